What follows belongs to an exercise in optimizing a design on an open flow for small area; a production flow would make more cautious choices. At most, simulation tests tie the RTL to the original design; equivalence was not proved. Runs are listed by start time; runs that overlapped did not see each other's results, and the first one shown may already differ from the original design. Some runs may be left out. An edit can pass the tests and still lose a function that they never use. Function not checked in runs 3 to 5: the RTL went through the layout flow alone. Power and IR drop assume default switching activity.

### run.sh
#!/bin/bash
# synth_recipe.tcl (not shown) runs the flow's synth.tcl, then flattens the netlist and writes it again
# the make line also repeats each setting of config.mk as NAME=value (left out here)
make -C /OpenROAD-flow-scripts/flow DESIGN_CONFIG=/design/flow/config.mk WORK_HOME=/design/flow/orfs CLKGATE_MAP_FILE= SYNTH_SCRIPT=/design/flow/synth_recipe.tcl finish
### config.mk
export PLATFORM = sky130hd
export DESIGN_NAME = CounterSelector
export DESIGN_NICKNAME = CounterSelector
export VERILOG_FILES = /design/flow/design.v
export SDC_FILE = /design/flow/constraint.sdc
export NUM_CORES = 4
export LEC_CHECK = 0
export CAP_MARGIN = 20
export CORE_MARGIN = 2
export CORE_UTILIZATION = 40
export SLEW_MARGIN = 20
### constraint.sdc
create_clock -name core_clock -period 150.0 [get_ports {clk}]
set_input_delay 30.0000 -clock core_clock [delete_from_list [all_inputs] [get_ports {clk}]]
set_output_delay 30.0000 -clock core_clock [all_outputs]
set_load 0.01 [all_outputs]
### design.v
module Decodificador9(input sw1, sw2, sw3, sw4, output [6:0]salida);
assign salida[0] = ~((~sw1 & ~sw2 & ~sw3 & ~sw4) | (~sw1 & ~sw2 & sw3 & ~sw4) | (~sw1 & ~sw2 & sw3 & sw4) | (~sw1 & sw2 & ~sw3 & sw4) | (~sw1 & sw2 & sw3 & ~sw4) | (~sw1 & sw2 & sw3 & sw4) |(sw1 & ~sw2 & ~sw3 & ~sw4) | (sw1 & ~sw2 & ~sw3 & sw4));
assign salida[1] = ~((~sw1 & ~sw2 & ~sw3 & ~sw4) | (~sw1 & ~sw2 & ~sw3 & sw4) | (~sw1 & ~sw2 & sw3 & ~sw4) | (~sw1 & ~sw2 & sw3 & sw4) | (~sw1 & sw2 & ~sw3 & ~sw4) | (~sw1 & sw2 & sw3 & sw4) | (sw1 & ~sw2 & ~sw3 & ~sw4) | (sw1 & ~sw2 & ~sw3 & sw4));
assign salida[2] = ~((~sw1 & ~sw2 & ~sw3 & ~sw4) | (~sw1 & ~sw2 & ~sw3 & sw4) |(~sw1 & ~sw2 & sw3 & sw4) | (~sw1 & sw2 & ~sw3 & ~sw4) | (~sw1 & sw2 & ~sw3 & sw4) | (~sw1 & sw2 & sw3 & ~sw4) | (~sw1 & sw2 & sw3 & sw4) | (sw1 & ~sw2 & ~sw3 & ~sw4) | (sw1 & ~sw2 & ~sw3 & sw4));
assign salida[3] = ~((~sw1 & ~sw2 & ~sw3 & ~sw4) | (~sw1 & ~sw2 & sw3 & ~sw4) | (~sw1 & ~sw2 & sw3 & sw4)  |(~sw1 & sw2 & ~sw3 & sw4)| (~sw1 & sw2 & sw3 & ~sw4) | (sw1 & ~sw2 & ~sw3 & ~sw4));
assign salida[4] = ~((~sw1 & ~sw2 & ~sw3 & ~sw4) | (~sw1 & ~sw2 & sw3 & ~sw4) | (~sw1 & sw2 & sw3 & ~sw4) | (sw1 & ~sw2 & ~sw3 & ~sw4));
assign salida[5] = ~((~sw1 & ~sw2 & ~sw3 & ~sw4) | (~sw1 & sw2 & ~sw3 & ~sw4) | (~sw1 & sw2 & ~sw3 & sw4) | (~sw1 & sw2 & sw3 & ~sw4) | (sw1 & ~sw2 & ~sw3 & ~sw4) | (sw1 & ~sw2 & ~sw3 & sw4));
assign salida[6] =~((~sw1 & ~sw2 & sw3 & ~sw4) | (~sw1 & ~sw2 & sw3 & sw4) | (~sw1 & sw2 & ~sw3 & ~sw4) | (~sw1 & sw2 & ~sw3 & sw4) | (~sw1 & sw2 & sw3 & ~sw4) | (sw1 & ~sw2 & ~sw3 & ~sw4) | (sw1 & ~sw2 & ~sw3 & sw4));
endmodule
module Decodificador150(
    input logic [7:0] num,           
    output logic [6:0] seg_centenas,  
    output logic [6:0] seg_decenas,   
    output logic [6:0] seg_unidades   
);
    logic [3:0] centenas, decenas, unidades;
    assign centenas = (num / 100) % 10;
    assign decenas = (num / 10) % 10;
    assign unidades = num % 10;
    Decodificador9 dec_centenas (
        .sw1(centenas[3]), 
        .sw2(centenas[2]), 
        .sw3(centenas[1]), 
        .sw4(centenas[0]), 
        .salida(seg_centenas)
    );
    Decodificador9 dec_decenas (
        .sw1(decenas[3]), 
        .sw2(decenas[2]), 
        .sw3(decenas[1]), 
        .sw4(decenas[0]), 
        .salida(seg_decenas)
    );
    Decodificador9 dec_unidades (
        .sw1(unidades[3]), 
        .sw2(unidades[2]), 
        .sw3(unidades[1]), 
        .sw4(unidades[0]), 
        .salida(seg_unidades)
    );
endmodule
module LED_Animation (
    input logic clk,
    input logic reset,
    input logic count_reached,
    output logic [4:0] led  
);
    logic [1:0] toggle_counter;     
    logic animation_active;         
    logic [3:0] animation_step;     
    logic slow_tick;                
    logic [8:0] div_counter;        
    always_ff @(posedge clk or posedge reset) begin
        if (reset)
            div_counter <= 0;
        else
            div_counter <= div_counter + 1;
    end
    assign slow_tick = (div_counter == 9'h0FF);
    always_ff @(posedge clk or posedge reset) begin
        if (reset) begin
            animation_active <= 0;
            toggle_counter <= 2'd0;
            led <= 5'b00000;
            animation_step <= 4'd0;
        end else if (slow_tick) begin
            if (count_reached && !animation_active) begin
                animation_active <= 1;
                animation_step <= 4'd1;
            end else if (animation_active) begin
                case (animation_step)
                    4'd1: begin
                        led <= 5'b00001;  
                        animation_step <= 4'd2;
                    end
                    4'd2: begin
                        led <= 5'b00011;  
                        animation_step <= 4'd3;
                    end
                    4'd3: begin
                        led <= 5'b00111;  
                        animation_step <= 4'd4;
                    end
                    4'd4: begin
                        led <= 5'b01111;  
                        animation_step <= 4'd5;
                    end
                    4'd5: begin
                        led <= 5'b11111;  
                        animation_step <= 4'd6;
                    end
                    4'd6: begin
                        led <= 5'b00000;  
                        animation_step <= 4'd1;  
                        toggle_counter <= toggle_counter + 1;
                        if (toggle_counter == 2'd2) begin
                            animation_active <= 0;  
                            toggle_counter <= 2'd0;
                        end
                    end
                    default: ;
                endcase
            end
        end
    end
endmodule
module Debounce(
    input logic clk,
    input logic reset,
    input logic button_in,
    output logic button_out
);
    parameter integer DEBOUNCE_TIME = 20;  
    logic [4:0] counter;  
    logic button_reg;      
    always_ff @(posedge clk or posedge reset) begin
        if (reset) begin
            counter <= 0;
            button_reg <= 0;
            button_out <= 0;
        end else begin
            if (button_in != button_reg) begin
                counter <= 0;  
            end else if (counter < DEBOUNCE_TIME) begin
                counter <= counter + 1;  
            end else begin
                button_out <= button_in;  
            end
            button_reg <= button_in;  
        end
    end
endmodule
module Adder1Automatic (
    input logic clk,
    input logic reset,
    input logic select_button,
    output logic [6:0] seg_centenas,  
    output logic [6:0] seg_decenas,   
    output logic [6:0] seg_unidades,  
    output logic count_reached,
    output logic [4:0] led
);
    localparam CLK_FREQ = 11'd2000;
    logic [7:0] count;            
    logic slow_pulse_1hz;         
    logic [10:0] div_counter;
    always_ff @(posedge clk or posedge reset) begin
        if (reset) begin
            div_counter <= 11'd0;
            slow_pulse_1hz <= 1'b0;
        end else if (div_counter == CLK_FREQ - 1) begin
            div_counter <= 11'd0;
            slow_pulse_1hz <= 1'b1;   
        end else begin
            div_counter <= div_counter + 1;
            slow_pulse_1hz <= 1'b0;
        end
    end
    Decodificador150 decodificador (
        .num(count),
        .seg_centenas(seg_centenas),
        .seg_decenas(seg_decenas),
        .seg_unidades(seg_unidades)
    );
    always_ff @(posedge clk or posedge reset) begin
        if (reset) begin
            count <= 8'd0;
            count_reached <= 0;
        end else if (slow_pulse_1hz) begin  
            if (count == 8'd150) begin
                count <= 8'd0;
                count_reached <= 1;
            end else if (select_button) begin
                count <= count + 8'd1;
            end else if (~select_button) begin
                count <= 8'd0;
                count_reached <= 0;
            end
        end else begin
            count_reached <= (count == 8'd150) ? 1 : 0;
        end
    end
    LED_Animation led_anim (.clk(clk), .reset(reset), .count_reached(count_reached), .led(led));
endmodule
module Adder4Automatic (
    input logic clk,
    input logic reset,
    input logic select_button,
    output logic [6:0] seg_centenas,  
    output logic [6:0] seg_decenas,   
    output logic [6:0] seg_unidades,  
    output logic count_reached,
    output logic [4:0] led
);
    localparam CLK_FREQ = 11'd2000;
    logic [7:0] count;            
    logic slow_pulse_1hz;         
    logic [10:0] div_counter;
    always_ff @(posedge clk or posedge reset) begin
        if (reset) begin
            div_counter <= 11'd0;
            slow_pulse_1hz <= 1'b0;
        end else if (div_counter == CLK_FREQ - 1) begin
            div_counter <= 11'd0;
            slow_pulse_1hz <= 1'b1;   
        end else begin
            div_counter <= div_counter + 1;
            slow_pulse_1hz <= 1'b0;
        end
    end
    Decodificador150 decodificador (
        .num(count),
        .seg_centenas(seg_centenas),
        .seg_decenas(seg_decenas),
        .seg_unidades(seg_unidades)
    );
    always_ff @(posedge clk or posedge reset) begin
        if (reset) begin
            count <= 8'd0;
            count_reached <= 0;
        end else if (slow_pulse_1hz) begin  
            if (count >= 8'd150) begin
                count <= 8'd0;
                count_reached <= 1;
            end else if (select_button) begin
                count <= count + 8'd4;
            end else if (~select_button) begin
                count <= 8'd0;
                count_reached <= 0;
            end
        end else begin
            count_reached <= (count >= 8'd150) ? 1 : 0;
        end
    end
    LED_Animation led_anim (.clk(clk), .reset(reset), .count_reached(count_reached), .led(led));
endmodule
module Adder10Automatic (
    input logic clk,
    input logic reset,
    input logic select_button,
    output logic [6:0] seg_centenas,  
    output logic [6:0] seg_decenas,   
    output logic [6:0] seg_unidades,  
    output logic count_reached,
    output logic [4:0] led
);
    localparam CLK_FREQ = 11'd2000;
    logic [7:0] count;            
    logic slow_pulse_1hz;         
    logic [10:0] div_counter;
    always_ff @(posedge clk or posedge reset) begin
        if (reset) begin
            div_counter <= 11'd0;
            slow_pulse_1hz <= 1'b0;
        end else if (div_counter == CLK_FREQ - 1) begin
            div_counter <= 11'd0;
            slow_pulse_1hz <= 1'b1;   
        end else begin
            div_counter <= div_counter + 1;
            slow_pulse_1hz <= 1'b0;
        end
    end
    Decodificador150 decodificador (
        .num(count),
        .seg_centenas(seg_centenas),
        .seg_decenas(seg_decenas),
        .seg_unidades(seg_unidades)
    );
    always_ff @(posedge clk or posedge reset) begin
        if (reset) begin
            count <= 8'd0;
            count_reached <= 0;
        end else if (slow_pulse_1hz) begin  
            if (count >= 8'd150) begin
                count <= 8'd0;
                count_reached <= 1;
            end else if (select_button) begin
                count <= count + 8'd10;
            end else if (~select_button) begin
                count <= 8'd0;
                count_reached <= 0;
            end
        end else begin
            count_reached <= (count >= 8'd150) ? 1 : 0;
        end
    end
    LED_Animation led_anim (.clk(clk), .reset(reset), .count_reached(count_reached), .led(led));
endmodule
module Adder1Manual (
    input logic clk,
    input logic reset,
    input logic buttonM,
    input logic selec,
    output logic [6:0] seg_centenas,  
    output logic [6:0] seg_decenas,   
    output logic [6:0] seg_unidades,  
    output logic count_reached,
    output logic [4:0] led
);
    logic [7:0] count;        
    logic buttonM_prev;       
    Decodificador150 decodificador (count, seg_centenas, seg_decenas, seg_unidades);
    always_ff @(posedge clk or posedge reset) begin
        if (reset) begin
            buttonM_prev <= 1'b0;
            count <= 8'd0;
            count_reached <= 0;
        end else begin
            buttonM_prev <= buttonM;
            if (buttonM && ~buttonM_prev) begin
                if (~selec) begin
                    count <= 8'd0;
                    count_reached <= 0;
                end else if (count == 8'd150) begin
                    count <= 8'd0;
                    count_reached <= 1;
                end else begin
                    count_reached <= 0;
                    count <= count + 8'd1;
                end
            end
        end
    end
    LED_Animation led_anim (clk, reset, count_reached, led);
endmodule
module Adder4Manual (
    input logic clk,
    input logic reset,
    input logic buttonM,
    input logic selec,
    output logic [6:0] seg_centenas,  
    output logic [6:0] seg_decenas,   
    output logic [6:0] seg_unidades,  
    output logic count_reached,
    output logic [4:0] led
);
    logic [7:0] count;        
    logic buttonM_prev;       
    Decodificador150 decodificador (count, seg_centenas, seg_decenas, seg_unidades);
    always_ff @(posedge clk or posedge reset) begin
        if (reset) begin
            buttonM_prev <= 1'b0;
            count <= 8'd0;
            count_reached <= 0;
        end else begin
            buttonM_prev <= buttonM;
            if (buttonM && ~buttonM_prev) begin
                if (~selec) begin
                    count <= 8'd0;
                    count_reached <= 0;
                end else if (count >= 8'd150) begin
                    count <= 8'd0;
                    count_reached <= 1;
                end else begin
                    count_reached <= 0;
                    count <= count + 8'd4;
                end
            end
        end
    end
    LED_Animation led_anim (clk, reset, count_reached, led);
endmodule
module Adder10Manual (
    input logic clk,
    input logic reset,
    input logic buttonM,
    input logic selec,
    output logic [6:0] seg_centenas,  
    output logic [6:0] seg_decenas,   
    output logic [6:0] seg_unidades,  
    output logic count_reached,
    output logic [4:0] led
);
    logic [7:0] count;        
    logic buttonM_prev;       
    Decodificador150 decodificador (count, seg_centenas, seg_decenas, seg_unidades);
    always_ff @(posedge clk or posedge reset) begin
        if (reset) begin
            buttonM_prev <= 1'b0;
            count <= 8'd0;
            count_reached <= 0;
        end else begin
            buttonM_prev <= buttonM;
            if (buttonM && ~buttonM_prev) begin
                if (~selec) begin
                    count <= 8'd0;
                    count_reached <= 0;
                end else if (count == 8'd150) begin
                    count <= 8'd0;
                    count_reached <= 1;
                end else begin
                    count_reached <= 0;
                    count <= count + 8'd10;
                end
            end
        end
    end
    LED_Animation led_anim (clk, reset, count_reached, led);
endmodule
module CounterSelector(
    input  logic clk,
    input  logic reset,
    input  logic next_button,
    input  logic select_button,    
    input  logic selec_A_M,
    input  logic buttonM,
    output logic [6:0] display_7seg,
    output logic [6:0] seg_centenas,
    output logic [6:0] seg_decenas,
    output logic [6:0] seg_unidades,
    output logic [4:0] led 
);
    parameter L = 7'b1000111;  
    parameter E = 7'b0000110;  
    parameter U = 7'b1000001;  
    logic [6:0] current_display;
    logic [2:0] active_auto_idx;
    logic [2:0] active_manual_idx;
    logic count_reached1, count_reached4, count_reached10;
    logic count_reached1M, count_reached4M, count_reached10M;
    logic next_button_clean, selec_A_M_clean, buttonM_clean;
    Debounce #(.DEBOUNCE_TIME(20)) db_next (
        .clk(clk), .reset(reset),
        .button_in(next_button),
        .button_out(next_button_clean)
    );
    Debounce #(.DEBOUNCE_TIME(20)) db_mode (
        .clk(clk), .reset(reset),
        .button_in(selec_A_M),
        .button_out(selec_A_M_clean)
    );
    Debounce #(.DEBOUNCE_TIME(20)) db_btnM (
        .clk(clk), .reset(reset),
        .button_in(buttonM),
        .button_out(buttonM_clean)
    );
    logic press;
    logic next_press;
    logic prev_select_button;
    logic prev_next_button;
    always_ff @(posedge clk or posedge reset) begin
      if (reset) begin
        press <= 0;
        next_press <= 0;
        prev_select_button <= 0;
        prev_next_button <= 0;
      end else begin
        prev_select_button <= select_button;
        if (select_button && ~prev_select_button)
            press <= 1;
        else
            press <= 0;
        prev_next_button <= next_button_clean;
        if (next_button_clean && ~prev_next_button)
            next_press <= 1;
        else
            next_press <= 0;
      end
    end
    always_ff @(posedge clk or posedge reset) begin
        if (reset) begin
            current_display   <= L;
            active_auto_idx   <= 3'd0;
            active_manual_idx <= 3'd0;
        end else begin
            if (count_reached1 | count_reached4 | count_reached10)
                active_auto_idx <= 3'd0;
            if (count_reached1M | count_reached4M | count_reached10M)
                active_manual_idx <= 3'd0;
            if (next_press && active_auto_idx == 3'd0 && active_manual_idx == 3'd0) begin
                case (current_display)
                    L: current_display <= E;
                    E: current_display <= U;
                    U: current_display <= L;
                endcase
            end
            if (press && active_auto_idx == 3'd0 && active_manual_idx == 3'd0) begin
                if (~selec_A_M_clean) begin  
                    case (current_display)
                        L: active_auto_idx <= 3'd1;
                        E: active_auto_idx <= 3'd2;
                        U: active_auto_idx <= 3'd3;
                    endcase
                end else begin  
                    case (current_display)
                        L: active_manual_idx <= 3'd1;
                        E: active_manual_idx <= 3'd2;
                        U: active_manual_idx <= 3'd3;
                    endcase
                end
            end
        end
    end
    logic [6:0] seg_centenas_a1, seg_decenas_a1, seg_unidades_a1;
    logic [6:0] seg_centenas_a4, seg_decenas_a4, seg_unidades_a4;
    logic [6:0] seg_centenas_a10, seg_decenas_a10, seg_unidades_a10;
    logic [6:0] seg_centenas_a1M, seg_decenas_a1M, seg_unidades_a1M;
    logic [6:0] seg_centenas_a4M, seg_decenas_a4M, seg_unidades_a4M;
    logic [6:0] seg_centenas_a10M, seg_decenas_a10M, seg_unidades_a10M;
    logic [4:0] led_a1, led_a4, led_a10;
    logic [4:0] led_a1M, led_a4M, led_a10M;
    logic select1, select4, select10;
    logic select1M, select4M, select10M;
    assign select1  = (active_auto_idx   == 3'd1);
    assign select4  = (active_auto_idx   == 3'd2);
    assign select10 = (active_auto_idx   == 3'd3);
    assign select1M  = (active_manual_idx == 3'd1);
    assign select4M  = (active_manual_idx == 3'd2);
    assign select10M = (active_manual_idx == 3'd3);
    Adder1Automatic  adder1  (clk, reset, select1,  seg_centenas_a1,  seg_decenas_a1,  seg_unidades_a1,  count_reached1,  led_a1);
    Adder4Automatic  adder4  (clk, reset, select4,  seg_centenas_a4,  seg_decenas_a4,  seg_unidades_a4,  count_reached4,  led_a4);
    Adder10Automatic adder10 (clk, reset, select10, seg_centenas_a10, seg_decenas_a10, seg_unidades_a10, count_reached10, led_a10);
    Adder1Manual  adder1M (clk, reset, buttonM_clean, select1M,  seg_centenas_a1M,  seg_decenas_a1M,  seg_unidades_a1M,  count_reached1M,  led_a1M);
    Adder4Manual  adder4M (clk, reset, buttonM_clean, select4M,  seg_centenas_a4M,  seg_decenas_a4M,  seg_unidades_a4M,  count_reached4M,  led_a4M);
    Adder10Manual adder10M(clk, reset, buttonM_clean, select10M, seg_centenas_a10M, seg_decenas_a10M, seg_unidades_a10M, count_reached10M, led_a10M);
    assign display_7seg = current_display;
    always_comb begin
        seg_centenas = 7'b0;
        seg_decenas  = 7'b0;
        seg_unidades = 7'b0;
        led          = 5'b0;
        if (selec_A_M_clean) begin  
            case (current_display)
                L: begin 
                    seg_centenas = seg_centenas_a1M;
                    seg_decenas  = seg_decenas_a1M;
                    seg_unidades = seg_unidades_a1M;
                    led = led_a1M;
                end
                E: begin 
                    seg_centenas = seg_centenas_a4M;
                    seg_decenas  = seg_decenas_a4M;
                    seg_unidades = seg_unidades_a4M;
                    led = led_a4M;
                end
                U: begin 
                    seg_centenas = seg_centenas_a10M;
                    seg_decenas  = seg_decenas_a10M;
                    seg_unidades = seg_unidades_a10M;
                    led = led_a10M;
                end
            endcase
        end else begin  
            case (current_display)
                L: begin 
                    seg_centenas = seg_centenas_a1;
                    seg_decenas  = seg_decenas_a1;
                    seg_unidades = seg_unidades_a1;
                    led = led_a1;
                end
                E: begin 
                    seg_centenas = seg_centenas_a4;
                    seg_decenas  = seg_decenas_a4;
                    seg_unidades = seg_unidades_a4;
                    led = led_a4;
                end
                U: begin 
                    seg_centenas = seg_centenas_a10;
                    seg_decenas  = seg_decenas_a10;
                    seg_unidades = seg_unidades_a10;
                    led = led_a10;
                end
            endcase
        end
    end
endmodule
==> impl_metrics.tcl, run 1 <==
set metrics [dict create \
    nets 2695 \
    use_met1_pct 28.21 \
    drtIter0Drc 1757 \
    gr-usage-all-layers_pct 20.31 \
    synth_top_flop_cell "dfrtp_1" \
    place_area_sq_mm 0.02187 \
    yosys.cell_count.top_type "nand2_1" \
    cp-end-kind "primary output" \
    die_x_um 234.1 \
    synthCells 2647 \
    critPathCapture "seg_decenas[0]" \
    synthArstFlopShare_pct 100.0 \
    syn_avg_cell_area_sq_um 8.000 \
    rrSetupSlack_ns 147.25 \
    hold_class "reg2reg" \
    port_buffers 34 \
    synth-seq-area-share_pct 28.14 \
    slew_viol_final 0 \
    slowest_stage "dfrtp_1" \
    rsz0062_at_grt "no" \
    dieArea_sq_mm 0.05480 \
    critPathKind "reg2out" \
    synth_common_cells "nand2_1, dfrtp_1, nor2_1, o21ai_0, a21oi_1" \
    post-dp-hpwl_mm 41.49 \
    synth_area_sq_mm 0.02118 \
    yosysTopAreaCellShare_pct 27.89 \
    gp_congestion 0.9136 \
    fin_ws_ns 110.73 \
    outcome "no timing/DRC/antenna violations" \
    final.setup.tns_ns 0 \
    tightest_slew_ns 1.086 \
    start_kind "flip-flop" \
    vias 20130 \
    instances_no_fill 3297 \
    slew_headroom_pct 27.36 \
    cts_hold_buf 0 \
    netlist_top_cells_area "dfrtp_1, ha_1, o21ai_0, a21oi_1, nand2_1" \
    period_minus_slack_ns 39.28 \
    finalSetupViolCount 0 \
    antenna_found_initial 0 \
    cts_root_buf "clkbuf_16" \
    crit_required_ns 120.00 \
    fp.coreArea_sq_mm 0.05245 \
    io_pins 39 \
    drv_cap 0 \
    place_inst 3245 \
    r2r.worst_path.cells 7 \
    cts_tree "built" \
    reg2reg_from "adder10.count[5]" \
    antenna_cells 0 \
    drc 0 \
    reg.largest.list "adder1.div_counter: 11 flops, adder10.div_counter: 11 flops, adder4.div_counter: 11 flops" \
    htree_levels 1 \
    wl_per_cell_um 17.19 \
    fin_skew_ns 0.01147 \
    crit_arrival_ns 9.28 \
    fp-row-count 84 \
    multi_input_area_sq_mm 0.01409 \
    fmax_ghz 0.02546 \
    clockBufferDepth 3 \
    drt.antenna.violating_nets 0 \
    grt_pass1_vias 18670 \
    crit_fanout 15 \
    drt-pass1-iter-count 6 \
    critPathMaxStageDelay_ns 0.63 \
    initial_utilization_pct 40.38 \
    regArea_sq_mm 0.005958 \
    yosysWarningCount 9 \
    dp_slack_ns 111.35 \
    finalInstanceArea_sq_mm 0.02290 \
    grt_start_max_net_pins 106 \
    ctsResizeCount 0 \
    nFillCells 5128 \
    yosys.cell_types.count 126 \
    clkTransAtPathRegs_ns 0.07 \
    area_growth_pct 8.148 \
    crit_path_start "adder10M.count[1]" \
    drt-total-wl_mm 56.67 \
    grt_most_used_layer "met2" \
    rr_endpoint "adder10.count[5]" \
    finalCritPeriodShare_pct 26.18 \
    yosys.area.top_type "dfrtp_1" \
    clk_latency_ns 0.56 \
    grt_pass1_wl_mm 93.83 \
    finalHoldViolations 0 \
    post_cts_buffers 0 \
    met3_usage_pct 2.797 \
    cpMostUsedCell "ha_1" \
    die_height_um 234.1 \
    synth_edf_count 0 \
    via_per_inst 6.107 \
    cts_buffers 28 \
    ys_ff_latch 238 \
    clock_sinks 238 \
    drive_gt1_share_pct 7.129 \
    overflow 0 \
    grt_use_met2_pct 32.45 \
]
## per-stage QoR
stage | hold slack [ns] | utilization [%]
3_3_place_gp | 0.4050 | 41.71
5_1_grt | 0.4309 | 43.67
4_1_cts | 0.4225 | 43.61
2_1_floorplan | 0.3761 | -
3_5_place_dp | 0.4149 | 41.71
6_report | 0.4103 | 43.67
## cell usage in the layout (no fill, tap or decap), types with 24 or more instances in the layout
cell	netlist	final
nand3_1	92	92
xor2_1	42	42
clkdlybuf4s50_1	0	34
ha_1	101	101
nor3_1	62	62
inv_1	124	123
o21ai_0	195	195
or3_1	24	24
o211ai_1	44	44
mux2i_1	41	41
dfrtp_1	236	236
clkbuf_16	0	29
a21oi_1	180	180
a211oi_1	34	34
a21o_1	29	29
nand2_1	237	237
xnor2_1	77	77
o21a_1	28	28
nor2_1	218	218
a31oi_1	44	43
nor2b_1	33	33
nand2b_1	51	51
nand4_1	34	34
o22ai_1	43	43
and3_1	35	35
and2_1	25	25
## cells by family (layout without fill, tap and decap cells)
logic type | after synthesis | after routing | synth area share (%)
xor gates and xnor gates | 120 | 120 | 4.999
DFF | 238 | 238 | 28.14
muxes | 56 | 56 | 2.806
and+or+nand+nor | 932 | 932 | 22.45
other | 1 | 4 | 0.01771
adders and majority gates | 109 | 109 | 6.346
buffers and inverters | 279 | 238 | 5.436
AOI/OAI and AO/OA | 912 | 912 | 29.81
## per-layer routing
metal  wire length (um)  vias up
met5                  0        -
met4               1579        0
met3               3219      102
met2              25400      609
met1              26480     9659
li1                   -     9764
## layout make-up
type / instances / area share (%)
repair buffers: 49 / 2.032
clock buffers: 36 / 3.415
well taps: 688 / 3.759
inverters: 138 / 2.322
clock inverters: 15 / 0.9397
flip-flops and latches: 238 / 26.02
multi-input cells: 2133 / 61.52
## worst max-delay path, delay by kind of cell, from the launching register on
family	cells	cell delay [ns]
muxes	2	0.39
buffers and inverters	4	1.28
DFF	1	0.63
adders and majority gates	3	1.03
and+or+nand+nor	8	2.30
AOI/OAI and AO/OA	11	3.06
## worst min-delay path by stage
stage | startpoint | endpoint | slack, ns | cells past startpoint
CTS | prev_next_button | next_press | 0.42 | 1
global route | prev_next_button | next_press | 0.43 | 1
detailed placement | prev_select_button | press | 0.41 | 1
global placement | prev_select_button | press | 0.40 | 1
floorplan | db_next.button_out | prev_next_button | 0.38 | 0
finish | prev_next_button | next_press | 0.41 | 1
Power of run 1 is not shown: the default activity estimate is doubtful for this run.
==> run 2, diff against run 1 <==
==> design.v (replaced) <==
module Debounce(
    input logic clk,
    input logic reset,
    input logic button_in,
    output logic button_out
);
    parameter integer DEBOUNCE_TIME = 20;  
    logic [4:0] counter;  
    logic button_reg;      
    logic settled;
    assign settled = counter[4] & counter[2];
    always_ff @(posedge clk or posedge reset) begin
        if (reset) begin
            counter <= 0;
            button_reg <= 0;
            button_out <= 0;
        end else begin
            if (button_in != button_reg) begin
                counter <= 0;  
            end else if (!settled) begin
                counter <= counter + 1;  
            end else begin
                button_out <= button_in;  
            end
            button_reg <= button_in;  
        end
    end
endmodule
module CounterSelector(
    input  logic clk,
    input  logic reset,
    input  logic next_button,
    input  logic select_button,    
    input  logic selec_A_M,
    input  logic buttonM,
    output logic [6:0] display_7seg,
    output logic [6:0] seg_centenas,
    output logic [6:0] seg_decenas,
    output logic [6:0] seg_unidades,
    output logic [4:0] led
);
    function automatic [7:0] step_add(input logic [7:0] b, input logic [1:0] k);
        logic [3:0] q, u;
        q = b[7:4];
        u = b[3:0];
        case (k)
            2'b01: if (u[3] & u[0]) begin q = q + 4'd1; u = 4'd0; end
                   else u = u + 4'd1;
            2'b10: if (u[3] | (u[2] & u[1])) begin q = q + 4'd1; u = u - 4'd6; end
                   else u = u + 4'd4;
            default: q = q + 4'd1;
        endcase
        step_add = {q, u};
    endfunction
    function automatic [6:0] seg7(input logic [3:0] d);
        case (d)
            4'd1: seg7 = 7'b1111001;
            4'd2: seg7 = 7'b0100100;
            4'd3: seg7 = 7'b0110000;
            4'd4: seg7 = 7'b0011001;
            4'd5: seg7 = 7'b0010010;
            4'd6: seg7 = 7'b0000010;
            4'd7: seg7 = 7'b1111000;
            4'd8: seg7 = 7'b0000000;
            4'd9: seg7 = 7'b0011000;
            default: seg7 = 7'b1000000;
        endcase
    endfunction
    logic [3:0] tb_lo;     
    logic [6:0] tb_sec;    
    logic [4:0] tb_led;    
    logic pulse, tick;
    always_ff @(posedge clk or posedge reset) begin
        if (reset) begin
            tb_lo  <= 4'd0;
            tb_sec <= 7'd0;
            tb_led <= 5'd0;
        end else begin
            tb_lo <= tb_lo + 4'd1;
            if (&tb_lo) begin
                tb_led <= tb_led + 5'd1;
                tb_sec <= (tb_sec[6:2] == 5'b11111 && tb_sec[0]) ? 7'd1 : tb_sec + 7'd1;
            end
        end
    end
    assign pulse = (tb_lo == 4'd0) && (tb_sec[6:2] == 5'b11111) && tb_sec[0];
    assign tick  = (&tb_lo) && (tb_led == 5'd15);
    logic next_button_clean, selec_A_M_clean, buttonM_clean;
    Debounce #(.DEBOUNCE_TIME(20)) db_next (
        .clk(clk), .reset(reset), .button_in(next_button), .button_out(next_button_clean));
    Debounce #(.DEBOUNCE_TIME(20)) db_mode (
        .clk(clk), .reset(reset), .button_in(selec_A_M), .button_out(selec_A_M_clean));
    Debounce #(.DEBOUNCE_TIME(20)) db_btnM (
        .clk(clk), .reset(reset), .button_in(buttonM), .button_out(buttonM_clean));
    logic press, next_press, prev_select_button, prev_next_button, buttonM_prev;
    logic bedge;
    always_ff @(posedge clk or posedge reset) begin
        if (reset) begin
            press <= 1'b0;
            next_press <= 1'b0;
            prev_select_button <= 1'b0;
            prev_next_button <= 1'b0;
            buttonM_prev <= 1'b0;
        end else begin
            prev_select_button <= select_button;
            press <= select_button & ~prev_select_button;
            prev_next_button <= next_button_clean;
            next_press <= next_button_clean & ~prev_next_button;
            buttonM_prev <= buttonM_clean;
        end
    end
    assign bedge = buttonM_clean & ~buttonM_prev;
    logic pE, pU;             
    logic [1:0] didx;         
    logic sm;                 
    logic [1:0] si;           
    logic aclr, mclr;
    assign didx = {pE | pU, ~pE};
    always_ff @(posedge clk or posedge reset) begin
        if (reset) begin
            pE <= 1'b0;
            pU <= 1'b0;
            sm <= 1'b0;
            si <= 2'd0;
        end else begin
            if (si == 2'd0) begin
                if (next_press) begin
                    pE <= ~pE & ~pU;
                    pU <= pE;
                end
                if (press) begin
                    sm <= selec_A_M_clean;
                    si <= didx;
                end
            end else if (sm ? mclr : aclr) begin
                si <= 2'd0;
            end
        end
    end
    assign display_7seg = {~pE, 3'b000, ~pU, ~pU, ~pE};
    logic [1:0] aw, ar;       
    logic [7:0] av;
    logic a_lim;
    assign a_lim = &av[7:4];
    always_ff @(posedge clk or posedge reset) begin
        if (reset) begin
            aw <= 2'd0;
            av <= 8'd0;
            ar <= 2'd0;
        end else begin
            ar <= a_lim ? aw : 2'd0;
            if (pulse) begin
                if (!sm && si != 2'd0) begin
                    if (aw == si && a_lim) begin
                        av <= 8'd0;
                    end else begin
                        av <= step_add((aw == si) ? av : 8'd0, si);
                        aw <= si;
                    end
                end else begin
                    av <= 8'd0;
                end
            end
        end
    end
    assign aclr = (ar != 2'd0);
    logic [1:0] mw;
    logic [7:0] mv;
    logic m_lim, m_z;
    assign m_lim = &mv[7:4];
    assign m_z   = mv[3] & mv[1];
    assign mclr  = m_z;
    always_ff @(posedge clk or posedge reset) begin
        if (reset) begin
            mw <= 2'd0;
            mv <= 8'd0;
        end else if (bedge) begin
            if (sm && si != 2'd0) begin
                if (mw == si && m_lim) begin
                    mv <= 8'h0A;
                end else begin
                    mv <= step_add((mw == si && !m_z) ? mv : 8'd0, si);
                    mw <= si;
                end
            end else begin
                mv <= 8'd0;
            end
        end
    end
    logic [1:0] aar;  logic [2:0] aas;  logic [1:0] aaw;    
    logic [1:0] r1, r4, r10;
    logic [2:0] s1, s4, s10;
    function automatic [4:0] anim_next(input logic [1:0] r, input logic [2:0] s, input logic go);
        if (r == 2'd3) begin
            if (go) r = 2'd0;
        end else if (s[2] & s[0]) begin
            s = 3'd0;
            r = r + 2'd1;
        end else begin
            s = s + 3'd1;
        end
        anim_next = {r, s};
    endfunction
    always_ff @(posedge clk or posedge reset) begin
        if (reset) begin
            aar <= 2'd3; aas <= 3'd0; aaw <= 2'd0;
            r1 <= 2'd3;  s1 <= 3'd0;
            r4 <= 2'd3;  s4 <= 3'd0;
            r10 <= 2'd3; s10 <= 3'd0;
        end else if (tick) begin
            {aar, aas} <= anim_next(aar, aas, aclr);
            if (aar == 2'd3) aaw <= ar;
            {r1, s1}   <= anim_next(r1, s1, m_z && mw == 2'd1);
            {r4, s4}   <= anim_next(r4, s4, m_z && mw == 2'd2);
            {r10, s10} <= anim_next(r10, s10, m_z && mw == 2'd3);
        end
    end
    logic [7:0] dv;
    logic [3:0] dq, dt;
    logic [2:0] ds;
    always_comb begin
        if (selec_A_M_clean) begin
            dv = (mw == didx) ? mv : 8'd0;
            case (didx)
                2'b01:   ds = s1;
                2'b10:   ds = s4;
                default: ds = s10;
            endcase
        end else begin
            dv = (aw == didx) ? av : 8'd0;
            ds = (aaw == didx) ? aas : 3'd0;
        end
    end
    assign dq = dv[7:4];
    assign dt = (dq >= 4'd10) ? dq - 4'd10 : dq;
    assign seg_centenas = (dq >= 4'd10) ? 7'b1111001 : 7'b1000000;
    assign seg_decenas  = seg7(dt);
    assign seg_unidades = seg7(dv[3:0]);
    assign led = {ds[2] & ds[0], ds[2], ds[2] | (ds[1] & ds[0]), ds[2] | ds[1], |ds};
endmodule
==> run 2 against run 1 <==
  * Core utilization up 2.0 points
  * Non-clock buffer count down 16
  * Sequential share of layout area up 10 points
  * Still clean
  * Worst setup slack better by 5.6 ns
  * Wire length down 79%
  * Sequential cell count down 147
  * Register-to-register slack better by 0.06 ns
  * Global-route usage down 3.1 points
  * First-iteration DRC count down 81%
  * Via count down 78%
  * Clock-buffer cell count down 25
  * Largest cell class unchanged
==> impl_metrics.tcl, run 2 <==
set metrics [dict create \
    dieArea_sq_mm 0.01501 \
    yosysTopAreaCellShare_pct 36.98 \
    die_height_um 122.5 \
    synth_common_cells "nand2_1, dfrtp_1, o21ai_0, nor2_1, ha_1" \
    fmax_ghz 0.02970 \
    antenna_found_initial 0 \
    gp_congestion 0.8924 \
    clockBufferDepth 2 \
    hold_class "reg2reg" \
    synth_edf_count 0 \
    finalSetupViolCount 0 \
    ctsResizeCount 0 \
    gr-usage-all-layers_pct 17.17 \
    crit_fanout 15 \
    yosys.area.top_type "dfrtp_1" \
    final.setup.tns_ns 0 \
    drt-total-wl_mm 12.13 \
    yosys.cell_count.top_type "nand2_1" \
    p_leak_nw 2.838 \
    drtIter0Drc 342 \
    p_comb_share_pct 23.5 \
    netSwitchingFraction_pct 33.77 \
    drt.antenna.violating_nets 0 \
    fp.coreArea_sq_mm 0.01377 \
    synth_top_flop_cell "dfrtp_1" \
    crit_path_start "pE" \
    p_per_area_mw_per_mm2 10.01 \
    drt-pass1-iter-count 7 \
    crit_arrival_ns 3.67 \
    ys_ff_latch 91 \
    post-route-util_pct 45.71 \
    critPathKind "reg2out" \
    synth_area_sq_mm 0.005617 \
    nets 672 \
    final_common_cell "nand2_1" \
    hp-start "prev_next_button" \
    switching_power_mw 0.02127 \
    p_seq_share_pct 42.8 \
    drv_cap 0 \
    reg2reg_from "si[0]" \
    post-dp-hpwl_mm 8.822 \
    tightest_slew_ns 0.8245 \
    post_cts_buffers 0 \
    slowest_stage "or4b_4" \
    htree_levels 3 \
    cp-end-kind "primary output" \
    cts_buffers 9 \
    syn_avg_cell_area_sq_um 9.208 \
    via_per_inst 5.464 \
    slew_viol_final 0 \
    yosys.cell_types.count 73 \
    fin_skew_ns 0.009802 \
    antenna_cells 0 \
    slew_headroom_pct 45.03 \
    period_minus_slack_ns 33.67 \
    ir_drop_uv 5.834 \
    finalInstanceArea_sq_mm 0.006296 \
    die_x_um 122.5 \
    fin_ws_ns 116.33 \
    path_cells "or4b_4 > a31oi_4 > a32o_2 > nand2_4 > o21ai_0 > inv_1 > ha_1 > mux2_4 > clkdlybuf4s50_1" \
    layout_common_cells "nand2_1, dfrtp_1, o21ai_0" \
    p_int_mw 0.04172 \
    vias 4453 \
    clock_sinks 91 \
    drc 0 \
    clkPwrFrac_pct 33.7 \
    yosysWarningCount 2 \
    drive_gt1_share_pct 8.504 \
    grt_pass1_vias 4129 \
    outcome "no timing/DRC/antenna violations" \
    synthCells 610 \
    synthArstFlopShare_pct 100.0 \
    port_buffers 32 \
    hold_ws_ns 0.3929 \
    wl_per_cell_um 14.88 \
    critPathMaxStageDelay_ns 0.59 \
    netlist_top_cells_area "dfrtp_1, ha_1, nand2_1, o21ai_0, dfstp_2" \
    clk_latency_ns 0.35 \
    dp_slack_ns 116.69 \
    overflow 0 \
    synth-seq-area-share_pct 40.72 \
    reg.largest.list "av: 8 flops, mv: 8 flops, tb_sec: 7 flops" \
    area_growth_pct 12.10 \
    io_pins 39 \
    place_area_sq_mm 0.006016 \
    cts_tree "built" \
    nFillCells 1340 \
    finalHoldViolations 0 \
    grt_start_max_net_pins 66 \
    rsz0062_at_grt "no" \
    finalCritPeriodShare_pct 22.45 \
    cts_hold_buf 0 \
    cts_root_buf "clkbuf_16" \
    grt_pass1_wl_mm 20.57 \
    crit_required_ns 120.00 \
    fp-row-count 43 \
    clkTransAtPathRegs_ns 0.07 \
    start_kind "flip-flop" \
    initial_utilization_pct 40.78 \
]
[run 2: cell count changes in the layout (fill, tap and decap cells not counted), sizes merged, moves of 71 or more]
cell,before,now
dfrtp,236,83
inv,133,28
nor2,218,47
nand2,240,85
nand3,95,24
o21ai,211,60
a21oi,185,16
[run 2: logic make-up (layout without fill, tap and decap cells)]
family                   after synthesis  count (layout)  synth area share (%)
other                                  2               6                0.1337
flip-flops                            91              91                 40.72
XOR/XNOR                              25              25                 3.898
AO/OA/AOI/OAI                        154             154                 18.82
multiplexers                          16              16                 3.208
adder cells (fa/ha/maj)               36              36                 8.020
buffers and inverters                 56              77                 4.901
AND/OR/NAND/NOR                      230             230                 20.29
[run 2: area by class of cell]
class | instances | area [sq um] | area share [%]
Clock inverter | 5 | 37.54 | 0.5962
Sequential cell | 91 | 2287 | 36.33
Clock buffer | 11 | 242.7 | 3.855
Multi-Input combinational cell | 467 | 3069 | 48.75
Inverter | 28 | 106.4 | 1.689
Tap cell | 180 | 225.2 | 3.577
Timing Repair Buffer | 33 | 327.8 | 5.207
[run 2: path summary, 6_finish.rpt]
kind | endpoint | slack [ns] | cells after the start
max | seg_decenas[3] | 116.33 | 9
min | next_press | 0.39 | 1
max reg2reg | mv[6] | 147.31 | 9
min reg2reg | next_press | 0.39 | 1
max in group asynchronous | aas[0] | 118.85 | 3
min in group asynchronous | s1[0] | 29.98 | 2
[run 2: metal layers]
metal	GRT usage (%)	part of all wire [%]	vias up
li1	-	-	2208
met1	24.06	48	2138
met2	26.15	46	92
met3	3.810	3.7	15
met4	6.034	1.3	0
met5	0	0	-
[run 2: stage by stage]
stage | cells | total power [mW]
after global placement | 799 | 0.04196
after floorplan | 614 | 0.03784
final | 815 | 0.06300
after detailed placement | 799 | 0.04193
after CTS | 815 | 0.06368
after global routing | 815 | 0.06674
[run 2: power groups by stage]
| stage | logic (mW) | registers [mW] | clock network (mW) |
|---|---|---|---|
| 2_1_floorplan | 0.0110 | 0.0269 | 0 |
| 5_1_grt | 0.0165 | 0.0271 | 0.0231 |
| 6_report | 0.0148 | 0.0270 | 0.0212 |
| 3_3_place_gp | 0.0146 | 0.0273 | 0 |
| 3_5_place_dp | 0.0145 | 0.0274 | 0 |
| 4_1_cts | 0.0146 | 0.0270 | 0.0221 |
[run 2: worst max-delay path: cells and delay by family (launching register included)]
kind | cells | cell delay [ns]
DFF | 1 | 0.52
AOI/OAI and AO/OA | 3 | 1.00
muxes | 1 | 0.27
and+or+nand+nor | 2 | 0.67
buffers and inverters | 2 | 0.61
adders and majority gates | 1 | 0.24
==> run 3, diff against run 2 <==
--- a/design.v
+++ b/design.v
@@ -1 +1,41 @@
+module Decodificador9(input logic [3:0] d, output logic [6:0] salida);
+    always_comb begin
+        case (d)
+            4'd1: salida = 7'b1111001;
+            4'd2: salida = 7'b0100100;
+            4'd3: salida = 7'b0110000;
+            4'd4: salida = 7'b0011001;
+            4'd5: salida = 7'b0010010;
+            4'd6: salida = 7'b0000010;
+            4'd7: salida = 7'b1111000;
+            4'd8: salida = 7'b0000000;
+            4'd9: salida = 7'b0011000;
+            default: salida = 7'b1000000;
+        endcase
+    end
+endmodule
+module LED_Animation (
+    input  logic clk,
+    input  logic reset,
+    input  logic tick,
+    input  logic count_reached,
+    output logic [2:0] s
+);
+    logic [1:0] r;
+    always_ff @(posedge clk or posedge reset) begin
+        if (reset) begin
+            r <= 2'd3;
+            s <= 3'd0;
+        end else if (tick) begin
+            if (r == 2'd3) begin
+                if (count_reached) r <= 2'd0;
+            end else if (s[2] & s[0]) begin
+                s <= 3'd0;
+                r <= r + 2'd1;
+            end else begin
+                s <= s + 3'd1;
+            end
+        end
+    end
+endmodule
 module Debounce(
@@ -27,2 +67,29 @@
     end
+endmodule
+module TimeBase (
+    input  logic clk,
+    input  logic reset,
+    output logic pulse,
+    output logic tick
+);
+    logic [3:0] tb_lo;     
+    logic [6:0] tb_sec;    
+    logic [4:0] tb_led;    
+    logic sec_end;
+    assign sec_end = (tb_sec[6:2] == 5'b11111) && tb_sec[0];
+    always_ff @(posedge clk or posedge reset) begin
+        if (reset) begin
+            tb_lo  <= 4'd0;
+            tb_sec <= 7'd0;
+            tb_led <= 5'd0;
+        end else begin
+            tb_lo <= tb_lo + 4'd1;
+            if (&tb_lo) begin
+                tb_led <= tb_led + 5'd1;
+                tb_sec <= sec_end ? 7'd1 : tb_sec + 7'd1;
+            end
+        end
+    end
+    assign pulse = (tb_lo == 4'd0) && sec_end;
+    assign tick  = (&tb_lo) && (tb_led == 5'd15);
 endmodule
@@ -54,35 +121,4 @@
     endfunction
-    function automatic [6:0] seg7(input logic [3:0] d);
-        case (d)
-            4'd1: seg7 = 7'b1111001;
-            4'd2: seg7 = 7'b0100100;
-            4'd3: seg7 = 7'b0110000;
-            4'd4: seg7 = 7'b0011001;
-            4'd5: seg7 = 7'b0010010;
-            4'd6: seg7 = 7'b0000010;
-            4'd7: seg7 = 7'b1111000;
-            4'd8: seg7 = 7'b0000000;
-            4'd9: seg7 = 7'b0011000;
-            default: seg7 = 7'b1000000;
-        endcase
-    endfunction
-    logic [3:0] tb_lo;     
-    logic [6:0] tb_sec;    
-    logic [4:0] tb_led;    
     logic pulse, tick;
-    always_ff @(posedge clk or posedge reset) begin
-        if (reset) begin
-            tb_lo  <= 4'd0;
-            tb_sec <= 7'd0;
-            tb_led <= 5'd0;
-        end else begin
-            tb_lo <= tb_lo + 4'd1;
-            if (&tb_lo) begin
-                tb_led <= tb_led + 5'd1;
-                tb_sec <= (tb_sec[6:2] == 5'b11111 && tb_sec[0]) ? 7'd1 : tb_sec + 7'd1;
-            end
-        end
-    end
-    assign pulse = (tb_lo == 4'd0) && (tb_sec[6:2] == 5'b11111) && tb_sec[0];
-    assign tick  = (&tb_lo) && (tb_led == 5'd15);
+    TimeBase timebase (.clk(clk), .reset(reset), .pulse(pulse), .tick(tick));
     logic next_button_clean, selec_A_M_clean, buttonM_clean;
@@ -140,28 +176,5 @@
     assign display_7seg = {~pE, 3'b000, ~pU, ~pU, ~pE};
-    logic [1:0] aw, ar;       
+    logic [1:0] aw, ar, aaw;       
     logic [7:0] av;
     logic a_lim;
-    assign a_lim = &av[7:4];
-    always_ff @(posedge clk or posedge reset) begin
-        if (reset) begin
-            aw <= 2'd0;
-            av <= 8'd0;
-            ar <= 2'd0;
-        end else begin
-            ar <= a_lim ? aw : 2'd0;
-            if (pulse) begin
-                if (!sm && si != 2'd0) begin
-                    if (aw == si && a_lim) begin
-                        av <= 8'd0;
-                    end else begin
-                        av <= step_add((aw == si) ? av : 8'd0, si);
-                        aw <= si;
-                    end
-                end else begin
-                    av <= 8'd0;
-                end
-            end
-        end
-    end
-    assign aclr = (ar != 2'd0);
     logic [1:0] mw;
@@ -169,2 +182,4 @@
     logic m_lim, m_z;
+    logic [7:0] sum;          
+    assign a_lim = &av[7:4];
     assign m_lim = &mv[7:4];
@@ -172,5 +187,27 @@
     assign mclr  = m_z;
-    always_ff @(posedge clk or posedge reset) begin
-        if (reset) begin
-            mw <= 2'd0;
+    assign sum = step_add(sm ? ((mw == si && !m_z) ? mv : 8'd0)
+                             : ((aw == si) ? av : 8'd0), si);
+    always_ff @(posedge clk) begin
+        if (pulse && !sm && si != 2'd0 && !(aw == si && a_lim))
+            aw <= si;
+        if (bedge && sm && si != 2'd0 && !(mw == si && m_lim))
+            mw <= si;
+    end
+    always_ff @(posedge clk or posedge reset) begin
+        if (reset) begin
+            av <= 8'd0;
+            ar <= 2'd0;
+        end else begin
+            ar <= a_lim ? aw : 2'd0;
+            if (pulse) begin
+                if (!sm && si != 2'd0 && !(aw == si && a_lim))
+                    av <= sum;
+                else
+                    av <= 8'd0;
+            end
+        end
+    end
+    assign aclr = (ar != 2'd0);
+    always_ff @(posedge clk or posedge reset) begin
+        if (reset) begin
             mv <= 8'd0;
@@ -178,8 +215,4 @@
             if (sm && si != 2'd0) begin
-                if (mw == si && m_lim) begin
-                    mv <= 8'h0A;
-                end else begin
-                    mv <= step_add((mw == si && !m_z) ? mv : 8'd0, si);
-                    mw <= si;
-                end
+                if (mw == si && m_lim) mv <= 8'h0A;
+                else mv <= sum;
             end else begin
@@ -189,30 +222,9 @@
     end
-    logic [1:0] aar;  logic [2:0] aas;  logic [1:0] aaw;    
-    logic [1:0] r1, r4, r10;
-    logic [2:0] s1, s4, s10;
-    function automatic [4:0] anim_next(input logic [1:0] r, input logic [2:0] s, input logic go);
-        if (r == 2'd3) begin
-            if (go) r = 2'd0;
-        end else if (s[2] & s[0]) begin
-            s = 3'd0;
-            r = r + 2'd1;
-        end else begin
-            s = s + 3'd1;
-        end
-        anim_next = {r, s};
-    endfunction
-    always_ff @(posedge clk or posedge reset) begin
-        if (reset) begin
-            aar <= 2'd3; aas <= 3'd0; aaw <= 2'd0;
-            r1 <= 2'd3;  s1 <= 3'd0;
-            r4 <= 2'd3;  s4 <= 3'd0;
-            r10 <= 2'd3; s10 <= 3'd0;
-        end else if (tick) begin
-            {aar, aas} <= anim_next(aar, aas, aclr);
-            if (aar == 2'd3) aaw <= ar;
-            {r1, s1}   <= anim_next(r1, s1, m_z && mw == 2'd1);
-            {r4, s4}   <= anim_next(r4, s4, m_z && mw == 2'd2);
-            {r10, s10} <= anim_next(r10, s10, m_z && mw == 2'd3);
-        end
-    end
+    logic [2:0] aas, s1, s4, s10;
+    LED_Animation anim_a   (.clk(clk), .reset(reset), .tick(tick), .count_reached(aclr), .s(aas));
+    LED_Animation anim_1M  (.clk(clk), .reset(reset), .tick(tick), .count_reached(m_z && mw == 2'd1), .s(s1));
+    LED_Animation anim_4M  (.clk(clk), .reset(reset), .tick(tick), .count_reached(m_z && mw == 2'd2), .s(s4));
+    LED_Animation anim_10M (.clk(clk), .reset(reset), .tick(tick), .count_reached(m_z && mw == 2'd3), .s(s10));
+    always_ff @(posedge clk)
+        if (aclr) aaw <= ar;
     logic [7:0] dv;
@@ -236,4 +248,4 @@
     assign seg_centenas = (dq >= 4'd10) ? 7'b1111001 : 7'b1000000;
-    assign seg_decenas  = seg7(dt);
-    assign seg_unidades = seg7(dv[3:0]);
+    Decodificador9 dec_decenas  (.d(dt), .salida(seg_decenas));
+    Decodificador9 dec_unidades (.d(dv[3:0]), .salida(seg_unidades));
     assign led = {ds[2] & ds[0], ds[2], ds[2] | (ds[1] & ds[0]), ds[2] | ds[1], |ds};
--- a/config.mk
+++ b/config.mk
@@ -10,2 +10,3 @@
 export CORE_UTILIZATION = 40
+export CTS_BUF_LIST = sky130_fd_sc_hd__clkbuf_8
 export SLEW_MARGIN = 20
==> run 3 against run 2 <==
  * Critical path type unchanged
  * Worst setup slack better by 0.19 ns
  * Still clean
  * Register-to-register slack got worse by 0.39 ns
  * Highest routed layer unchanged
  * Fmax increased by 0.57%
  * Area after synthesis is 7.1% lower
  * Worst hold slack better by 0.0042 ns
==> impl_metrics.tcl, run 3 <==
set metrics [dict create \
    crit_arrival_ns 3.48 \
    layout_common_cells "dfrtp_1, nand2_1, nor2_1" \
    switching_power_mw 0.01648 \
    tightest_slew_ns 0.7721 \
    grt_pass1_wl_mm 18.35 \
    drc 0 \
    grt_start_max_net_pins 86 \
    rrSetupSlack_ns 146.92 \
    min_to "next_press" \
    rsz0062_at_grt "no" \
    crit_required_ns 120.00 \
    synth-compound-area-share_pct 16.61 \
    cts_root_buf "clkbuf_8" \
    synth-seq-area-share_pct 44.39 \
    wl_per_cell_um 14.42 \
    drv_cap 0 \
    yosysTopAreaCellShare_pct 36.91 \
    yosys.area.top_type "dfrtp_1" \
    drt-pass1-iter-count 4 \
    drt.antenna.violating_nets 0 \
    crit_fanout 9 \
    p_per_area_mw_per_mm2 9.012 \
    synth_top_family_by_area "simple AND/OR/NAND/NOR gates" \
    io_pins 39 \
    cp-end-kind "primary output" \
    cts_tree "built" \
    met3_length_um 487 \
    synth_area_sq_mm 0.005220 \
    via_per_inst 5.268 \
    drt-total-wl_mm 10.80 \
    htree_levels 3 \
    cts_buffers 9 \
    post-dp-hpwl_mm 7.879 \
    synthArstFlopShare_pct 93.41 \
    ir_drop_uv 6.926 \
    gr-usage-all-layers_pct 16.20 \
    nFillCells 1220 \
    min_path_cells 1 \
    clockBufferDepth 2 \
    dr_wl_met2_mm 5.144 \
    top_layer "met4" \
    critPathKind "reg2out" \
    synth_common_cells "dfrtp_1, nand2_1, nor2_1, o21ai_0, ha_1" \
    netlist_top_cells_area "dfrtp_1, ha_1, nand2_1, dfstp_2, edfxtp_1" \
    slew_viol_final 0 \
    p_seq_share_pct 52.3 \
    p_comb_share_pct 18.2 \
    synthSimpleGateAreaFrac_pct 18.34 \
    drtIter0Drc 217 \
    netSwitchingFraction_pct 31.38 \
    path_cells "nor2b_1 > a22o_1 > and2_1 > a22oi_4 > nor2_1 > or2_1 > ha_1 > mux2_1 > clkdlybuf4s50_1" \
    hp-start "prev_next_button" \
    reg2reg_from "si[1]" \
    finalSetupViolCount 0 \
    antenna_cells 0 \
    initial_utilization_pct 41.20 \
    final.setup.tns_ns 0 \
    hold_ws_ns 0.3971 \
    clkPwrFrac_pct 29.5 \
    antenna_found_initial 0 \
    vias 3946 \
    p_int_mw 0.03602 \
    r2r.worst_path.cells 10 \
    fp-row-count 41 \
    yosysWarningCount 5 \
    finalHoldViolations 0 \
    slowest_stage "edfxtp_1" \
    rr_endpoint "av[5]" \
    synthCells 548 \
    reg.largest.list "av: 8 flops, mv: 8 flops, timebase.tb_sec: 7 flops" \
    synthXorXnorAreaFrac_pct 4.506 \
    post_cts_buffers 0 \
    p_leak_nw 2.591 \
    synth-adder-area-share_pct 7.910 \
    yosys-mux-area-fraction_pct 3.691 \
    ys_ff_latch 91 \
    die_x_um 118.2 \
    dieArea_sq_mm 0.01398 \
    final_common_cell "dfrtp_1" \
    ctsResizeCount 0 \
    die_height_um 118.2 \
    yosys.cell_types.count 66 \
    area_growth_pct 11.60 \
    synth_top_flop_cell "dfrtp_1" \
    fp.coreArea_sq_mm 0.01267 \
    drive_gt1_share_pct 6.932 \
    clkTransAtPathRegs_ns 0.09 \
    yosys.cell_count.top_type "dfrtp_1" \
    clock_sinks 91 \
    met1_length_mm 5.028 \
    cts_hold_buf 0 \
    syn_avg_cell_area_sq_um 9.526 \
    start_kind "flip-flop" \
    nets 611 \
    synth_edf_count 6 \
    gp_congestion 0.9174 \
    fmax_ghz 0.02987 \
    period_minus_slack_ns 33.48 \
    fin_skew_ns 0.01119 \
    finalCritPeriodShare_pct 22.32 \
    grt_pass1_vias 3774 \
    critPathMaxStageDelay_ns 0.50 \
    overflow 0 \
    clk_latency_ns 0.37 \
    slew_headroom_pct 48.52 \
    port_buffers 32 \
    hold_class "reg2reg" \
    outcome "no timing/DRC/antenna violations" \
]
-- run 3: cell families (layout without fill, tap and decap cells) --
logic type	after synthesis	in the layout
xor+xnor	26	26
other cells	2	6
mux	18	18
compound gates	131	131
flops	91	91
simple gates	199	199
fa+ha+maj	33	33
buf+inv	48	73
-- run 3: power by group through the flow --
stage / Clock (mW) / Sequential [mW] / Combinational, mW
global route: 0.0171 / 0.0277 / 0.0108
detailed placement: 0 / 0.0279 / 0.00949
finish: 0.0155 / 0.0274 / 0.00958
CTS: 0.0163 / 0.0274 / 0.00953
global placement: 0 / 0.0279 / 0.00938
floorplan: 0 / 0.0271 / 0.00764
-- run 3: layout make-up --
class | count | area [sq um] | share of cell area (%)
Clock buffer | 11 | 151.4 | 2.599
Multi-Input combinational cell | 413 | 2688 | 46.13
Timing Repair Buffer | 34 | 339.1 | 5.820
Clock inverter | 5 | 27.53 | 0.4725
Sequential cell | 91 | 2317 | 39.78
Tap cell | 172 | 215.2 | 3.694
Inverter | 23 | 87.58 | 1.503
-- run 3: metal layers --
metal,track usage [%],vias up
met5,0,-
met4,5.346,0
met3,4.006,13
met2,25.72,79
met1,21.66,1876
li1,-,1978
-- run 3: how the worst max path moves through the flow --
stage                     end  cells past startpoint   from
2_1_floorplan  seg_decenas[3]                      9  mw[1]
3_3_place_gp   seg_decenas[3]                      9  mw[1]
3_5_place_dp   seg_decenas[3]                      9  mw[1]
4_1_cts        seg_decenas[3]                      9  mw[1]
5_1_grt        seg_decenas[3]                      9     pE
6_report       seg_decenas[3]                      9  mw[1]
-- run 3: per-stage QoR --
| stage | cells | cell area, sq um | setup slack [ns] | utilization [%] | power, mW |
|---|---|---|---|---|---|
| floorplan | 552 | 5235 | 117.58 | - | 0.03477 |
| global route | 749 | 5826 | 116.34 | 45.98 | 0.05558 |
| global placement | 733 | 5643 | 117.06 | 44.53 | 0.03726 |
| finish | 749 | 5826 | 116.52 | 45.98 | 0.05250 |
| CTS | 749 | 5822 | 116.51 | 45.95 | 0.05322 |
| detailed placement | 733 | 5643 | 116.95 | 44.53 | 0.03738 |
-- run 3: worst max-delay path, delay by kind of cell, from the launching register on --
| family | cells | cell delay (ns) |
|---|---|---|
| compound gates | 2 | 0.63 |
| fa+ha+maj | 1 | 0.32 |
| buf+inv | 1 | 0.49 |
| flops | 1 | 0.50 |
| mux | 1 | 0.31 |
| simple gates | 4 | 0.85 |
==> run 4, diff against run 3 <==
--- a/config.mk
+++ b/config.mk
@@ -9,4 +9,4 @@
 export CORE_MARGIN = 2
-export CORE_UTILIZATION = 40
-export CTS_BUF_LIST = sky130_fd_sc_hd__clkbuf_8
+export CORE_UTILIZATION = 70
+export CTS_BUF_LIST = sky130_fd_sc_hd__clkbuf_4 sky130_fd_sc_hd__clkbuf_8
 export SLEW_MARGIN = 20
==> run 4 against run 3 <==
  * Power rose by 2.5%
  * Critical path type unchanged
  * Fmax grew 0.12%
  * Critical endpoint unchanged
  * Die area down 42%
  * Sequential cell count stayed put
  * Clock skew grew 0.0032 ns
  * Highest routed layer unchanged
==> impl_metrics.tcl, run 4 <==
set metrics [dict create \
    synthArstFlopShare_pct 93.41 \
    ir_drop_uv 7.239 \
    drt.antenna.violating_nets 0 \
    fin_skew_ns 0.01444 \
    synth-seq-area-share_pct 44.39 \
    antenna_found_initial 0 \
    die_x_um 90.36 \
    drtIter0Drc 318 \
    fp.coreArea_sq_mm 0.007253 \
    critPathKind "reg2out" \
    overflow 0 \
    finalHoldViolations 0 \
    yosys.cell_count.top_type "dfrtp_1" \
    cts_tree "built" \
    yosysWarningCount 5 \
    cts_hold_buf 0 \
    p_per_area_mw_per_mm2 9.355 \
    final.setup.tns_ns 0 \
    crit_required_ns 120.00 \
    wl_per_cell_um 15.67 \
    start_kind "flip-flop" \
    syn_avg_cell_area_sq_um 9.526 \
    synth_edf_count 6 \
    period_minus_slack_ns 33.44 \
    critPathMaxStageDelay_ns 0.51 \
    grt_pass1_vias 3955 \
    regArea_sq_mm 0.002317 \
    yosys.cell_types.count 66 \
    crit_fanout 9 \
    dieArea_sq_mm 0.008164 \
    die_height_um 90.36 \
    place_inst 660 \
    reg2reg_from "si[1]" \
    initial_utilization_pct 71.97 \
    instances_no_fill 676 \
    outcome "no timing/DRC/antenna violations" \
    r2r.worst_path.cells 10 \
    multi_input_area_sq_mm 0.002688 \
    power_mw 0.05382 \
    met3_length_um 606 \
    critPathCapture "seg_decenas[3]" \
    yosysTopAreaCellShare_pct 36.91 \
    crit_path_start "mw[1]" \
    post_cts_buffers 0 \
    slew_headroom_pct 48.83 \
    rr_endpoint "mv[6]" \
    fp-row-count 31 \
    io_pins 39 \
    synth_common_cells "dfrtp_1, nand2_1, nor2_1, o21ai_0, ha_1" \
    p_leak_nw 2.598 \
    layout_common_cells "dfrtp_1, nand2_1, nor2_1" \
    ys_ff_latch 91 \
    path_cells "nor2b_1 > a22o_1 > and2_1 > a22oi_4 > nor2_1 > or2_1 > ha_1 > mux2_1 > clkdlybuf4s50_1" \
    clk_latency_ns 0.36 \
    drive_gt1_share_pct 7.106 \
    fmax_ghz 0.02991 \
    top_layer "met4" \
    cts_root_buf "clkbuf_8" \
    via_per_inst 6.157 \
    drv_cap 0 \
    cts_buffers 9 \
    ctsResizeCount 0 \
    grt_pass1_wl_mm 18.14 \
    clockBufferDepth 2 \
    port_buffers 32 \
    drc 0 \
    clock_sinks 91 \
    nets 611 \
    gr-usage-all-layers_pct 27.07 \
    drt-pass1-iter-count 5 \
    dr_wl_met2_mm 5.143 \
    hold_class "reg2reg" \
    synthCells 548 \
    yosys.area.top_type "dfrtp_1" \
    netlist_top_cells_area "dfrtp_1, ha_1, nand2_1, dfstp_2, edfxtp_1" \
    finalSetupViolCount 0 \
    grt_start_max_net_pins 86 \
    antenna_cells 0 \
    post-dp-hpwl_mm 7.640 \
    vias 4162 \
    final_common_cell "dfrtp_1" \
    slowest_stage "edfxtp_1" \
    finalCritPeriodShare_pct 22.29 \
    area_growth_pct 10.21 \
    crit_arrival_ns 3.44 \
    slew_viol_final 0 \
    reg.largest.list "av: 8 flops, mv: 8 flops, timebase.tb_sec: 7 flops" \
    gp_congestion 0.8582 \
    drt-total-wl_mm 10.59 \
    nFillCells 484 \
    synth_area_sq_mm 0.005220 \
    rsz0062_at_grt "no" \
    synth_top_flop_cell "dfrtp_1" \
    htree_levels 3 \
    cp-end-kind "primary output" \
    met1_length_mm 4.660 \
    rrSetupSlack_ns 146.99 \
    clkTransAtPathRegs_ns 0.09 \
    tightest_slew_ns 0.7605 \
]
==> run 4: metal layers <==
layer	GRT usage, %	vias to the layer above
met1	36.92	1996
met2	44.67	161
met3	4.508	21
met4	8.718	0
met5	0	-
li1	-	1984
==> run 4: cells by family (layout without fill, tap and decap cells) <==
group / count (synthesis) / after routing / synth area share [%]
AOI/OAI and AO/OA: 131 / 131 / 16.61
xor gates and xnor gates: 26 / 26 / 4.506
adders and majority gates: 33 / 33 / 7.910
buffers and inverters: 48 / 73 / 4.410
DFF: 91 / 91 / 44.39
muxes: 18 / 18 / 3.691
other: 2 / 6 / 0.1439
and+or+nand+nor: 199 / 199 / 18.34
==> run 4: critical path, delay by kind of cell, from the launching register on <==
kind,cells,cell delay (ns)
muxes,1,0.30
buffers and inverters,1,0.48
and+or+nand+nor,4,0.85
adders and majority gates,1,0.32
DFF,1,0.51
AOI/OAI and AO/OA,2,0.63
==> run 4: per-stage QoR <==
step	utilization, %	instance area (sq um)	worst slack (ns)	hold slack [ns]
after floorplan	-	5235	117.58	0.3761
after global placement	76.54	5552	117.07	0.3841
after detailed placement	76.54	5552	116.99	0.3861
after CTS	79.27	5749	116.56	0.3978
after global routing	79.32	5753	116.41	0.4171
final	79.32	5753	116.56	0.3943
==> run 4: final cells by class <==
type                       instances  share of cell area [%]
multi-input combinational        413                   46.72
sequential                        91                   40.28
timing repair buffer              34                   5.894
clock buffer                      10                   2.284
tap                               99                   2.153
inverter                          23                   1.522
clock inverter                     6                   1.153
==> run 4: power by group <==
part           internal, mW  switching [mW]  leakage, nW
Combinational       0.00339         0.00620         1.36
Clock               0.00796         0.00885        0.104
Sequential           0.0258         0.00161         1.13
==> run 4: worst min path at each step <==
| stage | startpoint | to | slack (ns) | cells past startpoint |
|---|---|---|---|---|
| 3_5_place_dp | prev_select_button | press | 0.39 | 1 |
| 5_1_grt | prev_select_button | press | 0.42 | 1 |
| 6_report | prev_select_button | press | 0.39 | 1 |
| 3_3_place_gp | prev_select_button | press | 0.38 | 1 |
| 4_1_cts | prev_select_button | press | 0.40 | 1 |
| 2_1_floorplan | db_next.button_out | prev_next_button | 0.38 | 0 |
==> run 5, diff against run 4 <==
--- a/design.v
+++ b/design.v
@@ -46,10 +46,7 @@
 );
-    parameter integer DEBOUNCE_TIME = 20;  
-    logic [4:0] counter;  
+    logic [4:0] counter;
     logic button_reg;      
-    logic settled;
-    assign settled = counter[4] & counter[2];
-    always_ff @(posedge clk or posedge reset) begin
-        if (reset) begin
-            counter <= 0;
+    always_ff @(posedge clk or posedge reset) begin
+        if (reset) begin
+            counter <= 5'd11;
             button_reg <= 0;
@@ -58,7 +55,6 @@
             if (button_in != button_reg) begin
-                counter <= 0;  
-            end else if (!settled) begin
-                counter <= counter + 1;  
+                counter <= 5'd11;  
             end else begin
-                button_out <= button_in;  
+                counter <= counter + 5'd1;
+                if (&counter) button_out <= button_in;
             end
@@ -124,7 +120,7 @@
     logic next_button_clean, selec_A_M_clean, buttonM_clean;
-    Debounce #(.DEBOUNCE_TIME(20)) db_next (
+    Debounce db_next (
         .clk(clk), .reset(reset), .button_in(next_button), .button_out(next_button_clean));
-    Debounce #(.DEBOUNCE_TIME(20)) db_mode (
+    Debounce db_mode (
         .clk(clk), .reset(reset), .button_in(selec_A_M), .button_out(selec_A_M_clean));
-    Debounce #(.DEBOUNCE_TIME(20)) db_btnM (
+    Debounce db_btnM (
         .clk(clk), .reset(reset), .button_in(buttonM), .button_out(buttonM_clean));
==> flow/run.sh (new file) <==
#!/bin/bash
# Own layout flow: the standard ORFS flow (standard.sh) with two changes:
#  - synthesis maps the logic with an area-oriented ABC script (flow/abc_area.script)
#    in place of ORFS's speed script; everything else in synthesis is unchanged;
#  - port buffers use the smallest buffer, sky130_fd_sc_hd__buf_1.
# Each tool's full output goes to a log of its own in this folder and in orfs/logs/.
set -euo pipefail
W=$PWD
rm -rf "$W/scripts_area"
cp -r "$FLOW_HOME/scripts" "$W/scripts_area"
cp "$W/flow/abc_area.script" "$W/scripts_area/abc_speed.script"
SCRIPTS_DIR="$W/scripts_area" bash standard.sh synth > "$W/synth.log" 2>&1
BUFFER_PORTS_ARGS="-buffer_cell sky130_fd_sc_hd__buf_1" bash standard.sh finish > "$W/layout.log" 2>&1
rm -rf "$W/scripts_area"
==> flow/abc_area.script (new file) <==
strash
&get -n
&deepsyn -T 30
&dch
&nf -a
&put
==> standard.sh (new file) <==
#!/bin/bash
# synth_recipe.tcl (not shown) runs the flow's synth.tcl, then flattens the netlist and writes it again
# the make line also repeats each setting of config.mk as NAME=value (left out here)
make -C /OpenROAD-flow-scripts/flow DESIGN_CONFIG=/design/flow/config.mk WORK_HOME=/design/flow/orfs CLKGATE_MAP_FILE= SYNTH_SCRIPT=/design/flow/synth_recipe.tcl "${@:-finish}"
--- a/config.mk
+++ b/config.mk
@@ -9,4 +9,4 @@
 export CORE_MARGIN = 2
-export CORE_UTILIZATION = 70
-export CTS_BUF_LIST = sky130_fd_sc_hd__clkbuf_4 sky130_fd_sc_hd__clkbuf_8
+export CORE_UTILIZATION = 40
+export CTS_BUF_LIST = sky130_fd_sc_hd__clkbuf_8
 export SLEW_MARGIN = 20
removed: run.sh
==> run 5 against run 4 <==
  * Global-route usage fell by 11 points
  * Largest cell class unchanged
  * Highest routed layer unchanged
  * Still clean on timing, DRC and antenna
  * Clock skew fell by 0.0027 ns
  * Via count fell by 12%
  * Synthesized cell count fell by 11%
  * Worst setup slack got worse by 0.040 ns
==> impl_metrics.tcl, run 5 <==
set metrics [dict create \
    clk_latency_ns 0.37 \
    grt_start_max_net_pins 86 \
    synth_common_cells "dfrtp_1, nand2_1, nor2_1, ha_1, clkinv_1" \
    slowest_stage "a2111oi_0" \
    cts_tree "built" \
    area_growth_pct 9.365 \
    synth_top_flop_cell "dfrtp_1" \
    r2r.worst_path.cells 10 \
    synth_edf_count 6 \
    yosys.cell_types.count 47 \
    hp-start "db_next.button_out" \
    gr-usage-all-layers_pct 16.11 \
    hold_ws_ns 0.4007 \
    grt_pass1_vias 3654 \
    layout_common_cells "dfrtp_1, nand2_1, nor2_1" \
    period_minus_slack_ns 33.48 \
    fin_skew_ns 0.01169 \
    fmax_ghz 0.02987 \
    yosys.area.top_type "dfrtp_1" \
    yosysTopAreaCellShare_pct 34.80 \
    multi_input_area_sq_mm 0.002394 \
    rrSetupSlack_ns 146.75 \
    cp-end-kind "primary output" \
    cts_buffers 9 \
    overflow 0 \
    crit_arrival_ns 3.48 \
    clkTransAtPathRegs_ns 0.10 \
    drive_gt1_share_pct 6.818 \
    crit_required_ns 120.00 \
    fp-row-count 40 \
    regArea_sq_mm 0.002328 \
    outcome "no timing/DRC/antenna violations" \
    rsz0062_at_grt "no" \
    vias 3671 \
    start_kind "flip-flop" \
    syn_avg_cell_area_sq_um 10.08 \
    yosysWarningCount 5 \
    synth-seq-area-share_pct 47.62 \
    rr_endpoint "av[4]" \
    finalSetupViolCount 0 \
    port_buffers 32 \
    crit_fanout 11 \
    min_path_cells 0 \
    dieArea_sq_mm 0.01313 \
    ir_drop_uv 8.109 \
    nets 561 \
    synthCells 485 \
    antenna_found_initial 0 \
    drc 0 \
    netlist_top_cells_area "dfrtp_1, dfstp_2, ha_1, nand2_1, a22o_1" \
    finalHoldViolations 0 \
    cts_hold_buf 0 \
    path_cells "nor2_1 > o22ai_1 > a2111oi_0 > nor2_1 > o221a_1 > clkinv_1 > ha_1 > nor2b_1 > a211oi_1 > buf_1" \
    p_leak_nw 2.385 \
    reg2reg_from "si[1]" \
    htree_levels 3 \
    cpMostUsedCell "nor2_1" \
    drt.antenna.violating_nets 0 \
    initial_utilization_pct 40.88 \
    synth_area_sq_mm 0.004890 \
    critPathMaxStageDelay_ns 0.80 \
    die_height_um 114.6 \
    power_mw 0.06083 \
    clockBufferDepth 2 \
    final_common_cell "dfrtp_1" \
    via_per_inst 5.439 \
    drt-total-wl_mm 9.837 \
    fp.coreArea_sq_mm 0.01196 \
    wl_per_cell_um 14.57 \
    cts_root_buf "clkbuf_8" \
    min_to "prev_next_button" \
    post-dp-hpwl_mm 7.180 \
    reg.largest.list "av: 8 flops, mv: 8 flops, timebase.tb_sec: 7 flops" \
    drv_cap 0 \
    p_per_area_mw_per_mm2 11.38 \
    nFillCells 1155 \
    synthArstFlopShare_pct 93.41 \
    post_cts_buffers 0 \
    clock_sinks 91 \
    drtIter0Drc 246 \
    critPathKind "reg2out" \
    final.setup.tns_ns 0 \
    hold_class "reg2reg" \
    grt_pass1_wl_mm 16.86 \
    ys_ff_latch 91 \
    antenna_cells 0 \
    slew_headroom_pct 39.55 \
    ctsResizeCount 0 \
    finalCritPeriodShare_pct 22.32 \
    die_x_um 114.6 \
    yosys.cell_count.top_type "dfrtp_1" \
    tightest_slew_ns 0.8839 \
    gp_congestion 0.8285 \
    slew_viol_final 0 \
    io_pins 39 \
    drt-pass1-iter-count 5 \
]
## run 5: cell types whose count changed after synthesis, moves of 8 or more
| cell | before | now |
|---|---|---|
| clkinv_1 | 1 | 27 |
| inv_1 | 21 | 0 |
| nor2_1 | 43 | 35 |
| and2_1 | 8 | 0 |
| clkbuf_1 | 9 | 0 |
| nand2_1 | 70 | 53 |
| dfrtp_1 | 77 | 68 |
| o21ai_0 | 35 | 20 |
| o21ai_1 | 16 | 0 |
| dfstp_2 | 8 | 17 |
## run 5: how the worst max path moves through the flow
| stage | start | endpoint | slack [ns] | depth (start not counted) |
|---|---|---|---|---|
| finish | pE | seg_decenas[3] | 116.52 | 10 |
| global route | pE | seg_decenas[3] | 116.14 | 10 |
| CTS | pE | seg_decenas[3] | 116.51 | 10 |
| detailed placement | pE | seg_decenas[3] | 116.95 | 10 |
| global placement | pE | seg_decenas[3] | 117.10 | 10 |
| floorplan | pE | seg_decenas[3] | 117.34 | 9 |
## run 5: critical path: cells and delay by family, from the launching register on
kind	cells	cell delay, ns
buf+inv	2	0.26
fa+ha+maj	1	0.22
simple gates	3	0.69
compound gates	4	1.43
flops	1	0.50
## run 5: cell families (layout without fill, tap and decap cells)
family	count (synthesis)	in the layout	share of synthesized area, %
XOR/XNOR	26	26	4.657
AO/OA/AOI/OAI	120	120	17.22
adder cells (fa/ha/maj)	32	32	8.188
AND/OR/NAND/NOR	166	166	16.12
buffers and inverters	38	77	3.762
multiplexers	10	10	2.277
flip-flops	91	91	47.62
other	2	6	0.1536
## run 5: per-layer routing
metal  vias to the layer above  global-route usage (%)  part of all wire, %
li1                       1822                       -                    -
met1                      1771                   21.56                   47
met2                        59                   25.36                   47
met3                        19                   3.653                  3.7
met4                         0                   6.504                  1.9
met5                         -                       0                    0
## run 5: power breakdown
group	total, mW	internal, mW	switching [mW]
logic	0.0134	0.00467	0.00871
clock network	0.0169	0.00816	0.00876
registers	0.0305	0.0277	0.00284
total	0.0608	0.0405	0.0203
## run 5: area by class of cell
type,instances,area share (%)
Sequential cell,91,43.54
Timing Repair Buffer,34,2.597
Tap cell,147,3.439
Multi-Input combinational cell,360,44.76
Inverter,27,1.919
Clock inverter,6,1.170
Clock buffer,10,2.574
## run 5: per-stage QoR
stage	setup slack (ns)	instances	instance area [sq um]	utilization, %
global route	116.14	675	5348	44.71
CTS	116.51	675	5344	44.68
finish	116.52	675	5348	44.71
floorplan	117.34	489	4905	-
detailed placement	116.95	659	5144	43.00
global placement	117.10	659	5144	43.00
==> run 6, diff against run 5 <==
--- a/design.v
+++ b/design.v
@@ -46,3 +46,3 @@
 );
-    logic [4:0] counter;
+    logic [4:0] lfsr;
     logic button_reg;      
@@ -50,3 +50,3 @@
         if (reset) begin
-            counter <= 5'd11;
+            lfsr <= 5'b11101;
             button_reg <= 0;
@@ -55,6 +55,6 @@
             if (button_in != button_reg) begin
-                counter <= 5'd11;  
+                lfsr <= 5'b11101;  
             end else begin
-                counter <= counter + 5'd1;
-                if (&counter) button_out <= button_in;
+                lfsr <= {lfsr[3:0], lfsr[4] ^ lfsr[2]};
+                if (&lfsr) button_out <= button_in;
             end
@@ -230,3 +230,3 @@
         if (selec_A_M_clean) begin
-            dv = (mw == didx) ? mv : 8'd0;
+            dv = (mw == didx && !m_z) ? mv : 8'd0;
             case (didx)
@@ -245,3 +245,9 @@
     Decodificador9 dec_decenas  (.d(dt), .salida(seg_decenas));
-    Decodificador9 dec_unidades (.d(dv[3:0]), .salida(seg_unidades));
+    assign seg_unidades[0] = (~dv[3] & ~dv[2] & ~dv[1] & dv[0]) | (dv[2] & ~dv[1] & ~dv[0]);
+    assign seg_unidades[1] = dv[2] & (dv[1] ^ dv[0]);
+    assign seg_unidades[2] = ~dv[2] & dv[1] & ~dv[0];
+    assign seg_unidades[3] = (~dv[2] & ~dv[1] & dv[0]) | (dv[2] & ~dv[1] & ~dv[0]) | (dv[2] & dv[1] & dv[0]);
+    assign seg_unidades[4] = dv[0] | (dv[2] & ~dv[1]);
+    assign seg_unidades[5] = (~dv[2] & dv[1]) | (~dv[3] & ~dv[2] & dv[0]) | (dv[1] & dv[0]);
+    assign seg_unidades[6] = (~dv[3] & ~dv[2] & ~dv[1]) | (dv[2] & dv[1] & dv[0]);
     assign led = {ds[2] & ds[0], ds[2], ds[2] | (ds[1] & ds[0]), ds[2] | ds[1], |ds};
--- a/flow/run.sh
+++ b/flow/run.sh
@@ -3,3 +3,5 @@
 #  - synthesis maps the logic with an area-oriented ABC script (flow/abc_area.script)
-#    in place of ORFS's speed script; everything else in synthesis is unchanged;
+#    in place of ORFS's speed script, and leaves adders to ABC instead of mapping
+#    them to half/full adder cells first (ADDER_MAP_FILE empty); registers, their
+#    names and everything else in synthesis are unchanged;
 #  - port buffers use the smallest buffer, sky130_fd_sc_hd__buf_1.
@@ -11,3 +13,3 @@
 cp "$W/flow/abc_area.script" "$W/scripts_area/abc_speed.script"
-SCRIPTS_DIR="$W/scripts_area" bash standard.sh synth > "$W/synth.log" 2>&1
+ADDER_MAP_FILE= SCRIPTS_DIR="$W/scripts_area" bash standard.sh synth > "$W/synth.log" 2>&1
 BUFFER_PORTS_ARGS="-buffer_cell sky130_fd_sc_hd__buf_1" bash standard.sh finish > "$W/layout.log" 2>&1
==> run 6 against run 5 <==
  * Power shrank 3.0%
  * Fmax grew 0.33%
  * Die area shrank 11%
  * First-iteration DRC count shrank 22%
  * Still clean on timing, DRC and antenna
  * Critical endpoint is now seg_decenas[2]
  * Clock-buffer cell count shrank 1
  * Sequential share of layout area grew 5.6 points
  * Sequential power is essentially flat
  * Critical path depth shrank 2
  * Sequential cell count is the same
==> impl_metrics.tcl, run 6 <==
set metrics [dict create \
    outcome "no timing/DRC/antenna violations" \
    drtIter0Drc 193 \
    finalSetupViolCount 0 \
    grt_pass1_vias 2995 \
    io_pins 39 \
    overflow 0 \
    cts_tree "built" \
    synth-seq-area-share_pct 53.95 \
    critPathMaxStageDelay_ns 0.62 \
    tightest_slew_ns 0.9673 \
    layout_common_cells "dfrtp_1, nand2_1, nor2_1" \
    clockBufferDepth 2 \
    die_x_um 108.0 \
    path_depth 8 \
    critPathKind "reg2out" \
    grt_start_max_net_pins 86 \
    via_per_inst 5.396 \
    slowest_stage "a21oi_1" \
    r2r.worst_path.cells 7 \
    hold_class "reg2reg" \
    synth_area_sq_mm 0.004323 \
    vias 3324 \
    final.setup.tns_ns 0 \
    drv_cap 0 \
    area_growth_pct 9.812 \
    hold_ws_ns 0.3925 \
    netlist_top_cells_area "dfrtp_1, dfstp_2, edfxtp_1, nand2_1, o21ai_0" \
    antenna_cells 0 \
    cts_buffers 9 \
    cts_root_buf "clkbuf_8" \
    drt-total-wl_mm 8.680 \
    fmax_ghz 0.02997 \
    post_cts_buffers 0 \
    gp_congestion 0.9302 \
    crit_required_ns 120.00 \
    fp.coreArea_sq_mm 0.01042 \
    drive_gt1_share_pct 7.917 \
    finalHoldViolations 0 \
    grt_pass1_wl_mm 14.66 \
    ir_drop_uv 5.937 \
    fp-row-count 37 \
    p_leak_nw 1.899 \
    critical_path_buf_inv_count 1 \
    crit_arrival_ns 3.37 \
    synthCells 438 \
    clock_sinks 91 \
    slew_headroom_pct 35.02 \
    crit_fanout 11 \
    cts_hold_buf 0 \
    htree_levels 3 \
    ys_ff_latch 91 \
    synthArstFlopShare_pct 93.41 \
    yosys.area.top_type "dfrtp_1" \
    drt-pass1-iter-count 5 \
    yosys.cell_types.count 41 \
    synth_top_flop_cell "dfrtp_1" \
    wl_per_cell_um 14.09 \
    slew_viol_final 0 \
    dieArea_sq_mm 0.01165 \
    drc 0 \
    period_minus_slack_ns 33.37 \
    finalCritPeriodShare_pct 22.24 \
    yosys.cell_count.top_type "dfrtp_1" \
    path_delay_family "compound AO/OA/AOI/OAI gates" \
    ctsResizeCount 0 \
    antenna_found_initial 0 \
    synth_edf_count 6 \
    rsz0062_at_grt "no" \
    start_kind "flip-flop" \
    rr_endpoint "mv[7]" \
    reg.largest.list "av: 8 flops, mv: 8 flops, timebase.tb_sec: 7 flops" \
    synth_common_cells "dfrtp_1, nand2_1, nor2_1, o21ai_0, a21oi_1" \
    clkTransAtPathRegs_ns 0.10 \
    nFillCells 984 \
    gr-usage-all-layers_pct 16.07 \
    crit_path_start "pE" \
    initial_utilization_pct 41.50 \
    drt.antenna.violating_nets 0 \
    fin_skew_ns 0.01480 \
    port_buffers 32 \
    die_height_um 108.0 \
    cp-end-kind "primary output" \
    critPathCapture "seg_decenas[2]" \
    p_per_area_mw_per_mm2 12.44 \
    clk_latency_ns 0.37 \
    nets 481 \
    rrSetupSlack_ns 147.19 \
    yosysWarningCount 5 \
    final_common_cell "dfrtp_1" \
    path_cells "nor2_1 > o22ai_1 > a21oi_1 > a22oi_1 > or2_0 > a31oi_1 > and2_0 > buf_1" \
    yosysTopAreaCellShare_pct 37.63 \
    reg2reg_from "si[0]" \
    syn_avg_cell_area_sq_um 9.870 \
    post-dp-hpwl_mm 6.176 \
]
==> run 6: cell count changes in the layout (fill, tap and decap cells not counted), sizes merged, moves of 4 or more <==
cell,change
a22o,-15
a32oi,-4
and2,+5
and3,-7
clkinv,-14
ha,-32
mux2,-6
nand2,-6
nand2b,+7
nand3,+5
nand4,+5
o21a,+4
o21ai,+10
xor2,-5
==> run 6: through the flow <==
stage	power (mW)	setup slack [ns]	cells	instance area, sq um	util, %
2_1_floorplan	0.04003	117.55	442	4338	-
3_3_place_gp	0.04340	117.26	600	4554	43.72
3_5_place_dp	0.04370	117.05	600	4554	43.72
4_1_cts	0.05973	116.63	616	4743	45.54
5_1_grt	0.06289	116.28	616	4747	45.57
6_report	0.05904	116.63	616	4747	45.57
==> run 6: kinds of logic (layout without fill, tap and decap cells) <==
logic type	count (synthesis)	in the layout	share of synthesized area (%)
multiplexers	6	6	1.476
buffers and inverters	26	64	3.213
flip-flops	91	91	53.95
XOR/XNOR	21	21	4.255
AO/OA/AOI/OAI	110	110	16.03
other	2	6	0.1737
AND/OR/NAND/NOR	182	182	20.90
==> run 6: metal layers <==
metal | wire length, um | track usage, % | vias to the layer above
met5 | 0 | 0 | -
met4 | 150 | 5.128 | 0
met3 | 396 | 4.159 | 12
met2 | 3872 | 23.81 | 78
met1 | 4260 | 23.14 | 1595
li1 | - | - | 1639
==> run 6: worst min path at each step <==
stage / from / endpoint / slack (ns) / cells after the start
2_1_floorplan: db_next.button_out / prev_next_button / 0.36 / 0
3_3_place_gp: db_next.button_out / prev_next_button / 0.37 / 0
3_5_place_dp: db_next.button_out / prev_next_button / 0.38 / 0
4_1_cts: prev_next_button / next_press / 0.39 / 1
5_1_grt: prev_next_button / next_press / 0.40 / 1
6_report: prev_next_button / next_press / 0.39 / 1
==> run 6: worst register-to-register path, cell delays in order (launching register included) <==
cell and delay (ns):
dfrtp_1 0.61, xnor2_1 0.25, and4_1 0.30, or2_0 0.30, a221oi_1 0.68, nor4_1 0.15, a221oi_1 0.28, o21ai_0 0.12
==> run 6: final cells by class <==
type | count | area [sq um] | area share (%)
clock buffers | 9 | 123.9 | 2.609
multi-input cells | 325 | 1867 | 39.33
well taps | 136 | 170.2 | 3.585
inverters | 15 | 57.56 | 1.212
repair buffers | 33 | 131.4 | 2.768
clock inverters | 7 | 65.06 | 1.371
flip-flops and latches | 91 | 2332 | 49.13
==> run 6: power by group <==
part	internal, mW	switching, mW	total (mW)
clock network	0.00642	0.00943	0.0159
logic	0.00422	0.00814	0.0124
registers	0.0276	0.00321	0.0308
==> run 7, diff against run 6 <==
--- a/design.v
+++ b/design.v
@@ -131,6 +131,3 @@
             press <= 1'b0;
-            next_press <= 1'b0;
             prev_select_button <= 1'b0;
-            prev_next_button <= 1'b0;
-            buttonM_prev <= 1'b0;
         end else begin
@@ -138,6 +135,8 @@
             press <= select_button & ~prev_select_button;
-            prev_next_button <= next_button_clean;
-            next_press <= next_button_clean & ~prev_next_button;
-            buttonM_prev <= buttonM_clean;
-        end
+        end
+    end
+    always_ff @(posedge clk) begin
+        prev_next_button <= next_button_clean;
+        next_press <= next_button_clean & ~prev_next_button;
+        buttonM_prev <= buttonM_clean;
     end
@@ -154,3 +153,2 @@
             pU <= 1'b0;
-            sm <= 1'b0;
             si <= 2'd0;
@@ -162,6 +160,3 @@
                 end
-                if (press) begin
-                    sm <= selec_A_M_clean;
-                    si <= didx;
-                end
+                if (press) si <= didx;
             end else if (sm ? mclr : aclr) begin
@@ -171,2 +166,4 @@
     end
+    always_ff @(posedge clk)
+        if (si == 2'd0 && press) sm <= selec_A_M_clean;
     assign display_7seg = {~pE, 3'b000, ~pU, ~pU, ~pE};
@@ -191,2 +188,4 @@
     end
+    always_ff @(posedge clk)
+        ar <= a_lim ? aw : 2'd0;
     always_ff @(posedge clk or posedge reset) begin
@@ -194,5 +193,3 @@
             av <= 8'd0;
-            ar <= 2'd0;
-        end else begin
-            ar <= a_lim ? aw : 2'd0;
+        end else begin
             if (pulse) begin
==> flow/abc_area.script (replaced) <==
strash
&get -n
&deepsyn -I 1 -J 500
&dch -f
&nf -a -R 1000
&put
==> run 7 against run 6 <==
  * Power shrank 2.8%
  * Largest cell class unchanged
  * Fmax shrank 0.10%
  * Die area shrank 3.8%
  * Critical endpoint is now seg_decenas[5]
  * Worst setup slack lost 0.033 ns
  * Global-route usage shrank 0.81 points
  * Via count shrank 7.6%
  * First-iteration DRC count shrank 52%
  * Area after synthesis shrank 4.0%
  * Clock power grew 5%
==> impl_metrics.tcl, run 7 <==
set metrics [dict create \
    min_path_cells 1 \
    drt.antenna.violating_nets 0 \
    clock_sinks 91 \
    ys_ff_latch 91 \
    synth_top_flop_cell "dfrtp_1" \
    yosys.cell_types.count 37 \
    synth-seq-area-share_pct 55.70 \
    die_height_um 105.9 \
    switching_power_mw 0.01849 \
    rsz0062_at_grt "no" \
    drt-total-wl_mm 8.038 \
    ir_drop_uv 5.506 \
    slew_viol_final 0 \
    clockBufferDepth 2 \
    fin_ws_ns 116.60 \
    yosysWarningCount 5 \
    vias 3072 \
    cp-end-kind "primary output" \
    drv_cap 0 \
    clkTransAtPathRegs_ns 0.10 \
    grt_use_met2_pct 24.29 \
    grt_pass1_vias 2801 \
    grt_start_max_net_pins 80 \
    antenna_cells 0 \
    fp-row-count 37 \
    grt_most_used_layer "met2" \
    use_met1_pct 20.01 \
    ctsResizeCount 0 \
    drtIter0Drc 92 \
    clkPwrFrac_pct 29.1 \
    r2r.worst_path.cells 12 \
    period_minus_slack_ns 33.40 \
    fmax_ghz 0.02994 \
    final_common_cell "dfrtp_1" \
    finalCritPeriodShare_pct 22.27 \
    hold_class "reg2reg" \
    syn_avg_cell_area_sq_um 9.908 \
    yosys.area.top_type "dfrtp_1" \
    synth_area_sq_mm 0.004151 \
    drt-pass1-iter-count 4 \
    power_mw 0.05735 \
    tightest_slew_ns 1.016 \
    finalHoldViolations 0 \
    area_growth_pct 10.46 \
    antenna_found_initial 0 \
    critPathKind "reg2out" \
    cts_tree "built" \
    dp_slack_ns 117.01 \
    p_seq_share_pct 52.7 \
    fp.coreArea_sq_mm 0.01018 \
    drive_gt1_share_pct 8.225 \
    layout_common_cells "dfrtp_1, nand2_1, nor2_1" \
    slew_headroom_pct 31.71 \
    post-dp-hpwl_mm 5.594 \
    via_per_inst 5.137 \
    met3_usage_pct 4.267 \
    htree_levels 3 \
    initial_utilization_pct 40.76 \
    yosys.cell_count.top_type "dfrtp_1" \
    die_x_um 105.9 \
    post_cts_buffers 0 \
    outcome "no timing/DRC/antenna violations" \
    synth_common_cells "dfrtp_1, nand2_1, nor2_1, a21oi_1, o21ai_0" \
    netlist_top_cells_area "dfrtp_1, dfstp_2, edfxtp_1, nand2_1, a21oi_1" \
    crit_required_ns 120.00 \
    io_pins 39 \
    reg.largest.list "av: 8 flops, mv: 8 flops, timebase.tb_sec: 7 flops" \
    cts_buffers 9 \
    p_per_area_mw_per_mm2 12.51 \
    port_buffers 32 \
    finalInstanceArea_sq_mm 0.004586 \
    synthCells 419 \
    clk_latency_ns 0.37 \
    gp_congestion 0.8350 \
    overflow 0 \
    drc 0 \
    p_leak_nw 1.893 \
    start_kind "flip-flop" \
    dieArea_sq_mm 0.01121 \
    fin_skew_ns 0.01620 \
    cts_root_buf "clkbuf_8" \
    grt_pass1_wl_mm 13.52 \
    place_area_sq_mm 0.004389 \
    synth_edf_count 7 \
    yosysTopAreaCellShare_pct 35.56 \
    netSwitchingFraction_pct 32.24 \
    finalSetupViolCount 0 \
    p_comb_share_pct 18.2 \
    nets 463 \
    crit_arrival_ns 3.40 \
    cts_hold_buf 0 \
    crit_fanout 8 \
    wl_per_cell_um 13.44 \
    gr-usage-all-layers_pct 15.26 \
    p_int_mw 0.03886 \
    final.setup.tns_ns 0 \
    nFillCells 987 \
    synthArstFlopShare_pct 86.81 \
]
[run 7: changes by cell type after synthesis, moves of 5 or more]
cell,delta
nand3_1,-14
a22o_1,+8
a21oi_1,+7
dfrtp_1,-6
dfxtp_1,+5
nand4_1,-5
nor2_1,+5
[run 7: cells by family after synthesis]
kind of cell	Yosys count	share of synthesized area (%)
XOR/XNOR	17	3.586
AND/OR/NAND/NOR	166	19.47
multiplexers	5	1.326
AO/OA/AOI/OAI	108	16.03
buffers and inverters	30	3.707
other	2	0.1809
flip-flops	91	55.70
[run 7: worst max-delay path, cell delays in order, from the launching register on]
cell	delay (ns)
dfrtp_1	0.45
nor2_1	0.38
o21ai_0	0.14
a21oi_1	0.13
a31oi_1	0.05
nor2_1	0.46
a22o_1	0.32
xor2_1	0.27
o21ai_0	0.20
nand2b_1	0.14
nand2_1	0.07
nor2_1	0.17
o32ai_1	0.11
buf_1	0.15
[run 7: final cells by class]
cell class	count	area, sq um	area share (%)
timing repair buffer	34	135.1	2.947
clock buffer	9	123.9	2.701
inverter	19	71.32	1.555
tap	136	170.2	3.711
sequential	91	2312	50.42
multi-input combinational	302	1700	37.08
clock inverter	7	72.57	1.583
[run 7: final timing paths]
path | start | end | slack [ns]
max in group asynchronous | reset | mv[1] | 119.45
min in group asynchronous | reset | timebase.tb_sec[2] | 29.91
worst max-delay path | pE | seg_decenas[5] | 116.60
worst min register to register | prev_next_button | next_press | 0.38
worst min-delay path | prev_next_button | next_press | 0.38
worst max register to register | si[0] | mv[7] | 146.52
[run 7: per-stage QoR]
step                      hold slack, ns  utilization [%]  instances
after global placement            0.3747            43.10        582
after CTS                         0.3963            45.02        598
after global routing              0.4010            45.02        598
after detailed placement          0.3768            43.10        582
after floorplan                   0.3566                -        423
final                             0.3842            45.02        598
[run 7: power by group through the flow]
stage / sequential (mW) / clock (mW) / combinational, mW
detailed placement: 0.0307 / 0 / 0.0105
floorplan: 0.0299 / 0 / 0.00821
global route: 0.0307 / 0.0183 / 0.0118
finish: 0.0302 / 0.0167 / 0.0104
CTS: 0.0302 / 0.0173 / 0.0105
global placement: 0.0306 / 0 / 0.0103
[run 7: layer usage]
layer  part of all wire, %  routed length (um)
met3                   4.1                 329
met1                    48                3888
met4                   1.3                 106
met5                     0                   0
met2                    46                3715
==> run 8, diff against run 7 <==
--- a/design.v
+++ b/design.v
@@ -70,22 +70,18 @@
 );
-    logic [3:0] tb_lo;     
-    logic [6:0] tb_sec;    
-    logic [4:0] tb_led;    
-    logic sec_end;
-    assign sec_end = (tb_sec[6:2] == 5'b11111) && tb_sec[0];
-    always_ff @(posedge clk or posedge reset) begin
-        if (reset) begin
-            tb_lo  <= 4'd0;
-            tb_sec <= 7'd0;
-            tb_led <= 5'd0;
-        end else begin
-            tb_lo <= tb_lo + 4'd1;
-            if (&tb_lo) begin
-                tb_led <= tb_led + 5'd1;
-                tb_sec <= sec_end ? 7'd1 : tb_sec + 7'd1;
-            end
-        end
-    end
-    assign pulse = (tb_lo == 4'd0) && sec_end;
-    assign tick  = (&tb_lo) && (tb_led == 5'd15);
+    logic [10:0] sec;
+    logic [8:0]  led;
+    logic sec_p, led_z;
+    assign sec_p = (sec == 11'b10011111111);
+    assign led_z = (led[7:0] == 8'd0);
+    always_ff @(posedge clk or posedge reset) begin
+        if (reset) begin
+            sec <= 11'b00011111111;
+            led <= 9'b010100000;
+        end else begin
+            sec <= {sec[9:0], (sec[10] ^ sec[8]) & ~sec_p};
+            led <= {led[7:0], led[8] ^ led[4] ^ led_z};
+        end
+    end
+    assign pulse = sec_p;
+    assign tick  = led_z & ~led[8];
 endmodule
@@ -169,3 +165,3 @@
     assign display_7seg = {~pE, 3'b000, ~pU, ~pU, ~pE};
-    logic [1:0] aw, ar, aaw;       
+    logic [1:0] aw, aaw;      
     logic [7:0] av;
@@ -188,4 +184,6 @@
     end
-    always_ff @(posedge clk)
-        ar <= a_lim ? aw : 2'd0;
+    always_ff @(posedge clk) begin
+        aclr <= a_lim;
+        if (a_lim) aaw <= aw;
+    end
     always_ff @(posedge clk or posedge reset) begin
@@ -202,3 +200,2 @@
     end
-    assign aclr = (ar != 2'd0);
     always_ff @(posedge clk or posedge reset) begin
@@ -220,4 +217,2 @@
     LED_Animation anim_10M (.clk(clk), .reset(reset), .tick(tick), .count_reached(m_z && mw == 2'd3), .s(s10));
-    always_ff @(posedge clk)
-        if (aclr) aaw <= ar;
     logic [7:0] dv;
--- a/flow/run.sh
+++ b/flow/run.sh
@@ -6,3 +6,4 @@
 #    names and everything else in synthesis are unchanged;
-#  - port buffers use the smallest buffer, sky130_fd_sc_hd__buf_1.
+#  - port buffers use the smallest buffer, sky130_fd_sc_hd__buf_1;
+#  - clock tree synthesis uses clkbuf_8 buffers and inserts no dummy loads.
 # Each tool's full output goes to a log of its own in this folder and in orfs/logs/.
@@ -14,2 +15,3 @@
 ADDER_MAP_FILE= SCRIPTS_DIR="$W/scripts_area" bash standard.sh synth > "$W/synth.log" 2>&1
+CTS_ARGS="-sink_clustering_enable -repair_clock_nets -dont_use_dummy_load -buf_list sky130_fd_sc_hd__clkbuf_8" \
 BUFFER_PORTS_ARGS="-buffer_cell sky130_fd_sc_hd__buf_1" bash standard.sh finish > "$W/layout.log" 2>&1
==> run 8 against run 7 <==
  * Global-route usage is essentially flat
  * Cell count down 5.9%
  * First-iteration DRC count increased by 68%
  * Fmax decreased by 0.27%
  * Design area is 3.3% lower
  * Largest cell class unchanged
  * Still clean on timing, DRC and antenna
  * Clock-buffer cell count is the same
==> impl_metrics.tcl, run 8 <==
set metrics [dict create \
    outcome "no timing/DRC/antenna violations" \
    dieArea_sq_mm 0.01100 \
    clk_latency_ns 0.35 \
    cts_root_buf "clkbuf_8" \
    port_buffers 32 \
    grt_start_max_net_pins 84 \
    synthCells 394 \
    post-dp-hpwl_mm 5.416 \
    crit_fanout 10 \
    largest_register "timebase.sec" \
    die_height_um 104.9 \
    critPathMaxStageDelay_ns 0.68 \
    clock_sinks 94 \
    syn_avg_cell_area_sq_um 10.33 \
    cts_tree "built" \
    gr-usage-all-layers_pct 15.30 \
    fp-row-count 36 \
    final.setup.tns_ns 0 \
    drt.antenna.violating_nets 0 \
    drc 0 \
    slew_viol_final 0 \
    ctsResizeCount 0 \
    drive_gt1_share_pct 9.767 \
    die_x_um 104.9 \
    wl_per_cell_um 14.04 \
    yosysWarningCount 5 \
    rr_endpoint "av[7]" \
    switching_power_mw 0.01752 \
    critical_path_buf_inv_count 2 \
    finalCritPeriodShare_pct 22.33 \
    largest_reg_flops 11 \
    synth_edf_count 7 \
    synth_area_sq_mm 0.004071 \
    finalHoldViolations 0 \
    fin_skew_ns 0.02641 \
    yosysTopAreaCellShare_pct 32.58 \
    rrSetupSlack_ns 146.33 \
    critPathKind "reg2out" \
    gp_congestion 0.8754 \
    grt_pass1_vias 2841 \
    p_comb_share_pct 19.7 \
    dp_slack_ns 116.96 \
    drv_cap 0 \
    overflow 0 \
    cp-end-kind "primary output" \
    ys_ff_latch 94 \
    post-route-util_pct 45.16 \
    vias 2960 \
    fin_ws_ns 116.51 \
    path_delay_family "compound AO/OA/AOI/OAI gates" \
    drtIter0Drc 155 \
    yosys.area.top_type "dfrtp_1" \
    grt_use_met2_pct 22.77 \
    clkPwrFrac_pct 23.3 \
    synth-seq-area-share_pct 59.07 \
    r2r.worst_path.cells 14 \
    grt_pass1_wl_mm 13.79 \
    antenna_cells 0 \
    final_common_cell "nand2_1" \
    io_pins 39 \
    yosys.cell_types.count 43 \
    start_kind "flip-flop" \
    slew_headroom_pct 38.98 \
    use_met1_pct 22.78 \
    rsz0062_at_grt "no" \
    layout_common_cells "nand2_1, dfrtp_1, nor2_1" \
    p_seq_share_pct 57.1 \
    post_cts_buffers 0 \
    reg2reg_from "si[1]" \
    drt-total-wl_mm 7.906 \
    fmax_ghz 0.02986 \
    synth_common_cells "nand2_1, dfrtp_1, nor2_1" \
    min_to "timebase.sec[5]" \
    initial_utilization_pct 41.46 \
    slowest_stage "a21oi_1" \
    htree_levels 3 \
    crit_required_ns 120.00 \
    p_per_area_mw_per_mm2 12.39 \
    synth_top_flop_cell "dfrtp_1" \
    fp.coreArea_sq_mm 0.009819 \
    drt-pass1-iter-count 4 \
    area_growth_pct 8.912 \
    ir_drop_uv 5.982 \
    hp-start "timebase.sec[4]" \
    crit_path_start "pE" \
    antenna_found_initial 0 \
    clockBufferDepth 2 \
    hold_class "reg2reg" \
    min_path_cells 0 \
    grt_most_used_layer "met1" \
    synthArstFlopShare_pct 88.30 \
    period_minus_slack_ns 33.49 \
    cts_hold_buf 0 \
    netlist_top_cells_area "dfrtp_1, dfstp_2, edfxtp_1, nand2_1, a21oi_1" \
    reg.largest.list "timebase.sec: 11 flops, timebase.led: 9 flops" \
    path_cells "nor2_1 > o211ai_1 > a21oi_1 > a31oi_1 > a21oi_1 > a22oi_1 > clkinv_1 > nor2_1 > o21ai_0 > o21ai_0 > nor3_1 > buf_1" \
    clkTransAtPathRegs_ns 0.08 \
    p_int_mw 0.03742 \
    yosys.cell_count.top_type "nand2_1" \
    finalSetupViolCount 0 \
    cts_buffers 9 \
    tightest_slew_ns 0.9153 \
    crit_arrival_ns 3.49 \
    netSwitchingFraction_pct 31.89 \
    nets 438 \
    via_per_inst 5.258 \
    met3_usage_pct 2.246 \
    p_leak_nw 1.777 \
]
==> run 8: cells by family (layout without fill, tap and decap cells) <==
group           after synthesis  count (layout)  share of synthesized area (%)
compound gates              107             107                          16.32
xor+xnor                     11              11                          2.366
buf+inv                      22              54                          3.042
flops                        94              94                          59.07
mux                           4               4                          1.076
other cells                   2               6                         0.1845
simple gates                154             154                          17.95
==> run 8: stage by stage <==
step | instances | total power, mW | hold slack (ns) | cell area (sq um)
floorplan | 398 | 0.03917 | 0.3454 | 4086
global placement | 554 | 0.04229 | 0.3551 | 4307
detailed placement | 554 | 0.04257 | 0.3583 | 4307
CTS | 563 | 0.05554 | 0.3578 | 4431
global route | 563 | 0.05857 | 0.3609 | 4434
finish | 563 | 0.05494 | 0.3582 | 4434
==> run 8: worst max path at each step <==
stage | to | slack (ns) | cells past startpoint
after floorplan | seg_decenas[1] | 117.49 | 11
after global placement | seg_decenas[1] | 117.15 | 12
after detailed placement | seg_decenas[1] | 116.96 | 12
after CTS | seg_decenas[1] | 116.57 | 12
after global routing | seg_decenas[1] | 116.25 | 12
final | seg_decenas[1] | 116.51 | 12
==> run 8: worst register-to-register path, stage by stage, from the launching register on <==
cell      delay, ns
dfrtp_1        0.55
xnor2_1        0.29
nand2_1        0.07
nor2_1         0.48
a22o_1         0.32
nor2b_1        0.24
mux2i_1        0.15
nor2_1         0.12
nand2_1        0.07
or3_1          0.41
nand4_1        0.16
or2_0          0.22
nor2_1         0.07
a221oi_1       0.27
o21ai_0        0.13
==> run 8: area by class of cell <==
class / instances / area (sq um)
fillers: 949 / 5385
inverters: 11 / 42.54
well taps: 133 / 166.4
flip-flops and latches: 94 / 2405
clock buffers: 9 / 123.9
multi-input cells: 282 / 1558
repair buffers: 34 / 138.9
==> run 8: metal layers <==
metal / part of all wire [%] / wire, um
met1: 49 / 3911
met2: 45 / 3567
met3: 4.6 / 365
met4: 0.77 / 61
met5: 0 / 0
==> run 8: power groups by stage <==
| stage | Clock, mW | Combinational [mW] | Sequential (mW) |
|---|---|---|---|
| 2_1_floorplan | 0 | 0.00831 | 0.0309 |
| 3_3_place_gp | 0 | 0.0106 | 0.0317 |
| 3_5_place_dp | 0 | 0.0108 | 0.0318 |
| 4_1_cts | 0.0134 | 0.0109 | 0.0313 |
| 5_1_grt | 0.0144 | 0.0123 | 0.0318 |
| 6_report | 0.0128 | 0.0108 | 0.0314 |
==> run 9, diff against run 8 <==
--- a/design.v
+++ b/design.v
@@ -3,12 +3,12 @@
         case (d)
-            4'd1: salida = 7'b1111001;
-            4'd2: salida = 7'b0100100;
-            4'd3: salida = 7'b0110000;
-            4'd4: salida = 7'b0011001;
-            4'd5: salida = 7'b0010010;
-            4'd6: salida = 7'b0000010;
-            4'd7: salida = 7'b1111000;
-            4'd8: salida = 7'b0000000;
-            4'd9: salida = 7'b0011000;
-            default: salida = 7'b1000000;
+            4'd1, 4'd11: salida = 7'b1111001;
+            4'd2, 4'd12: salida = 7'b0100100;
+            4'd3, 4'd13: salida = 7'b0110000;
+            4'd4, 4'd14: salida = 7'b0011001;
+            4'd5, 4'd15: salida = 7'b0010010;
+            4'd6:        salida = 7'b0000010;
+            4'd7:        salida = 7'b1111000;
+            4'd8:        salida = 7'b0000000;
+            4'd9:        salida = 7'b0011000;
+            default:     salida = 7'b1000000;
         endcase
@@ -26,10 +26,10 @@
         if (reset) begin
-            r <= 2'd3;
+            r <= 2'd0;
             s <= 3'd0;
         end else if (tick) begin
-            if (r == 2'd3) begin
-                if (count_reached) r <= 2'd0;
+            if (r == 2'd0) begin
+                if (count_reached) r <= 2'd3;
             end else if (s[2] & s[0]) begin
                 s <= 3'd0;
-                r <= r + 2'd1;
+                r <= r - 2'd1;
             end else begin
@@ -50,3 +50,3 @@
         if (reset) begin
-            lfsr <= 5'b11101;
+            lfsr <= 5'b00010;
             button_reg <= 0;
@@ -55,6 +55,6 @@
             if (button_in != button_reg) begin
-                lfsr <= 5'b11101;  
+                lfsr <= 5'b00010;  
             end else begin
-                lfsr <= {lfsr[3:0], lfsr[4] ^ lfsr[2]};
-                if (&lfsr) button_out <= button_in;
+                lfsr <= {lfsr[3:0], ~(lfsr[4] ^ lfsr[2])};
+                if (lfsr == 5'b00000) button_out <= button_in;
             end
@@ -73,3 +73,3 @@
     logic sec_p, led_z;
-    assign sec_p = (sec == 11'b10011111111);
+    assign sec_p = (sec == 11'b01100000000);
     assign led_z = (led[7:0] == 8'd0);
@@ -77,6 +77,6 @@
         if (reset) begin
-            sec <= 11'b00011111111;
+            sec <= 11'b11100000000;
             led <= 9'b010100000;
         end else begin
-            sec <= {sec[9:0], (sec[10] ^ sec[8]) & ~sec_p};
+            sec <= {sec[9:0], ~(sec[10] ^ sec[8]) | sec_p};
             led <= {led[7:0], led[8] ^ led[4] ^ led_z};
@@ -218,3 +218,3 @@
     logic [7:0] dv;
-    logic [3:0] dq, dt;
+    logic [3:0] dq;
     logic [2:0] ds;
@@ -234,5 +234,4 @@
     assign dq = dv[7:4];
-    assign dt = (dq >= 4'd10) ? dq - 4'd10 : dq;
     assign seg_centenas = (dq >= 4'd10) ? 7'b1111001 : 7'b1000000;
-    Decodificador9 dec_decenas  (.d(dt), .salida(seg_decenas));
+    Decodificador9 dec_decenas  (.d(dq), .salida(seg_decenas));
     assign seg_unidades[0] = (~dv[3] & ~dv[2] & ~dv[1] & dv[0]) | (dv[2] & ~dv[1] & ~dv[0]);
==> run 9 against run 8 <==
  * First-iteration DRC count is 5.8% lower
  * Worst hold slack better by 0.016 ns
  * Global-route usage is 0.42 points lower
  * Area after synthesis is 0.28% lower
  * Wire length is 1.9% lower
  * Combinational power is 12% lower
  * Critical path depth is 1 higher
  * Non-clock buffer count is 1 lower
==> impl_metrics.tcl, run 9 <==
set metrics [dict create \
    nets 434 \
    slowest_stage "a21oi_1" \
    gr-usage-all-layers_pct 14.89 \
    finalCritPeriodShare_pct 22.11 \
    reg.largest.list "timebase.sec: 11 flops, timebase.led: 9 flops" \
    outcome "no timing/DRC/antenna violations" \
    drt-pass1-iter-count 4 \
    drv_cap 0 \
    cts_root_buf "clkbuf_8" \
    p_leak_nw 1.857 \
    clock_sinks 94 \
    grt_start_max_net_pins 84 \
    met1_length_mm 3.962 \
    place_area_sq_mm 0.004288 \
    fin_skew_ns 0.01502 \
    synthCells 391 \
    syn_avg_cell_area_sq_um 10.38 \
    synth_area_sq_mm 0.004060 \
    dr_wl_met2_mm 3.450 \
    path_cells "nor2_1 > o211ai_1 > a21oi_1 > a31oi_1 > a21oi_1 > a22oi_1 > nand2b_1 > xnor2_1 > nand2_1 > nand2_1 > nor2_1 > nor2_1 > buf_1" \
    antenna_found_initial 0 \
    tightest_slew_ns 0.9277 \
    wl_per_cell_um 13.88 \
    period_minus_slack_ns 33.17 \
    hold_class "reg2reg" \
    crit_fanout 8 \
    grt_pass1_vias 2691 \
    yosysTopAreaCellShare_pct 46.22 \
    post-dp-hpwl_mm 5.428 \
    synth-seq-area-share_pct 58.55 \
    ir_drop_uv 5.998 \
    area_growth_pct 8.752 \
    die_height_um 104.8 \
    largest_reg_flops 11 \
    cts_hold_buf 0 \
    grt_pass1_wl_mm 13.12 \
    ctsResizeCount 0 \
    cts_tree "built" \
    io_pins 39 \
    drc 0 \
    top_layer "met4" \
    slew_viol_final 0 \
    htree_levels 3 \
    fp.coreArea_sq_mm 0.009819 \
    drt.antenna.violating_nets 0 \
    antenna_cells 0 \
    finalInstanceArea_sq_mm 0.004415 \
    fmax_ghz 0.03015 \
    finalSetupViolCount 0 \
    drive_gt1_share_pct 4.460 \
    drtIter0Drc 146 \
    yosysWarningCount 5 \
    fp-row-count 36 \
    synth_common_cells "dfrtp_1, nand2_1, nor2_1, o21ai_0, a21oi_1" \
    die_x_um 104.8 \
    critPathMaxStageDelay_ns 0.53 \
    synth_top_flop_cell "dfrtp_1" \
    crit_arrival_ns 3.17 \
    gp_congestion 0.8428 \
    largest_register "timebase.sec" \
    yosys.cell_types.count 44 \
    clkTransAtPathRegs_ns 0.08 \
    met3_length_um 226 \
    rsz0062_at_grt "no" \
    cp-end-kind "primary output" \
    via_per_inst 5.109 \
    vias 2856 \
    clk_latency_ns 0.35 \
    port_buffers 32 \
    final_common_cell "dfrtp_1" \
    clockBufferDepth 2 \
    yosys.area.top_type "dfrtp_1" \
    synthArstFlopShare_pct 88.30 \
    final.setup.tns_ns 0 \
    start_kind "flip-flop" \
    ys_ff_latch 94 \
    hold_ws_ns 0.3739 \
    p_per_area_mw_per_mm2 12.02 \
    yosys.cell_count.top_type "dfrtp_1" \
    initial_utilization_pct 41.35 \
    netlist_top_cells_area "dfrtp_1, dfstp_2, edfxtp_1, nand2_1, a22o_1" \
    nFillCells 982 \
    critical_path_buf_inv_count 1 \
    dieArea_sq_mm 0.01097 \
    power_mw 0.05307 \
    finalHoldViolations 0 \
    slew_headroom_pct 37.68 \
    drt-total-wl_mm 7.757 \
    path_delay_family "compound AO/OA/AOI/OAI gates" \
    post_cts_buffers 0 \
    layout_common_cells "dfrtp_1, nand2_1, nor2_1" \
    cts_buffers 9 \
    synth_edf_count 7 \
    overflow 0 \
    crit_required_ns 120.00 \
    critPathKind "reg2out" \
    cpMostUsedCell "nor2_1" \
]
-- run 9: cell count changes in the layout (fill, tap and decap cells not counted), sizes merged, moves of 4 or more --
| cell | before | now |
|---|---|---|
| dfrtp | 53 | 75 |
| o21ai | 30 | 26 |
| dfstp | 30 | 8 |
| nand3 | 9 | 15 |
| a31oi | 7 | 1 |
| a22oi | 11 | 7 |
| nand4 | 8 | 1 |
| xnor2 | 7 | 13 |
| a21oi | 30 | 22 |
| a22o | 8 | 15 |
-- run 9: worst paths after layout --
kind | from | endpoint | slack [ns] | cells past startpoint
setup reg to reg | si[1] | mv[3] | 146.82 | 11
hold / removal | timebase.sec[2] | timebase.sec[3] | 0.37 | 0
hold reg to reg | timebase.sec[2] | timebase.sec[3] | 0.37 | 0
min in group asynchronous | reset | db_next.lfsr[4] | 29.82 | 3
max in group asynchronous | reset | press | 119.68 | 3
setup / recovery | pE | seg_decenas[6] | 116.84 | 13
-- run 9: layout make-up --
type / count / area (sq um) / area share [%]
multi-input cells: 276 / 1563 / 35.39
repair buffers: 33 / 131.4 / 2.975
inverters: 14 / 53.80 / 1.218
clock buffers: 9 / 123.9 / 2.805
flip-flops and latches: 94 / 2377 / 53.84
well taps: 133 / 166.4 / 3.769
-- run 9: cells by family after synthesis --
group	synth area share, %
and+or+nand+nor	18.18
AOI/OAI and AO/OA	15.04
DFF	58.55
buffers and inverters	3.328
xor gates and xnor gates	3.883
muxes	0.8320
other	0.1850
-- run 9: through the flow --
step                      setup slack, ns  util [%]  instances
after floorplan                    117.56         -        395
final                              116.84     44.97        559
after global placement             117.32     43.67        550
after detailed placement           117.21     43.67        550
after global routing               116.48     44.97        559
after CTS                          116.81     44.93        559
-- run 9: metal layers --
layer | vias to the layer above | global-route usage [%]
met4 | 0 | 7.238
met3 | 12 | 2.620
met5 | - | 0
met1 | 1359 | 21.37
li1 | 1427 | -
met2 | 58 | 21.75
-- run 9: worst register-to-register path, cell delays in order, from the launching register on --
cell and delay [ns]:
dfrtp_1 0.50, xor2_1 0.22, nor3_1 0.76, a22o_1 0.32, nor2b_1 0.24, xnor2_1 0.12, o21ai_0 0.22, a21oi_1 0.08
o21ai_0 0.16, o31ai_1 0.10, nand2b_1 0.15, a22o_1 0.19
-- run 9: power by group --
part	internal [mW]	total (mW)	switching (mW)
Sequential	0.0281	0.0307	0.00255
Combinational	0.00315	0.00948	0.00633
Clock	0.00539	0.0129	0.00752
Total	0.0367	0.0531	0.0164
==> run 10, diff against run 9 <==
==> flow/run.sh (replaced) <==
#!/bin/bash
# Own layout flow: the standard ORFS flow (standard.sh) with these changes:
#  - synthesis maps the logic with an area-oriented ABC script (flow/abc_area.script:
#    deepsyn, then area-oriented mapping) in place of ORFS's speed script, and leaves
#    adders to ABC instead of mapping them to half/full adder cells first
#    (ADDER_MAP_FILE empty); registers, their names and everything else in
#    synthesis are unchanged. deepsyn is run with several random seeds, each in a
#    trial synthesis of its own, and the seed whose netlist has the smallest cell
#    area is used for the synthesis the layout is made from;
#  - port buffers use the smallest buffer, sky130_fd_sc_hd__buf_1;
#  - clock tree synthesis uses clkbuf_8 buffers and inserts no dummy loads.
# Each tool's full output goes to a log of its own in this folder and in orfs/logs/.
set -euo pipefail
W=$PWD
SEEDS="0 1 2 3 4 5 6 7 8 9 10 11"

make_scripts() {   # folder seed: ORFS's scripts with the area ABC script for that seed
    rm -rf "$1"
    cp -r "$FLOW_HOME/scripts" "$1"
    sed "s/@SEED@/$2/" "$W/flow/abc_area.script" > "$1/abc_speed.script"
}

trial() {          # seed: a trial synthesis in trial_<seed>/
    local t="$W/trial_$1"
    rm -rf "$t"; mkdir -p "$t"
    make_scripts "$t/scripts" "$1"
    ADDER_MAP_FILE= SCRIPTS_DIR="$t/scripts" bash standard.sh synth WORK_HOME="$t/orfs" \
        > "$t/synth.log" 2>&1 || true
}

n=0
for s in $SEEDS; do
    trial "$s" &
    n=$((n + 1))
    if (( n % ${NUM_CORES:-4} == 0 )); then wait; fi
done
wait

best=0; best_area=
for s in $SEEDS; do
    stat="$W/trial_$s/orfs/reports/$FLOW_PLATFORM/CounterSelector/base/synth_stat.txt"
    [[ -f "$stat" ]] || continue
    a=$(awk '/Chip area for module/ {print $NF}' "$stat" | tail -1)
    [[ -n "$a" ]] || continue
    echo "seed $s: synthesis cell area $a" >> "$W/seeds.log"
    if [[ -z "$best_area" ]] || awk -v a="$a" -v b="$best_area" 'BEGIN {exit !(a < b)}'; then
        best=$s; best_area=$a
    fi
done
echo "chosen seed: $best" >> "$W/seeds.log"
for s in $SEEDS; do rm -rf "$W/trial_$s/orfs/results" "$W/trial_$s/orfs/objects" "$W/trial_$s/scripts"; done

make_scripts "$W/scripts_area" "$best"
ADDER_MAP_FILE= SCRIPTS_DIR="$W/scripts_area" bash standard.sh synth > "$W/synth.log" 2>&1
rm -rf "$W/scripts_area"
CTS_ARGS="-sink_clustering_enable -repair_clock_nets -dont_use_dummy_load -buf_list sky130_fd_sc_hd__clkbuf_8" \
BUFFER_PORTS_ARGS="-buffer_cell sky130_fd_sc_hd__buf_1" bash standard.sh finish > "$W/layout.log" 2>&1
==> flow/abc_area.script (replaced) <==
strash
&get -n
&deepsyn -I 1 -J 100 -S @SEED@
&dch -f
&nf -a -R 1000
&put
==> run 10 against run 9 <==
  * Still clean on timing, DRC and antenna
  * Sequential cell count stayed put
  * Clock skew is 0.0015 ns higher
  * Global-route usage increased by 0.38 points
  * Worst setup slack worse by 0.14 ns
  * Clock power is essentially flat
  * Critical endpoint unchanged
  * Highest routed layer unchanged
  * Non-clock buffer count grew 1
  * Core utilization is 0.051 points lower
==> impl_metrics.tcl, run 10 <==
set metrics [dict create \
    outcome "no timing/DRC/antenna violations" \
    cpMostUsedCell "nor2_1" \
    hp-start "timebase.sec[9]" \
    rsz0062_at_grt "no" \
    antenna_found_initial 0 \
    antenna_cells 0 \
    synthCells 381 \
    overflow 0 \
    crit_required_ns 120.00 \
    path_delay_family "compound AO/OA/AOI/OAI gates" \
    power_mw 0.05442 \
    post_cts_buffers 0 \
    path_cells "clkinv_1 > nor2_1 > o22ai_1 > a21oi_1 > a22o_1 > and2_0 > or2_0 > nor2_1 > nor2_1 > a21oi_1 > nor2_1 > nor3_1 > buf_1" \
    wl_per_cell_um 14.02 \
    synth-seq-area-share_pct 58.73 \
    finalSetupViolCount 0 \
    fin_skew_ns 0.01649 \
    largest_register "timebase.sec" \
    synthArstFlopShare_pct 88.30 \
    yosysWarningCount 5 \
    ctsResizeCount 0 \
    drive_gt1_share_pct 4.796 \
    via_per_inst 5.195 \
    clock_sinks 94 \
    drtIter0Drc 136 \
    hold_class "reg2reg" \
    critPathMaxStageDelay_ns 0.65 \
    drv_cap 0 \
    crit_fanout 9 \
    die_height_um 104.6 \
    cts_root_buf "clkbuf_8" \
    htree_levels 3 \
    clk_latency_ns 0.34 \
    vias 2857 \
    nets 425 \
    port_buffers 32 \
    synth_area_sq_mm 0.004048 \
    final.setup.tns_ns 0 \
    p_leak_nw 1.831 \
    gr-usage-all-layers_pct 15.27 \
    drc 0 \
    cp-end-kind "primary output" \
    area_growth_pct 8.964 \
    tightest_slew_ns 0.9014 \
    synth_top_flop_cell "dfrtp_1" \
    start_kind "flip-flop" \
    slew_viol_final 0 \
    critPathKind "reg2out" \
    drt.antenna.violating_nets 0 \
    io_pins 39 \
    ys_ff_latch 94 \
    dieArea_sq_mm 0.01094 \
    layout_common_cells "dfrtp_1, nand2_1, o21ai_0" \
    cts_tree "built" \
    yosys.cell_count.top_type "dfrtp_1" \
    drt-pass1-iter-count 4 \
    clkTransAtPathRegs_ns 0.08 \
    fmax_ghz 0.03003 \
    reg2reg_from "si[0]" \
    largest_reg_flops 11 \
    cts_buffers 9 \
    multi_input_area_sq_mm 0.001558 \
    regArea_sq_mm 0.002377 \
    critical_path_buf_inv_count 2 \
    netlist_top_cells_area "dfrtp_1, dfstp_2, edfxtp_1, nand2_1, o21ai_0" \
    finalHoldViolations 0 \
    nFillCells 962 \
    die_x_um 104.6 \
    p_per_area_mw_per_mm2 12.34 \
    slew_headroom_pct 39.45 \
    slowest_stage "a21oi_1" \
    gp_congestion 0.8690 \
    final_common_cell "dfrtp_1" \
    grt_pass1_vias 2745 \
    ir_drop_uv 6.682 \
    crit_path_start "pE" \
    yosysTopAreaCellShare_pct 46.37 \
    crit_arrival_ns 3.30 \
    synth_common_cells "dfrtp_1, nand2_1, o21ai_0, nor2_1, a21oi_1" \
    cts_hold_buf 0 \
    grt_start_max_net_pins 84 \
    yosys.cell_types.count 45 \
    fp.coreArea_sq_mm 0.009819 \
    drt-total-wl_mm 7.710 \
    finalCritPeriodShare_pct 22.20 \
    reg.largest.list "timebase.sec: 11 flops, timebase.led: 9 flops" \
    initial_utilization_pct 41.22 \
    post-dp-hpwl_mm 5.373 \
    fp-row-count 36 \
    syn_avg_cell_area_sq_um 10.62 \
    clockBufferDepth 2 \
    grt_pass1_wl_mm 13.41 \
    period_minus_slack_ns 33.30 \
    yosys.area.top_type "dfrtp_1" \
    synth_edf_count 7 \
]
[run 10: final timing paths]
path                       slack (ns)  cells after the start                to
max reg2reg                    146.91                      8             av[6]
min reg2reg                      0.37                      0  timebase.sec[10]
min                              0.37                      0  timebase.sec[10]
max                            116.70                     13    seg_decenas[6]
max in group asynchronous      119.67                      3             mv[2]
min in group asynchronous       29.83                      3   db_btnM.lfsr[4]
[run 10: worst register-to-register path, delay by kind of cell (launching register included)]
kind,cells,cell delay [ns]
DFF,1,0.53
AOI/OAI and AO/OA,3,0.71
and+or+nand+nor,3,1.39
xor gates and xnor gates,2,0.35
[run 10: cells by family (layout without fill, tap and decap cells)]
logic type | count (synthesis) | count (layout) | share of synthesized area, %
xor gates and xnor gates | 17 | 17 | 3.678
DFF | 94 | 94 | 58.73
muxes | 5 | 5 | 1.329
AOI/OAI and AO/OA | 101 | 101 | 15.80
other | 2 | 6 | 0.1855
and+or+nand+nor | 139 | 139 | 17.13
buffers and inverters | 23 | 55 | 3.153
[run 10: where the power goes]
part	switching [mW]	internal, mW	total (mW)
Combinational	0.00704	0.00373	0.0108
Sequential	0.00265	0.0282	0.0309
Clock	0.00740	0.00539	0.0128
Total	0.0171	0.0373	0.0544
[run 10: stage by stage]
stage | cell area [sq um] | util [%] | std cells | hold slack (ns) | setup slack [ns]
after floorplan | 4063 | - | 385 | 0.3509 | 117.11
after global placement | 4283 | 43.62 | 541 | 0.3585 | 117.21
after detailed placement | 4283 | 43.62 | 541 | 0.3550 | 117.07
after CTS | 4407 | 44.88 | 550 | 0.3727 | 116.67
after global routing | 4410 | 44.92 | 550 | 0.3761 | 116.28
final | 4410 | 44.92 | 550 | 0.3710 | 116.70
[run 10: final cells by class]
class,instances,share of cell area (%)
clock buffers,9,2.809
well taps,133,3.773
flip-flops and latches,94,53.90
multi-input cells,268,35.32
inverters,12,1.050
repair buffers,34,3.149
[run 10: layer usage]
metal  share of wire (%)  GRT usage, %
met5                   0             0
met4                0.39         4.952
met3                 5.6         4.741
met2                  44         21.43
met1                  50         22.48

## port drivers added, routing unchanged
No port has a modelled driver above. Below, the same layouts with a new extraction and two added sets of constraints. Step 1 (the two cells are an assumption about what drives the block):
set clk [get_ports {clk}]
set_driving_cell -lib_cell sky130_fd_sc_hd__clkbuf_16 $clk
set_driving_cell -lib_cell sky130_fd_sc_hd__buf_2 [delete_from_list [all_inputs] $clk]
Step 2, shift: input delay + t, output delay - t, t = (earliest + latest rising clock arrival at the registers) / 2. This alone moves slack from input paths to output paths. Three values: no drivers, after step 1, after step 2; two values: the first two.
| run | t, ns | setup WS [ns] | worst setup path at the end | slew at the worst register clock pin (ns) |
|---|---|---|---|---|
| run 1 | 0.599 | 110.725 / 110.672 / 111.271 | register to output | 0.07 / 0.07 |
| run 2 | 0.380 | 116.332 / 116.294 / 116.674 | register to output | 0.07 / 0.07 |
| run 3 | 0.398 | 116.523 / 116.492 / 116.890 | register to output | 0.09 / 0.09 |
| run 4 | 0.389 | 116.563 / 116.531 / 116.920 | register to output | 0.10 / 0.10 |
| run 5 | 0.397 | 116.523 / 116.490 / 116.886 | register to output | 0.10 / 0.10 |
| run 6 | 0.393 | 116.634 / 116.600 / 116.993 | register to output | 0.10 / 0.10 |
| run 7 | 0.393 | 116.601 / 116.569 / 116.962 | register to output | 0.10 / 0.10 |
| run 8 | 0.369 | 116.509 / 116.479 / 116.848 | register to output | 0.10 / 0.10 |
| run 9 | 0.373 | 116.835 / 116.804 / 117.178 | register to output | 0.09 / 0.09 |
| run 10 | 0.364 | 116.698 / 116.668 / 117.032 | register to output | 0.09 / 0.09 |
After both steps every run listed still meets setup and hold.
